From an optimization exercise on the open Yosys and OpenROAD flow, aimed at small area; shortcuts taken in it are not production practice.
Function was checked by simulation only, so behaviour that the tests miss may differ from the original.
The runs stand in the order in which they began. Some may have run side by side, so a run need not build on the results above it, and the first need not be the original design.
Not every run is shown, and edits may drop behaviour that the tests do not exercise.
Power figures rest on the tool's default switching activity, not on a simulated workload.

[run.sh]
#!/bin/bash
# synth_recipe.tcl (not shown) runs the flow's synth.tcl, then flattens the netlist and writes it again
# the make line also repeats each setting of config.mk as NAME=value (left out here)
make -C /OpenROAD-flow-scripts/flow DESIGN_CONFIG=/design/flow/config.mk WORK_HOME=/design/flow/orfs CLKGATE_MAP_FILE= SYNTH_SCRIPT=/design/flow/synth_recipe.tcl finish
[config.mk]
export PLATFORM = sky130hd
export DESIGN_NAME = pcpu
export DESIGN_NICKNAME = pcpu
export VERILOG_FILES = /design/flow/design.v
export SDC_FILE = /design/flow/constraint.sdc
export NUM_CORES = 4
export LEC_CHECK = 0
export CAP_MARGIN = 20
export CORE_MARGIN = 2
export CORE_UTILIZATION = 40
export PLACE_DENSITY = 0.6
export SLEW_MARGIN = 20
[constraint.sdc]
create_clock -name core_clock -period 8.0 [get_ports {clock}]
set_input_delay 1.6000 -clock core_clock [delete_from_list [all_inputs] [get_ports {clock}]]
set_output_delay 1.6000 -clock core_clock [all_outputs]
set_load 0.01 [all_outputs]
[design.v]
`timescale 1ns / 1ps
module pcpu(
 input wire clock, enable, reset, start,
 input wire [15:0] d_datain,   
 input wire [15:0] i_datain,   
 output  [7:0] i_addr,
 output  [7:0] d_addr,
 output  [15:0] d_dataout,
 output  d_we
    );
reg [15:0] gr [7:0];
reg nf, zf, cf;
reg cf_q;
reg state, next_state;
reg dw;
reg [7:0] pc;
reg [15:0] id_ir;
reg [15:0] wb_ir;
reg [15:0] ex_ir;
reg [15:0] mem_ir;
reg [15:0] smdr;
reg [15:0] smdr1;
reg signed [15:0] reg_C1;
reg signed [15:0] reg_A;
reg signed [15:0] reg_B;
reg signed [15:0] reg_C;
reg signed [15:0] ALUo;
reg signed [15:0] alu_last;
always @(posedge clock)
	begin
		if (!reset)
			state <= 1'b0;
		else
			state <= next_state;
	end
always @(*)
	begin
		case (state)
			1'b0 : 
				if ((enable == 1'b1) 
				&& (start == 1'b1))
					next_state = 1'b1;
				else	
					next_state = 1'b0;
			1'b1 :
				if ((enable == 1'b0) 
				|| (wb_ir[15:11] == 5'b00001))
					next_state = 1'b0;
				else
					next_state = 1'b1;
		endcase
	end
assign i_addr = pc;  
always @(posedge clock or negedge reset)
	begin
		if (!reset)
			begin
            id_ir <= 16'b0;
            pc <= 8'b0;
			end
		else if (state ==1'b1)
		begin
			if((i_datain[15:11] == 5'b01000 
				||i_datain[15:11] == 5'b10001
				||i_datain[15:11] == 5'b01011
				||i_datain[15:11] == 5'b10111 
				||i_datain[15:11] == 5'b01100 
				||i_datain[15:11] == 5'b01101 
				||i_datain[15:11] == 5'b01111 
				||i_datain[15:11] == 5'b01110) 
			  &&( (id_ir[15:11] == 5'b00010 && (id_ir[10:8]  == i_datain[6:4] || id_ir[10:8]  == i_datain[2:0])) 
			    ||(ex_ir[15:11] == 5'b00010 && (ex_ir[10:8]  == i_datain[6:4] || ex_ir[10:8]  == i_datain[2:0]))
				)
			  )  
			    begin
				   id_ir <= 16'b0;
				   pc <= pc;   
			    end		  			
  			else if (( i_datain[15:11] == 5'b00100
			         ||i_datain[15:11] == 5'b00110
					 ||i_datain[15:11] == 5'b00101
					 ||i_datain[15:11] == 5'b00111
					 ||i_datain[15:11] == 5'b00011)
                    &&((id_ir[15:11] == 5'b00010 &&(id_ir[10:8]  == i_datain[6:4])) 
					  ||(ex_ir[15:11] == 5'b00010 &&(ex_ir[10:8]  == i_datain[6:4]))
					  )
					)
					begin
					   id_ir <= 16'b0;
					   pc <= pc;   
					end 
			else if(id_ir[15:14] == 2'b11 || ex_ir[15:14] == 2'b11)
			        begin
				       id_ir <= 16'b0;
					   pc <= pc;   
					end 
			else
			  begin
				if(((mem_ir[15:11] == 5'b11010)
					&& (zf == 1'b1)) 
				|| ((mem_ir[15:11] == 5'b11011)
					&& (zf == 1'b0)))
				begin
					id_ir <= 16'b0;
					pc <= reg_C[7:0];
				end
				else if(((mem_ir[15:11] == 5'b11100)
					&& (nf == 1'b1)) 
				|| ((mem_ir[15:11] == 5'b11101)
					&& (nf == 1'b0)))
				begin
					id_ir <= 16'b0;
					pc <= reg_C[7:0];
				end
				else if(((mem_ir[15:11] == 5'b11110)
					&& (cf == 1'b1)) 
				|| ((mem_ir[15:11] == 5'b11111)
					&& (cf == 1'b0)))
				begin
					id_ir <= 16'b0;
					pc <= reg_C[7:0];
				end
				else if((mem_ir[15:11] == 5'b11000)			
				|| (mem_ir[15:11] == 5'b11001))
				begin
					id_ir <= 16'b0;
					pc <= reg_C[7:0];
				end
				else
				begin
				    id_ir <= i_datain;
					pc <= pc + 1;
				end
			  end   
		end  
	end  
always @(posedge clock or negedge reset) 
    begin
	    if (!reset)
			begin
				ex_ir <= 16'b0;
				reg_A <= 16'b0;
				reg_B <= 16'b0;
				smdr <= 16'b0;
			end
		else if (state == 1'b1)
			begin
				ex_ir <= id_ir;
				 if ((id_ir[15:14] == 2'b11 && id_ir[15:11] != 5'b11000) 
				|| (id_ir[15:11] == 5'b10000)
				|| (id_ir[15:11] == 5'b01001)
				|| (id_ir[15:11] == 5'b10011))
					reg_A <= gr[id_ir[10:8]];
				else if (id_ir[15:11] == 5'b00010) 
					reg_A <= gr[id_ir[6:4]];
				 else if(id_ir[6:4] == ex_ir[10:8])
				      reg_A <= ALUo;
			    else if(id_ir[6:4] == wb_ir[10:8]) 
				      reg_A <= reg_C1;
			    else if(id_ir[6:4] == mem_ir[10:8]) 
				      reg_A <= reg_C;
				else 
					reg_A <= gr[id_ir[6:4]];
			  if (id_ir[15:11] == 5'b00011)
					begin
						reg_B <= {12'b0000_0000_0000, id_ir[3:0]};  
						smdr <= gr[id_ir[10:8]];  
			      end
				else if(id_ir[2:0] == ex_ir[10:8])
				      reg_B <= ALUo;
			    else if(id_ir[2:0] == wb_ir[10:8]) 
				      reg_B <= reg_C1;
			    else if(id_ir[2:0] == mem_ir[10:8]) 
				      reg_B <= reg_C;
				else if  ((id_ir[15:11] == 5'b01000)
                || (id_ir[15:11] == 5'b10001)
				    || (id_ir[15:11] == 5'b01011)
				    || (id_ir[15:11] == 5'b10111)
				    || (id_ir[15:11] == 5'b01100)
					 || (id_ir[15:11] == 5'b01101)
					 || (id_ir[15:11] == 5'b01111)
					 || (id_ir[15:11] == 5'b01110))
					reg_B <= gr[id_ir[2:0]];
			end
	end		
always @ (*) 
    begin
		ALUo = alu_last;
		cf = cf_q;
		if  (ex_ir[15:11] == 5'b11000)
			ALUo = {8'b0, ex_ir[7:0]};
		else if  (ex_ir[15:14] == 2'b11)
		    ALUo = reg_A + {8'b0, ex_ir[7:0]};
		else 
		begin
			case(ex_ir[15:11])
			5'b00010: ALUo = reg_A + {12'b0000_0000_0000, ex_ir[3:0]};
			5'b00011: ALUo = reg_A + reg_B;
			5'b10000: {cf, ALUo} = reg_A + { ex_ir[7:0], 8'b0 };
			5'b01000: {cf, ALUo} = reg_A + reg_B;
			5'b01001:{cf, ALUo} = reg_A + { 8'b0, ex_ir[7:0] };
			5'b10001: {cf, ALUo} = reg_A + reg_B + cf_q;
			5'b01011: {cf, ALUo} = {{1'b0, reg_A} - reg_B};
			5'b10011: {cf, ALUo} = {1'b0, reg_A }- { 8'b0, ex_ir[7:0] };
			5'b10111:{cf, ALUo} = {{1'b0, reg_A} - reg_B - cf_q};
			5'b01100: {cf, ALUo} = {{1'b0, reg_A} - reg_B};
			5'b01101: {cf, ALUo} = {1'b0, reg_A & reg_B};
			5'b01111: {cf, ALUo} = {1'b0, reg_A | reg_B};
			5'b01110: {cf, ALUo} = {1'b0, reg_A ^ reg_B};
			5'b00100: {cf, ALUo} = {reg_A[4'b1111 - ex_ir[3:0]], reg_A << ex_ir[3:0]};
			5'b00110: {cf, ALUo} = {reg_A[ex_ir[3:0] - 4'b0001], reg_A >> ex_ir[3:0]};
			5'b00101: {cf, ALUo} = {reg_A[ex_ir[3:0] - 4'b0001], reg_A <<< ex_ir[3:0]};
			5'b00111: {cf, ALUo} = {reg_A[4'b1111 - ex_ir[3:0]], reg_A >>> ex_ir[3:0]};
			default: begin
					 end
        endcase								
		end
 end
always @(posedge clock or negedge reset)
    begin
	    if (!reset)
			begin
				alu_last <= 16'b0;
				cf_q <= 1'b0;
			end
		else if (state == 1'b1)
			begin
				alu_last <= ALUo;
				cf_q <= cf;
			end
	end
always @(posedge clock or negedge reset) 
    begin
	    if (!reset)
			begin
				mem_ir <= 16'b0;
				reg_C <= 16'b0;
				dw <= 0;
				nf <= 0;
				zf <= 0;
				smdr1 <= 16'b0;
			end
		else if (state == 1'b1)
			begin
				mem_ir <= ex_ir;
				reg_C <= ALUo;
				if (ex_ir[15:11] == 5'b00011)
					begin
						dw <= 1'b1;
						smdr1 <= smdr;
					end
				else if(ex_ir[15:14] != 2'b11 && ex_ir[15:11] != 5'b00010)
				     begin
				       zf <= (ALUo == 0)? 1:0;
					   nf <= (ALUo[15] == 1'b1)? 1:0;
						dw <= 1'b0;
				     end	
            else		
                 dw <= 1'b0;				
			end		
    end
assign d_dataout = smdr1;
assign d_we = dw;
assign d_addr = reg_C[7:0];
always @(posedge clock or negedge reset) 
    begin
	    if (!reset)
			begin
				wb_ir <= 16'b0;
				reg_C1 <= 16'b0;
			end
		else if (state == 1'b1)
			begin
				wb_ir <= mem_ir;			
				if (mem_ir[15:11] == 5'b00010)
					reg_C1 <= d_datain;
				else if(mem_ir[15:14] != 2'b11)
					reg_C1 <= reg_C;				
			end			
	end
always @(posedge clock or negedge reset) 
    begin
	    if (!reset)
			begin
			   gr[0] <= 16'b0;
				gr[1] <= 16'b0;
				gr[2] <= 16'b0;
				gr[3] <= 16'b0;
				gr[4] <= 16'b0;
				gr[5] <= 16'b0;
				gr[6] <= 16'b0;
				gr[7] <= 16'b0;
			end			
		else if (state == 1'b1)
			begin
				if ((wb_ir[15:14] != 2'b11) 
				   &&(wb_ir[15:11] != 5'b00011)		  
				   &&(wb_ir[15:11] != 5'b01100)
				)
					gr[wb_ir[10:8]] <= reg_C1;
			end	
   end
endmodule
==> out/qor.csv, run 1 <==
stage;metric;value;unit
outcome;outcome;timing/DRC/antenna clean;
cells_and_area;final_layout_size_suffix_gt1_share;15.9;%
synthesis;share_of_synthesized_area_occupied_by_flip_flops_and_latches;29.5;%
sta;rsz0062_at_grt;false;
die;floorplan.die_area;0.0623;sq mm
sta;layout_min_cycle_time;6.15;ns
clock_tree;cts_buffer_count;29;
synthesis;synth_edf_count;0;
global_routing;antenna_found_initial;0;
sta;setup_viol;0;
synthesis;mapped_cell_area;0.0241;sq mm
placement;finalWeightedCongestion;1.06;
synthesis;yosys.cell_types.count;95;
critical_path;worst_setup_path_end_kind;register;
clock_tree;cts_tree;built;
critical_path;crit_path_top_delay_cell;nor3_4;
sta;timing.final.max_slew_violations;0;
global_routing;grt_max_degree;133;
critical_path;timing.critical_path.required;8.51;ns
sta;hold_violations;0;
synthesis;syn_inst;2745;
synthesis;synth_top_cells_by_count;284 x dfrtp_1, 223 x nor2_1, 205 x mux2_2;
cells_and_area;design_area;0.0264;sq mm
clock_tree;ctsHoldBuffers;0;
synthesis;yosys.area.top_type;dfrtp_1;
cells_and_area;fillerInstances;5938;
global_routing;globalRouteOverflowTotal;0;
cells_and_area;net_count_of_the_finished_layout;2792;
critical_path;start_kind;register;
sta;final.period_utilization;76.9;%
route;post_detailed_route_count_of_antenna_violating_nets;0;
route;drt-initial-drc-count;2573;
die;placeableCoreArea;0.0600;sq mm
sta;final_critical_path_setup_slack;1.85;ns
global_routing;grt_pass1_wl;160000;um
sta;worst-slew-pin-transition;1.23;ns
sta;finalClockSkew;0.0138;ns
pwr;p_per_area;514;mW/mm^2
pwr;cellLeakagePower;10.7;nW
synthesis;synthArstFlopShare;99.6;%
route;routed_wire_length_per_instance;31.7;um
pwr;p_total;13.6;mW
global_routing;first_global_vias;22344;
placement;placedInstanceArea;0.0255;sq mm
cells_and_area;area_growth;9.51;%
die;start_util;40.2;%
placement;detailedPlacementHpwl;82500;um
placement;place_ws;2.04;ns
clock_tree;post_cts.repair.setup_buffers;0;
synthesis;postSynthRegisterBits;285;
critical_path;timing.critical_path.slowest_cell_delay;0.87;ns
die;number_of_top_level_design_ports;69;
clock_tree;clk_root_buffer_cell;clkbuf_16;
synthesis;ys.warnings.count;2;
synthesis;synth_ff_type;dfrtp_1;
clock_tree;cts_sinks;285;
placement;port_buffers;68;
cells_and_area;register_area;0.00714;sq mm
synthesis;post_synth.cell_area_avg;8.80;sq um
clock_tree;htree_levels;1;
critical_path;worst_endpoint_data_arrival_time;6.66;ns
synthesis;synth.net_count;2865;
die;die_x;250;um
die;chipHeight;250;um
cells_and_area;multi_input_comb_area;0.0157;sq mm
pwr;vdd.ir_drop.worst;0.000223;V
clock_tree;clk_latency;0.57;ns
clock_tree;cts-root-to-sink-buffers;3;
route;drt_drc_violations_left;0;
flow_run;cap_violations;0;
clock_tree;post_cts_resized;0;
cells_and_area;layout.core_utilization;44.1;%
route;postRouteWirelength;110000;um
critical_path;worst_path_class_setup;reg2reg;
clock_tree;clkSlewWorstSetupHoldPaths;0.07;ns
critical_path;worstPathCellList;inv_1 -> ha_1 -> nor2b_1 -> o21ai_0 -> a31oi_1 -> nor3b_1 -> and2_0 -> or4b_4 -> o31ai_1 -> a311oi_2 -> nor3_4 -> and2_4 -> a22o_1;
sta;slew_headroom;17.5;%
die;placementRows;90;
critical_path;worstPathMaxFanout;21;
route;detail_route.vias_per_cell;6.64;
sta;fmax;162;MHz
synthesis;post-synth-top-area-fraction;29.4;%
route;routed-via-count;23096;
sta;totalNegativeSetupSlack;0;ns
synthesis;synth_most_common_cell;dfrtp_1;
route;drt_first_pass_iters;6;
min_path;worstHoldPathType;reg2reg;
synthesis;ys_top_cells_by_area;dfrtp_1 29%, mux2_2 9.6%, mux4_2 5.4%;
global_routing;grt_use_total;34.8;%
[cell type report]
class	instances	share of cell area, %
multi-input cells	2120	59.5
flip-flops and latches	285	27.0
repair buffers	138	4.63
well taps	782	3.70
clock buffers	38	2.95
inverters	98	1.39
clock inverters	14	0.776
diodes	1	0.00946
[logic make-up (layout without fill, tap and decap cells)]
group	count (synthesis)	count (layout)	synth area share (%)
multiplexers	353	353	18.7
AO/OA/AOI/OAI	825	825	22.8
adder cells (fa/ha/maj)	84	84	4.57
AND/OR/NAND/NOR	778	778	15.9
flip-flops	285	285	29.5
buffers and inverters	340	288	5.55
XOR/XNOR	80	80	2.93
other	0	1	0
[worst paths after layout]
path,from,endpoint,slack (ns),depth (start not counted)
setup / recovery,reg_A[4],id_ir[1],1.85,13
hold / removal,smdr[9],smdr[9],0.48,2
setup reg to reg,reg_A[4],id_ir[1],1.85,13
hold reg to reg,smdr[9],smdr[9],0.48,2
max in group asynchronous,reset,reg_B[11],5.68,2
min in group asynchronous,reset,gr[4][9],1.00,1
[where the power goes]
| part | leakage, nW | internal (mW) | switching (mW) |
|---|---|---|---|
| Sequential | 3.61 | 1.98 | 0.923 |
| Combinational | 6.66 | 3.29 | 5.96 |
| Clock | 0.483 | 0.845 | 0.595 |
| Total | 10.7 | 6.11 | 7.48 |
[registers in the layout (all words and copies together) (netlist names), 16 cells and up]
register and cells:
id_ir 16, smdr1 16, ex_ir 16, smdr 16, reg_C1 16, gr 128, reg_A 16, reg_B 16
alu_last 16
[critical path, delay by kind of cell, from the launching register on]
kind / cells / cell delay, ns
flip-flops: 1 / 0.85
adder cells (fa/ha/maj): 1 / 0.77
buffers and inverters: 1 / 0.24
AND/OR/NAND/NOR: 6 / 2.84
AO/OA/AOI/OAI: 5 / 1.36
[routing by layer]
metal	global-route usage, %	vias up	routed length, um
li1	-	10103	-
met1	43.8	11587	43700
met2	57.0	1121	51200
met3	3.58	285	6610
met4	22.7	0	8550
met5	0	-	0
[layout by cell type (no fill, tap or decap), drive strengths merged, types with 23 or more instances in the layout]
cell type      count
a211oi            46
a21oi            176
a221oi            31
a22o              40
a22oi             23
a31oi             25
and3              27
buf               71
clkbuf            38
clkdlybuf4s50     67
dfrtp            284
ha                77
inv               91
mux2             205
mux2i             90
mux4              58
nand2            202
nand2b            26
nand3             58
nand4             27
nor2             223
nor2b             32
nor3              54
o211ai            63
o21ai            194
o22ai             27
xnor2             65
[stage by stage]
stage	cells	hold slack (ns)
after floorplan	2745	0.444
after global placement	3423	0.472
after global routing	3475	0.509
after CTS	3475	0.483
after detailed placement	3423	0.469
final	3476	0.478
==> run 2: changes to the inputs <==
==> design.v (replaced) <==
`timescale 1ns / 1ps
module pcpu(
 input wire clock, enable, reset, start,
 input wire [15:0] d_datain,
 input wire [15:0] i_datain,
 output  [7:0] i_addr,
 output  [7:0] d_addr,
 output  [15:0] d_dataout,
 output  d_we
    );
reg [15:0] gr [7:0];
reg [7:0] gv;           
reg state;
reg [7:0] pc;
reg [15:8] id_hi;       
reg [7:0] id_lo;        
reg [15:8] ex_hi;
reg [7:0] ex_lo;
reg [2:0] mem_d;        
reg m_ctl, m_tk, m_ld, m_nw, m_ht;
reg [2:0] wb_d;
reg w_nw, w_ht, c1v;
reg [15:0] reg_A, reg_B, reg_C, reg_C1, smdr1;
reg nf, zf, cf_q, dw;
wire exec = state;
wire [15:0] id_ir = {id_hi, id_lo};
wire [15:0] ex_ir = {ex_hi, ex_lo};
always @(posedge clock)
  if (!reset) state <= 1'b0;
  else if (state) state <= enable & ~w_ht;
  else state <= enable & start;
assign i_addr = pc;
wire [4:0] iop = i_datain[15:11];
wire [4:0] idop = id_ir[15:11];
wire [4:0] exop = ex_ir[15:11];
wire i_rr = iop == 5'b01000 || iop == 5'b10001 || iop == 5'b01011 || iop == 5'b10111 ||
            iop == 5'b01100 || iop == 5'b01101 || iop == 5'b01111 || iop == 5'b01110;
wire i_sh = iop[4:2] == 3'b001 || iop == 5'b00011;
wire id_ld = idop == 5'b00010;
wire ex_ld = exop == 5'b00010;
wire hz2 = (id_ld && id_ir[10:8] == i_datain[6:4]) || (ex_ld && ex_ir[10:8] == i_datain[6:4]);
wire hz3 = (id_ld && id_ir[10:8] == i_datain[2:0]) || (ex_ld && ex_ir[10:8] == i_datain[2:0]);
wire stall = (i_rr && (hz2 || hz3)) || (i_sh && hz2) ||
             id_ir[15:14] == 2'b11 || ex_ir[15:14] == 2'b11;
wire taken = m_ctl & m_tk;
wire [8:0] pcc;
wire [7:0] pc_inc;
assign pcc[0] = 1'b1;
genvar pj;
generate for (pj = 0; pj < 8; pj = pj + 1) begin : g_inc
  assign pc_inc[pj] = pc[pj] ^ pcc[pj];
  assign pcc[pj+1] = pc[pj] & pcc[pj];
end endgenerate
always @(posedge clock or negedge reset)
  if (!reset) begin
    id_hi <= 8'b0;
    pc <= 8'b0;
  end else if (exec) begin
    if (stall) begin
      id_hi <= 8'b0;
    end else if (taken) begin
      id_hi <= 8'b0;
      pc <= reg_C[7:0];
    end else begin
      id_hi <= i_datain[15:8];
      pc <= pc_inc;
    end
  end
always @(posedge clock)
  if (exec) id_lo <= i_datain[7:0];
wire [2:0] r1 = id_ir[10:8], r2 = id_ir[6:4], r3 = id_ir[2:0];
wire [2:0] exd = ex_ir[10:8];
wire id_ctl = idop[4:3] == 2'b11;
wire id_jmp = idop == 5'b11000;
wire id_st = idop == 5'b00011;
wire id_a1 = (id_ctl && !id_jmp) || idop == 5'b10000 || idop == 5'b01001 || idop == 5'b10011;
wire id_imlo = id_ctl || idop == 5'b01001 || idop == 5'b10011;
wire id_imhi = idop == 5'b10000;
wire a_fw = !id_a1 && !id_ld && !id_jmp;
wire a_ex = r2 == exd;
wire a_wb = r2 == wb_d;
wire a_mm = r2 == mem_d;
wire sa_ex = exec & a_fw & a_ex;
wire sa_wb = exec & a_fw & !a_ex & a_wb;
wire sa_mm = exec & a_fw & !a_ex & !a_wb & a_mm;
wire sa_rf = exec & !id_jmp & !(a_fw & (a_ex | a_wb | a_mm));
wire [2:0] ra = id_a1 ? r1 : r2;
wire b_fw = !id_st && !id_imlo && !id_imhi;
wire b_ex = r3 == exd;
wire b_wb = r3 == wb_d;
wire b_mm = r3 == mem_d;
wire sb_ex = exec & b_fw & b_ex;
wire sb_wb = exec & b_fw & !b_ex & b_wb;
wire sb_mm = exec & b_fw & !b_ex & !b_wb & b_mm;
wire sb_rf = exec & !id_imlo & !id_imhi & !(b_fw & (b_ex | b_wb | b_mm));
wire [2:0] rb = id_st ? r1 : r3;
wire [15:0] ALUo;
reg [15:0] rfa, rfb;
integer k;
always @(*) begin
  rfa = 16'b0;
  rfb = 16'b0;
  for (k = 0; k < 8; k = k + 1) begin
    rfa = rfa | ({16{sa_rf & gv[k] & (ra == k)}} & gr[k]);
    rfb = rfb | ({16{sb_rf & gv[k] & (rb == k)}} & gr[k]);
  end
end
wire [15:0] a_nx = ({16{sa_ex}} & ALUo) | ({16{sa_wb}} & reg_C1) |
                   ({16{sa_mm}} & reg_C) | rfa;
wire [15:0] b_nx = ({16{sb_ex}} & ALUo) | ({16{sb_wb}} & reg_C1) |
                   ({16{sb_mm}} & reg_C) | rfb |
                   ({16{exec & id_imlo}} & {8'b0, id_ir[7:0]}) |
                   ({16{exec & id_imhi}} & {id_ir[7:0], 8'b0});
always @(posedge clock) begin
  reg_A <= a_nx | ({16{~exec}} & reg_A);
  reg_B <= b_nx | ({16{~exec}} & reg_B);
end
always @(posedge clock or negedge reset)
  if (!reset) ex_hi <= 8'b0;
  else if (exec) ex_hi <= id_hi;
always @(posedge clock)
  if (exec) ex_lo <= id_lo;
wire ex_ctl = exop[4:3] == 2'b11;
wire ex_ls = exop[4:1] == 4'b0001;        
wire ex_sub = exop == 5'b01011 || exop == 5'b10011 || exop == 5'b10111 || exop == 5'b01100;
wire ex_add = ex_ctl || ex_ls || exop == 5'b10000 || exop == 5'b01000 ||
              exop == 5'b01001 || exop == 5'b10001 || ex_sub;
wire ex_and = exop == 5'b01101, ex_or = exop == 5'b01111, ex_xor = exop == 5'b01110;
wire ex_shf = exop[4:2] == 3'b001;
wire ex_hold = !(ex_add || ex_and || ex_or || ex_xor || ex_shf);
wire cin = (exop == 5'b10001) ? cf_q : (exop == 5'b10111) ? ~cf_q : ex_sub;
wire [15:0] bop = ex_ls ? {12'b0, ex_ir[3:0]} : reg_B;
wire [15:0] bx = bop ^ {16{ex_sub}};
wire [15:0] p = reg_A ^ bx;
wire [15:0] g = reg_A & bx;
wire [16:0] cy;
assign cy[0] = cin;
genvar gi;
generate for (gi = 0; gi < 16; gi = gi + 1) begin : g_add
  assign cy[gi+1] = g[gi] | (p[gi] & cy[gi]);
end endgenerate
wire cout = cy[16];
wire [15:0] xx = ({16{ex_add}} & cy[15:0]) | ({16{ex_or}} & g) | ({16{ex_and}} & (reg_A | reg_B));
wire [15:0] lo = p ^ xx;
wire [3:0] sh = ex_ir[3:0];
wire sh_r = exop[1];
wire sh_f = exop[1] & exop[0] & reg_A[15];    
wire [15:0] st0, st1, st2, st3, shr;
function [15:0] shstage(input [15:0] x, input en, input r, input f, input integer d);
  integer i;
  begin
    for (i = 0; i < 16; i = i + 1)
      if (!en) shstage[i] = x[i];
      else if (!r) shstage[i] = (i >= d) ? x[i-d] : 1'b0;
      else shstage[i] = (i + d <= 15) ? x[i+d] : f;
  end
endfunction
assign st1 = shstage(reg_A, sh[0], sh_r, sh_f, 1);
assign st2 = shstage(st1, sh[1], sh_r, sh_f, 2);
assign st3 = shstage(st2, sh[2], sh_r, sh_f, 4);
assign shr = shstage(st3, sh[3], sh_r, sh_f, 8);
wire [3:0] shi = (exop[1] ^ exop[0]) ? sh - 4'b0001 : ~sh;
wire shc = reg_A[shi];
assign ALUo = ({16{ex_add | ex_and | ex_or | ex_xor}} & lo) |
              ({16{ex_shf}} & shr) |
              ({16{ex_hold}} & reg_C);
reg cf;
always @(*)
  if (exop == 5'b01000) cf = p[15] ^ cout;
  else if (exop == 5'b10000 || exop == 5'b01001 || exop == 5'b10001) cf = cout;
  else if (ex_sub) cf = ~cout;
  else if (ex_and || ex_or || ex_xor) cf = 1'b0;
  else if (ex_shf) cf = shc;
  else cf = cf_q;
reg cond;
always @(*)
  case (exop[2:0])
    3'b000, 3'b001: cond = 1'b1;
    3'b010: cond = zf;
    3'b011: cond = ~zf;
    3'b100: cond = nf;
    3'b101: cond = ~nf;
    3'b110: cond = cf_q;
    default: cond = ~cf_q;
  endcase
always @(posedge clock or negedge reset)
  if (!reset) begin
    reg_C <= 16'b0;
    cf_q <= 1'b0;
    dw <= 1'b0;
    mem_d <= 3'b0;
    m_ctl <= 1'b0; m_tk <= 1'b0; m_ld <= 1'b0; m_nw <= 1'b0; m_ht <= 1'b0;
  end else if (exec) begin
    reg_C <= ALUo;
    cf_q <= cf;
    dw <= exop == 5'b00011;
    mem_d <= exd;
    m_ctl <= ex_ctl;
    m_tk <= cond;
    m_ld <= ex_ld;
    m_nw <= exop == 5'b00011 || exop == 5'b01100;
    m_ht <= exop == 5'b00001;
  end
always @(posedge clock) if (exec) begin
  smdr1 <= reg_B;
  if (!ex_ctl && !ex_ld && exop != 5'b00011) begin
    zf <= ALUo == 16'b0;
    nf <= ALUo[15];
  end
end
assign d_dataout = smdr1;
assign d_we = dw;
assign d_addr = reg_C[7:0];
always @(posedge clock or negedge reset)
  if (!reset) begin
    wb_d <= 3'b0;
    w_nw <= 1'b0;
    w_ht <= 1'b0;
    c1v <= 1'b0;
  end else if (exec) begin
    wb_d <= mem_d;
    w_nw <= m_ctl | m_nw;
    w_ht <= !m_ctl & m_ht;
    c1v <= 1'b1;
  end
always @(posedge clock)
  if (exec) begin
    if (m_ld) reg_C1 <= d_datain;
    else if (!m_ctl) reg_C1 <= reg_C;
  end
always @(posedge clock or negedge reset)
  if (!reset) gv <= 8'b0;
  else if (exec && !w_nw) gv[wb_d] <= c1v;
always @(posedge clock)
  if (exec && !w_nw) gr[wb_d] <= reg_C1;
endmodule
==> run 2 against run 1 <==
Still clean on timing, DRC and antenna. Fmax is 18% higher. Design area is 31% lower. Non-clock buffer count is 42 lower. Synthesized area is 33% lower. Sequential share of layout area is 14 points higher. Synthesized cell count is 43% lower. Count of clock-buffer cells in the layout is 1 lower. Clock skew is 0.0017 ns lower. Die area is 33% lower. Clock power is 4% lower. Sequential power is about 20% lower. Critical path type unchanged. Largest cell class unchanged. Largest power group unchanged.
==> out/qor.csv, run 2 <==
stage;metric;value;unit;change
clock_tree;post_cts_resized;0;;unchanged
sta;layout_min_cycle_time;5.22;ns;-0.934 ns
placement;detailedPlacementHpwl;40100;um;-51%
flow_run;cap_violations;0;;unchanged
route;post_detailed_route_count_of_antenna_violating_nets;0;;unchanged
sta;totalNegativeSetupSlack;0;ns;unchanged
critical_path;start_kind;register;;
sta;finalClockSkew;0.0122;ns;-0.00166 ns
route;postRouteWirelength;57500;um;-48%
cells_and_area;area_growth;12.0;%;
route;drt_first_pass_iters;6;;unchanged
clock_tree;post_cts.repair.setup_buffers;0;;unchanged
cells_and_area;net_count_of_the_finished_layout;1630;;-42%
clock_tree;htree_levels;1;;unchanged
global_routing;grt_use_total;27.2;%;-7.6 points
clock_tree;clk_latency;0.57;ns;about the same
global_routing;grt_pass1_wl;85600;um;-47%
sta;slew_headroom;27.6;%;+10 points
cells_and_area;most_used_cells_in_the_layout_excluding_fill_and_tap_cells;174 x edfxtp_1, 148 x nand2_1, 125 x nor2_1;;
synthesis;yosys.cell_types.count;100;;+5.3%
pwr;vdd.ir_drop.worst;0.000159;V;-29%
clock_tree;clk_root_buffer_cell;clkbuf_16;;
pwr;p_per_area;338;mW/mm^2;-34%
synthesis;ys.warnings.count;1;;-1
cells_and_area;max_flop_register;gr;;
synthesis;syn_inst;1572;;-43%
synthesis;post-synth-top-area-fraction;32.3;%;+2.9 points
cells_and_area;most_common_cell_after_layout_fill_and_taps_aside;edfxtp_1;;
critical_path;timing.critical_path.required;8.41;ns;-0.10 ns
synthesis;mapped_cell_area;0.0162;sq mm;-33%
critical_path;worst_endpoint_data_arrival_time;5.63;ns;-1.03 ns
synthesis;ys_top_cells_by_area;edfxtp_1 32%, dfrtp_1 9.9%, dfxtp_1 4.1%;;
sta;final.period_utilization;65.2;%;-12 points
cells_and_area;fillerInstances;3782;;-36%
sta;hold_violations;0;;unchanged
route;drt_drc_violations_left;0;;unchanged
pwr;p_total;6.12;mW;-55%
placement;port_buffers;68;;unchanged
sta;worst-slew-pin-transition;1.08;ns;-0.141 ns
clock_tree;cts-root-to-sink-buffers;3;;unchanged
clock_tree;cts_tree;built;;
global_routing;globalRouteOverflowTotal;0;;unchanged
clock_tree;cts_buffer_count;30;;+3.4%
sta;setup_viol;0;;unchanged
synthesis;postSynthRegisterBits;271;;-4.9%
clock_tree;cts_sinks;271;;-4.9%
die;start_util;40.6;%;+0.39 points
cells_and_area;multi_input_comb_area;0.00800;sq mm;-49%
synthesis;synth.net_count;1639;;-43%
synthesis;synth_top_cells_by_count;174 x edfxtp_1, 148 x nand2_1, 126 x nor2_1;;
global_routing;antenna_found_initial;1;;+1
die;placementRows;73;;-19%
critical_path;worst_path_class_setup;reg2reg;;
synthesis;synthArstFlopShare;23.6;%;-76 points
clock_tree;clkSlewWorstSetupHoldPaths;0.06;ns;about the same
cells_and_area;final_layout_size_suffix_gt1_share;10.3;%;-5.6 points
die;floorplan.die_area;0.0421;sq mm;-33%
outcome;outcome;timing/DRC/antenna clean;;
sta;fmax;192;MHz;+18%
global_routing;first_global_vias;13325;;-40%
die;chipHeight;205;um;-18%
synthesis;post_synth.cell_area_avg;10.3;sq um;+17%
cells_and_area;largest_register_ffs;128;;unchanged
synthesis;synth_edf_count;174;;+174
die;number_of_top_level_design_ports;69;;unchanged
route;routed-via-count;13748;;-40%
clock_tree;ctsHoldBuffers;0;;unchanged
global_routing;grt_max_degree;62;;-53%
sta;rsz0062_at_grt;false;;
die;placeableCoreArea;0.0398;sq mm;-34%
sta;timing.final.max_slew_violations;0;;unchanged
critical_path;worst_setup_path_end_kind;register;;
cells_and_area;insertedDiodeCount;0;;-1
route;drt-initial-drc-count;2002;;-22%
synthesis;synth_most_common_cell;edfxtp_1;;
synthesis;synth_ff_type;edfxtp_1;;
synthesis;yosys.area.top_type;edfxtp_1;;
synthesis;share_of_synthesized_area_occupied_by_flip_flops_and_latches;46.3;%;+17 points
cells_and_area;register_area;0.00749;sq mm;+4.9%
critical_path;worstPathMaxFanout;53;;+150%
die;die_x;205;um;-18%
route;detail_route.vias_per_cell;6.51;;-2.0%
min_path;worstHoldPathType;reg2reg;;
route;routed_wire_length_per_instance;27.2;um;-14%
pwr;cellLeakagePower;6.35;nW;-41%
placement;finalWeightedCongestion;0.949;;-10%
## run 2: cell count changes after synthesis, moves of 62 or more
cell	previous run	this run
dfrtp_1	284	64
edfxtp_1	0	174
mux2_2	205	34
o21ai_0	190	54
clkbuf_1	193	70
nor2_1	223	126
a21oi_1	176	82
inv_1	90	23
a222oi_1	1	63
## run 2: cells by family (layout without fill, tap and decap cells)
| logic type | Yosys count | count (layout) | share of synthesized area, % |
|---|---|---|---|
| compound gates | 468 | 468 | 22.3 |
| xor+xnor | 50 | 50 | 2.71 |
| fa+ha+maj | 31 | 31 | 2.40 |
| buf+inv | 162 | 177 | 4.55 |
| flops | 271 | 271 | 46.3 |
| mux | 82 | 82 | 5.93 |
| simple gates | 508 | 508 | 15.8 |
## run 2: area by class of cell
class	instances	share of cell area, %
Multi-Input combinational cell	1139	44.2
Sequential cell	271	41.4
Timing Repair Buffer	96	4.90
Clock buffer	37	4.41
Tap cell	525	3.63
Clock inverter	19	1.02
Inverter	25	0.518
## run 2: metrics by stage
| stage | instances | utilization (%) | worst slack (ns) | hold slack, ns | instance area (sq um) |
|---|---|---|---|---|---|
| after CTS | 2112 | 45.5 | 2.85 | 0.467 | 18100 |
| after detailed placement | 2056 | 43.0 | 2.90 | 0.456 | 17100 |
| final | 2112 | 45.5 | 2.78 | 0.460 | 18100 |
| after global placement | 2056 | 43.0 | 2.96 | 0.457 | 17100 |
| after floorplan | 1572 | - | 3.00 | 0.424 | 16200 |
| after global routing | 2112 | 45.5 | 2.34 | 0.477 | 18100 |
## run 2: worst max-delay path, cell delays in order (launching register included)
cell       delay (ns)
dfrtp_2          0.35
buf_4            0.50
ha_1             0.68
mux2_4           0.29
a22o_1           0.13
buf_4            0.36
xnor2_1          0.13
ha_1             0.35
a21o_1           0.20
a21oi_1          0.38
nand2_1          0.22
a2111oi_2        0.44
nor3_1           0.14
nor4_4           0.37
and4_1           0.24
nand4_1          0.11
nor3_2           0.16
## run 2: path summary, 6_finish.rpt
path                       slack, ns  startpoint  cells past startpoint     to
setup / recovery                2.78   ex_hi[12]                     16     zf
hold / removal                  0.46        w_ht                      1  state
setup reg to reg                2.78   ex_hi[12]                     16     zf
hold reg to reg                 0.46        w_ht                      1  state
max in group asynchronous       6.08       reset                      2   m_ld
min in group asynchronous       0.85       reset                      1  gv[4]
## run 2: per-layer routing
metal	global-route usage, %	up-vias	share of wire [%]
li1	-	6121	-
met1	36.6	6689	41
met2	43.6	764	46
met3	4.44	174	8.6
met4	11.5	0	4.5
met5	0	-	0
## run 2: power by group
group / total (mW) / internal, mW / switching, mW
combinational: 2.43 / 1.01 / 1.41
sequential: 2.31 / 1.76 / 0.554
clock: 1.38 / 0.807 / 0.574
==> run 3: changes to the inputs <==
--- a/design.v
+++ b/design.v
@@ -17,7 +17,7 @@
 reg [15:8] ex_hi;
 reg [7:0] ex_lo;
 reg [2:0] mem_d;        
-reg m_ctl, m_tk, m_ld, m_nw, m_ht;
+reg m_ctl, m_a, m_b;
 reg [2:0] wb_d;
 reg w_nw, w_ht, c1v;
 reg [15:0] reg_A, reg_B, reg_C, reg_C1, smdr1;
@@ -42,7 +42,8 @@
 wire hz3 = (id_ld && id_ir[10:8] == i_datain[2:0]) || (ex_ld && ex_ir[10:8] == i_datain[2:0]);
 wire stall = (i_rr && (hz2 || hz3)) || (i_sh && hz2) ||
              id_ir[15:14] == 2'b11 || ex_ir[15:14] == 2'b11;
-wire taken = m_ctl & m_tk;
+wire taken = m_ctl & m_a;
+wire m_ld = !m_ctl & !m_a & m_b;
 wire [8:0] pcc;
 wire [7:0] pc_inc;
 assign pcc[0] = 1'b1;
@@ -161,9 +162,9 @@
 assign shr = shstage(st3, sh[3], sh_r, sh_f, 8);
 wire [3:0] shi = (exop[1] ^ exop[0]) ? sh - 4'b0001 : ~sh;
 wire shc = reg_A[shi];
-assign ALUo = ({16{ex_add | ex_and | ex_or | ex_xor}} & lo) |
-              ({16{ex_shf}} & shr) |
-              ({16{ex_hold}} & reg_C);
+assign ALUo = ({16{exec & (ex_add | ex_and | ex_or | ex_xor)}} & lo) |
+              ({16{exec & ex_shf}} & shr) |
+              ({16{~exec | ex_hold}} & reg_C);
 reg cf;
 always @(*)
   if (exop == 5'b01000) cf = p[15] ^ cout;
@@ -189,17 +190,17 @@
     cf_q <= 1'b0;
     dw <= 1'b0;
     mem_d <= 3'b0;
-    m_ctl <= 1'b0; m_tk <= 1'b0; m_ld <= 1'b0; m_nw <= 1'b0; m_ht <= 1'b0;
-  end else if (exec) begin
+    m_ctl <= 1'b0; m_a <= 1'b0; m_b <= 1'b0;
+  end else begin
     reg_C <= ALUo;
+    if (exec) begin
     cf_q <= cf;
     dw <= exop == 5'b00011;
     mem_d <= exd;
     m_ctl <= ex_ctl;
-    m_tk <= cond;
-    m_ld <= ex_ld;
-    m_nw <= exop == 5'b00011 || exop == 5'b01100;
-    m_ht <= exop == 5'b00001;
+    m_a <= ex_ctl ? cond : (exop == 5'b00011 || exop == 5'b01100 || exop == 5'b00001);
+    m_b <= !ex_ctl && (ex_ld || exop == 5'b00001);
+    end
   end
 always @(posedge clock) if (exec) begin
   smdr1 <= reg_B;
@@ -219,8 +220,8 @@
     c1v <= 1'b0;
   end else if (exec) begin
     wb_d <= mem_d;
-    w_nw <= m_ctl | m_nw;
-    w_ht <= !m_ctl & m_ht;
+    w_nw <= m_ctl | (m_a & !m_b);
+    w_ht <= !m_ctl & m_a & m_b;
     c1v <= 1'b1;
   end
 always @(posedge clock)
==> flow/run.sh (new file) <==
#!/bin/bash
# Own layout flow: the standard flow (standard.sh, the ORFS make flow with
# the standard flow's config.mk and knobs) with two changes:
#  - synthesis is synth_recipe.tcl unchanged except that ABC maps the logic with
#    an area-oriented script (flow/area.abc); every Yosys step that creates or
#    names registers is the standard one, so the registers are the standard
#    synthesis's, by name and cell;
#  - the port buffers that global placement inserts are the smallest buffer;
#  - clock tree synthesis uses clkbuf_4 in clusters of up to 8 sinks (50 um) and
#    inserts no dummy loads.
# Each tool's full output goes to the ORFS logs under orfs/logs and to
# own_flow.log in the work folder.
set -euo pipefail
W=$(pwd)
F=$W/flow
export OWN_ABC_SCRIPT=$F/area.abc
cat > $W/own_synth.tcl <<EOT
proc abc {args} {
  set i [lsearch -exact \$args -script]
  if {\$i >= 0} { lset args [expr {\$i + 1}] \$::env(OWN_ABC_SCRIPT) }
  yosys abc {*}\$args
}
source $W/synth_recipe.tcl
EOT
grep -q "SYNTH_SCRIPT=" standard.sh
sed -e "s#SYNTH_SCRIPT=[^ ]*#SYNTH_SCRIPT=$W/own_synth.tcl 'BUFFER_PORTS_ARGS=-buffer_cell sky130_fd_sc_hd__buf_1' 'CTS_ARGS=-sink_clustering_enable -repair_clock_nets -dont_use_dummy_load -buf_list sky130_fd_sc_hd__clkbuf_4 -sink_clustering_size 8 -sink_clustering_max_diameter 50'#" \
  standard.sh > $W/own_standard.sh
bash $W/own_standard.sh finish > $W/own_flow.log 2>&1
test -s $W/out/final.def
==> flow/area.abc (new file) <==
&get -n
&st
&syn4
&dch
&nf -R 2000
&put
==> standard.sh (new file) <==
#!/bin/bash
# synth_recipe.tcl (not shown) runs the flow's synth.tcl, then flattens the netlist and writes it again
# the make line also repeats each setting of config.mk as NAME=value (left out here)
make -C /OpenROAD-flow-scripts/flow DESIGN_CONFIG=/design/flow/config.mk WORK_HOME=/design/flow/orfs CLKGATE_MAP_FILE= SYNTH_SCRIPT=/design/flow/synth_recipe.tcl "${@:-finish}"
removed: run.sh
==> run 3 against run 2 <==
Flip-flop and latch count shrank 2. Final cell count shrank 16%. Sequential share of layout area grew 8.6 points. Synthesized cell count shrank 23%. Setup slack lost 1.5 ns. Via count shrank 13%. Fmax shrank 22%.
==> out/qor.csv, run 3 <==
stage;metric;value;unit;change
cells_and_area;most_common_cell_after_layout_fill_and_taps_aside;edfxtp_1;;
synthesis;ys_top_cells_by_area;edfxtp_1 38%, dfrtp_1 11%, a222oi_1 7.9%;;
cells_and_area;most_used_cells_in_the_layout_excluding_fill_and_tap_cells;174 x edfxtp_1, 137 x nor2_1, 116 x nand2_1;;
global_routing;globalRouteOverflowTotal;0;;unchanged
sta;finalClockSkew;0.0612;ns;+0.0491 ns
flow_run;cap_violations;0;;unchanged
cells_and_area;max_flop_register;gr;;
clock_tree;clk_root_buffer_cell;clkbuf_4;;
route;drt_first_pass_iters;11;;+5
sta;totalNegativeSetupSlack;0;ns;unchanged
die;die_x;188;um;-8.1%
route;postRouteWirelength;48900;um;-15%
critical_path;worst_endpoint_data_arrival_time;7.10;ns;+1.47 ns
clock_tree;clk_latency;0.68;ns;+0.11 ns
pwr;p_per_area;295;mW/mm^2;-13%
die;number_of_top_level_design_ports;69;;unchanged
global_routing;use_met3;5.48;%;+1.0 points
critical_path;crit_path_frequent_cell;a21o_1;;
global_routing;grt_busiest_layer;met2;;
die;chipHeight;188;um;-8.1%
cells_and_area;final_layout_size_suffix_gt1_share;5.48;%;-4.9 points
clock_tree;post_cts_resized;0;;unchanged
clock_tree;ctsHoldBuffers;0;;unchanged
cells_and_area;final-instance-count-excl-fill;1782;;-16%
global_routing;grt_use_total;26.9;%;-0.36 points
pwr;cellLeakagePower;5.16;nW;-19%
route;post_detailed_route_count_of_antenna_violating_nets;0;;unchanged
sta;rsz0062_at_grt;false;;
clock_tree;cts-root-to-sink-buffers;3;;unchanged
synthesis;synth_edf_count;174;;unchanged
synthesis;yosys.cell_types.count;51;;-49%
synthesis;synth.net_count;1276;;-22%
global_routing;grt_max_degree;64;;+3.2%
sta;final.period_utilization;83.7;%;+18 points
global_routing;first_global_vias;11461;;-14%
clock_tree;htree_levels;2;;+1
die;floorplan.die_area;0.0355;sq mm;-16%
placement;port_buffers;68;;unchanged
critical_path;worstPathMaxFanout;28;;-47%
route;drt-initial-drc-count;2367;;+18%
clock_tree;cts_sinks;269;;-0.74%
critical_path;worst_setup_path_end_kind;register;;
synthesis;yosys.area.top_type;edfxtp_1;;
pwr;vdd.ir_drop.worst;0.000102;V;-36%
cells_and_area;largest_register_ffs;128;;unchanged
sta;worst-slew-pin-transition;1.17;ns;+0.0889 ns
synthesis;postSynthRegisterBits;269;;-0.74%
placement;numPlacedInstances;1738;;-15%
placement;detailedPlacementHpwl;32700;um;-18%
critical_path;timing.critical_path.slowest_cell_delay;0.51;ns;-0.17 ns
synthesis;share_of_synthesized_area_occupied_by_flip_flops_and_latches;54.6;%;+8.4 points
clock_tree;cts_buffer_count;42;;+40%
route;routed_wire_length_per_instance;27.4;um;+0.78%
global_routing;grt_use_met2;40.5;%;-3.1 points
clock_tree;cts_tree;built;;
critical_path;timing.critical_path.required;8.41;ns;about the same
critical_path;start_kind;register;;
synthesis;mapped_cell_area;0.0136;sq mm;-16%
cells_and_area;area_growth;9.43;%;
die;start_util;40.6;%;about the same
synthesis;post-synth-top-area-fraction;38.4;%;+6.1 points
synthesis;syn_inst;1209;;-23%
cells_and_area;fillerInstances;3192;;-16%
sta;fmax;149;MHz;-22%
synthesis;synth_top_cells_by_count;174 x edfxtp_1, 139 x nor2_1, 116 x nand2_1;;
sta;setup_viol;0;;unchanged
route;drt_drc_violations_left;0;;unchanged
clock_tree;clkSlewWorstSetupHoldPaths;0.09;ns;+0.03 ns
clock_tree;post_cts.repair.setup_buffers;0;;unchanged
sta;hold_violations;0;;unchanged
die;placementRows;67;;-8.2%
critical_path;crit_path_top_delay_cell;ha_1;;
critical_path;worst_path_class_setup;reg2reg;;
synthesis;synth_ff_type;edfxtp_1;;
synthesis;post_synth.cell_area_avg;11.3;sq um;+9.4%
global_routing;antenna_found_initial;2;;+1
sta;fin_hold_ws;0.452;ns;-0.00723 ns
min_path;worstHoldPathType;reg2reg;;
sta;timing.final.max_slew_violations;0;;unchanged
global_routing;global_route.usage.met1;36.8;%;+0.28 points
route;detail_route.vias_per_cell;6.72;;+3.2%
placement;finalWeightedCongestion;0.931;;-2.0%
sta;layout_min_cycle_time;6.70;ns;+1.48 ns
synthesis;ys.warnings.count;1;;unchanged
global_routing;grt_pass1_wl;71800;um;-16%
synthesis;synth_most_common_cell;edfxtp_1;;
synthesis;synthArstFlopShare;23.0;%;-0.57 points
sta;slew_headroom;20.9;%;-6.7 points
cells_and_area;net_count_of_the_finished_layout;1401;;-14%
die;placeableCoreArea;0.0335;sq mm;-16%
route;routed-via-count;11974;;-13%
outcome;outcome;timing/DRC/antenna clean;;
[run 3: cell type report]
cell class | instances | area, sq um | area share (%)
Sequential cell | 269 | 7440 | 49.9
Clock buffer | 42 | 315 | 2.12
Inverter | 23 | 86.3 | 0.580
Tap cell | 448 | 561 | 3.76
Timing Repair Buffer | 89 | 414 | 2.78
Antenna cell | 2 | 5.00 | 0.0336
Multi-Input combinational cell | 909 | 6070 | 40.8
[run 3: path summary, 6_finish.rpt]
| check | from | end | slack (ns) | cells past startpoint |
|---|---|---|---|---|
| min in group asynchronous | reset | wb_d[2] | 1.12 | 2 |
| worst min register to register | w_ht | state | 0.45 | 1 |
| worst min-delay path | w_ht | state | 0.45 | 1 |
| worst max register to register | ex_hi[12] | zf | 1.30 | 32 |
| max in group asynchronous | reset | reg_C[2] | 6.22 | 2 |
| worst max-delay path | ex_hi[12] | zf | 1.30 | 32 |
[run 3: metal layers]
metal,part of all wire (%),vias to the layer above
met1,40,5772
met4,4.8,2
li1,-,5194
met2,43,835
met5,0.033,-
met3,11,171
[run 3: cells by family after synthesis]
group	after synthesis	share of synthesized area, %
compound gates	361	20.6
buf+inv	31	1.08
simple gates	428	14.6
mux	31	2.51
xor+xnor	58	3.73
flops	269	54.6
fa+ha+maj	31	2.85
[run 3: power by group]
part           internal, mW  switching [mW]
Sequential             1.73           0.450
Clock                 0.240           0.460
Combinational         0.639           0.873
[run 3: per-stage QoR]
stage	cell area [sq um]	util [%]	setup slack, ns	power (mW)
detailed placement	14600	43.5	1.40	3.67
floorplan	13600	-	1.82	3.10
global route	14900	44.4	0.784	4.63
CTS	14900	44.4	1.42	4.35
global placement	14600	43.5	1.55	3.65
finish	14900	44.4	1.30	4.39
[run 3: worst max-delay path: cells and delay by family, from the launching register on]
family	cells	cell delay (ns)
AOI/OAI and AO/OA	15	3.24
buffers and inverters	2	0.55
adders and majority gates	2	0.81
DFF	1	0.32
xor gates and xnor gates	1	0.10
and+or+nand+nor	12	1.43
==> run 4: changes to the inputs <==
--- a/design.v
+++ b/design.v
@@ -224,14 +224,18 @@
     w_ht <= !m_ctl & m_a & m_b;
     c1v <= 1'b1;
   end
-always @(posedge clock)
-  if (exec) begin
-    if (m_ld) reg_C1 <= d_datain;
-    else if (!m_ctl) reg_C1 <= reg_C;
-  end
-always @(posedge clock or negedge reset)
-  if (!reset) gv <= 8'b0;
-  else if (exec && !w_nw) gv[wb_d] <= c1v;
+wire c1_ld = exec & m_ld;
+wire c1_c = exec & !m_ctl & !m_ld;
+always @(posedge clock)
+  reg_C1 <= ({16{c1_ld}} & d_datain) | ({16{c1_c}} & reg_C) |
+            ({16{!(c1_ld | c1_c)}} & reg_C1);
+wire gwe = exec & !w_nw;
+genvar gj;
+generate for (gj = 0; gj < 8; gj = gj + 1) begin : g_gv
+  always @(posedge clock or negedge reset)
+    if (!reset) gv[gj] <= 1'b0;
+    else if (gwe && c1v && wb_d == gj) gv[gj] <= 1'b1;
+end endgenerate
 always @(posedge clock)
   if (exec && !w_nw) gr[wb_d] <= reg_C1;
 endmodule
==> run 4 against run 3 <==
Total power is 2.9% higher. Global-route usage rose by 1.0 points. Critical endpoint unchanged. Flip-flop and latch count unchanged. Still clean. Largest cell class unchanged.
==> out/qor.csv, run 4 <==
stage;metric;value;unit;change
critical_path;worst_path_class_setup;reg2reg;;
pwr;vdd.ir_drop.worst;0.000112;V;+10%
synthesis;synth_top_cells_by_count;158 x edfxtp_1, 141 x nand2_1, 125 x nor2_1;;
sta;final_critical_path_setup_slack;1.08;ns;-0.226 ns
cells_and_area;final_layout_size_suffix_gt1_share;5.56;%;+0.075 points
synthesis;yosys.area.top_type;edfxtp_1;;
synthesis;synth.net_count;1255;;-1.6%
die;floorplan.die_area;0.0348;sq mm;-1.9%
clock_tree;post_cts.repair.setup_buffers;0;;unchanged
sta;fmax;144;MHz;-3.3%
cells_and_area;area_growth;9.45;%;about the same
flow_run;cap_violations;0;;unchanged
sta;worst-slew-pin-transition;1.20;ns;+0.0250 ns
clock_tree;cts-root-to-sink-buffers;3;;unchanged
route;drt_drc_violations_left;0;;unchanged
critical_path;worst-path-buf-inv;2;;unchanged
sta;timing.final.max_slew_violations;0;;unchanged
cells_and_area;final-instance-count-excl-fill;1757;;-1.4%
route;drt_first_pass_iters;12;;+1
cells_and_area;max_flop_register;gr;;
clock_tree;clkSlewWorstSetupHoldPaths;0.09;ns;about the same
pwr;cellLeakagePower;5.28;nW;+2.3%
synthesis;mapped_cell_area;0.0133;sq mm;-2.0%
synthesis;synthArstFlopShare;23.0;%;unchanged
pwr;switching_share;40.7;%;+0.060 points
placement;detailedPlacementHpwl;32400;um;-1.1%
cells_and_area;fillerInstances;3165;;-0.85%
die;number_of_top_level_design_ports;69;;unchanged
cells_and_area;most_used_cells_in_the_layout_excluding_fill_and_tap_cells;158 x edfxtp_1, 141 x nand2_1, 123 x nor2_1;;
sta;rsz0062_at_grt;false;;
cells_and_area;multi_input_comb_area;0.00599;sq mm;-1.4%
synthesis;share_of_synthesized_area_occupied_by_flip_flops_and_latches;54.5;%;-0.11 points
global_routing;grt_use_total;27.9;%;+1.0 points
cells_and_area;register_area;0.00728;sq mm;-2.2%
clock_tree;clk_root_buffer_cell;clkbuf_4;;
clock_tree;htree_levels;2;;unchanged
global_routing;grt_max_degree;64;;unchanged
route;post_detailed_route_count_of_antenna_violating_nets;0;;unchanged
critical_path;worst_endpoint_data_arrival_time;7.26;ns;+0.16 ns
clock_tree;post_cts_resized;0;;unchanged
die;start_util;40.8;%;+0.22 points
critical_path;worst_setup_path_end_kind;register;;
global_routing;first_global_vias;11578;;+1.0%
synthesis;syn_inst;1192;;-1.4%
sta;layout_min_cycle_time;6.92;ns;+0.226 ns
cells_and_area;most_common_cell_after_layout_fill_and_taps_aside;edfxtp_1;;
placement;place_ws;1.27;ns;-0.127 ns
route;routed_wire_length_per_instance;28.3;um;+3.0%
clock_tree;cts_buffer_count;42;;unchanged
pwr;pwr-share-clk;15.4;%;-0.6 points
route;drt-initial-drc-count;2176;;-8.1%
synthesis;synth_ff_type;edfxtp_1;;
sta;slew_headroom;20.1;%;-0.84 points
cells_and_area;largest_register_ffs;128;;unchanged
placement;placedInstanceArea;0.0143;sq mm;-2.0%
cells_and_area;design_area;0.0146;sq mm;-1.9%
sta;totalNegativeSetupSlack;0;ns;unchanged
pwr;p_int;2.68;mW;+2.8%
synthesis;yosys.cell_types.count;53;;+3.9%
die;chipHeight;187;um;-0.96%
placement;port_buffers;68;;unchanged
route;routed-via-count;11885;;-0.74%
synthesis;ys.warnings.count;1;;unchanged
synthesis;postSynthRegisterBits;269;;unchanged
min_path;worstHoldPathType;reg2reg;;
critical_path;crit_path_top_delay_cell;o21ai_0;;
clock_tree;cts_sinks;269;;unchanged
critical_path;worstPathMaxFanout;28;;unchanged
global_routing;grt_pass1_wl;73500;um;+2.4%
pwr;power.net_switching;1.84;mW;+3.1%
placement;finalWeightedCongestion;0.934;;+0.33%
sta;final.period_utilization;86.5;%;+2.8 points
sta;setup_viol;0;;unchanged
route;detail_route.vias_per_cell;6.76;;+0.67%
die;placementRows;66;;-1.5%
pwr;comb_power_share;31.6;%;-2.9 points
synthesis;post_synth.cell_area_avg;11.2;sq um;-0.56%
sta;hold_violations;0;;unchanged
placement;numPlacedInstances;1714;;-1.4%
synthesis;synth_edf_count;158;;-9.2%
die;die_x;187;um;-0.96%
global_routing;antenna_found_initial;2;;unchanged
critical_path;timing.critical_path.slowest_cell_delay;0.69;ns;+0.18 ns
synthesis;synth_most_common_cell;edfxtp_1;;
route;postRouteWirelength;49700;um;+1.6%
sta;finalClockSkew;0.148;ns;+0.0868 ns
synthesis;post-synth-top-area-fraction;35.6;%;-2.8 points
clock_tree;ctsHoldBuffers;0;;unchanged
outcome;outcome;timing/DRC/antenna clean;;
cells_and_area;layout.core_utilization;44.7;%;+0.24 points
pwr;seq_power_share;53.0;%;+3.4 points
critical_path;start_kind;register;;
critical_path;crit_family;compound AO/OA/AOI/OAI gates;;
cells_and_area;net_count_of_the_finished_layout;1379;;-1.6%
die;placeableCoreArea;0.0327;sq mm;-2.5%
global_routing;globalRouteOverflowTotal;0;;unchanged
critical_path;timing.critical_path.required;8.34;ns;-0.07 ns
synthesis;ys_top_cells_by_area;edfxtp_1 36%, dfrtp_1 12%, a222oi_1 7.4%;;
critical_path;crit_path_frequent_cell;a21o_1;;
clock_tree;clk_latency;0.71;ns;+0.03 ns
clock_tree;cts_tree;built;;
pwr;p_per_area;309;mW/mm^2;+4.9%
[run 4: cell count changes in the layout (fill, tap and decap cells not counted), moves of 10 or more]
cell      previous run  this run
a21oi_1             42        24
a221o_1             12        31
a222oi_1           108        98
a22oi_1              9        28
dfxtp_1             32        48
edfxtp_1           174       158
mux2_1              25        12
nand2_1            116       141
nor2_1             137       123
xor2_1              28        18
[run 4: metrics by stage]
step / total power, mW / hold WS (ns)
3_5_place_dp: 3.79 / 0.453
6_report: 4.51 / 0.468
2_1_floorplan: 3.19 / 0.429
4_1_cts: 4.48 / 0.476
3_3_place_gp: 3.78 / 0.448
5_1_grt: 4.77 / 0.485
[run 4: area by class of cell]
type	count	share of cell area [%]
antenna	1	0.0171
clock buffer	42	2.16
inverter	16	0.411
multi-input combinational	899	41.0
sequential	269	49.8
tap	442	3.79
timing repair buffer	88	2.78
[run 4: final timing paths]
| path | slack (ns) | cells past startpoint | to | startpoint |
|---|---|---|---|---|
| worst max-delay path | 1.08 | 29 | zf | ex_hi[12] |
| worst min register to register | 0.47 | 1 | reg_A[6] | gr[1][6] |
| min in group asynchronous | 1.12 | 2 | reg_C[15] | reset |
| max in group asynchronous | 6.18 | 2 | reg_C[8] | reset |
| worst max register to register | 1.08 | 29 | zf | ex_hi[12] |
| worst min-delay path | 0.47 | 1 | reg_A[6] | gr[1][6] |
[run 4: cell families after synthesis]
| group | count (synthesis) | synth area share (%) |
|---|---|---|
| DFF | 269 | 54.5 |
| buffers and inverters | 24 | 0.900 |
| xor gates and xnor gates | 55 | 3.61 |
| adders and majority gates | 27 | 2.53 |
| AOI/OAI and AO/OA | 367 | 22.0 |
| muxes | 20 | 1.61 |
| and+or+nand+nor | 430 | 14.8 |
[run 4: worst register-to-register path, delay by kind of cell (launching register included)]
family | cells | cell delay [ns]
xor gates and xnor gates | 1 | 0.10
AOI/OAI and AO/OA | 18 | 4.14
DFF | 1 | 0.34
buffers and inverters | 2 | 0.57
and+or+nand+nor | 6 | 0.68
adders and majority gates | 2 | 0.79
[run 4: layer usage]
| layer | wire (um) | track usage [%] | share of wire (%) |
|---|---|---|---|
| met5 | 13 | 0 | 0.026 |
| met3 | 5620 | 5.74 | 11 |
| met4 | 2420 | 13.6 | 4.9 |
| met1 | 19900 | 38.0 | 40 |
| met2 | 21700 | 42.4 | 44 |
[run 4: power by group through the flow]
stage / Sequential (mW) / Clock (mW) / Combinational [mW]
2_1_floorplan: 2.16 / 0 / 1.03
3_3_place_gp: 2.39 / 0 / 1.39
3_5_place_dp: 2.39 / 0 / 1.40
4_1_cts: 2.36 / 0.708 / 1.41
5_1_grt: 2.42 / 0.765 / 1.58
6_report: 2.39 / 0.696 / 1.43
==> run 5: changes to the inputs <==
--- a/design.v
+++ b/design.v
@@ -96,25 +96,23 @@
 wire sb_rf = exec & !id_imlo & !id_imhi & !(b_fw & (b_ex | b_wb | b_mm));
 wire [2:0] rb = id_st ? r1 : r3;
 wire [15:0] ALUo;
-reg [15:0] rfa, rfb;
-integer k;
-always @(*) begin
-  rfa = 16'b0;
-  rfb = 16'b0;
-  for (k = 0; k < 8; k = k + 1) begin
-    rfa = rfa | ({16{sa_rf & gv[k] & (ra == k)}} & gr[k]);
-    rfb = rfb | ({16{sb_rf & gv[k] & (rb == k)}} & gr[k]);
-  end
-end
-wire [15:0] a_nx = ({16{sa_ex}} & ALUo) | ({16{sa_wb}} & reg_C1) |
-                   ({16{sa_mm}} & reg_C) | rfa;
-wire [15:0] b_nx = ({16{sb_ex}} & ALUo) | ({16{sb_wb}} & reg_C1) |
-                   ({16{sb_mm}} & reg_C) | rfb |
-                   ({16{exec & id_imlo}} & {8'b0, id_ir[7:0]}) |
-                   ({16{exec & id_imhi}} & {id_ir[7:0], 8'b0});
+wire [7:0] sga, sgb;
+genvar gk;
+generate for (gk = 0; gk < 8; gk = gk + 1) begin : g_sel
+  assign sga[gk] = sa_rf & gv[gk] & (ra == gk);
+  assign sgb[gk] = sb_rf & gv[gk] & (rb == gk);
+end endgenerate
+wire [15:0] a_nx, b_nx;
+wire [127:0] grv = {gr[7], gr[6], gr[5], gr[4], gr[3], gr[2], gr[1], gr[0]};
+pcpu_sela sel_a(.sg(sga), .se(sa_ex), .sw(sa_wb), .sm(sa_mm), .sh(~exec),
+  .g(grv), .e(ALUo), .w(reg_C1), .m(reg_C), .h(reg_A), .y(a_nx));
+pcpu_sel sel_b(.sg(sgb), .se(sb_ex), .sw(sb_wb), .sm(sb_mm), .sh(~exec),
+  .si(exec & (id_imlo | id_imhi)),
+  .g(grv), .e(ALUo), .w(reg_C1), .m(reg_C), .h(reg_B),
+  .i(id_imhi ? {id_ir[7:0], 8'b0} : {8'b0, id_ir[7:0]}), .y(b_nx));
 always @(posedge clock) begin
-  reg_A <= a_nx | ({16{~exec}} & reg_A);
-  reg_B <= b_nx | ({16{~exec}} & reg_B);
+  reg_A <= a_nx;
+  reg_B <= b_nx;
 end
 always @(posedge clock or negedge reset)
   if (!reset) ex_hi <= 8'b0;
@@ -144,22 +142,8 @@
 wire [15:0] xx = ({16{ex_add}} & cy[15:0]) | ({16{ex_or}} & g) | ({16{ex_and}} & (reg_A | reg_B));
 wire [15:0] lo = p ^ xx;
 wire [3:0] sh = ex_ir[3:0];
-wire sh_r = exop[1];
-wire sh_f = exop[1] & exop[0] & reg_A[15];    
-wire [15:0] st0, st1, st2, st3, shr;
-function [15:0] shstage(input [15:0] x, input en, input r, input f, input integer d);
-  integer i;
-  begin
-    for (i = 0; i < 16; i = i + 1)
-      if (!en) shstage[i] = x[i];
-      else if (!r) shstage[i] = (i >= d) ? x[i-d] : 1'b0;
-      else shstage[i] = (i + d <= 15) ? x[i+d] : f;
-  end
-endfunction
-assign st1 = shstage(reg_A, sh[0], sh_r, sh_f, 1);
-assign st2 = shstage(st1, sh[1], sh_r, sh_f, 2);
-assign st3 = shstage(st2, sh[2], sh_r, sh_f, 4);
-assign shr = shstage(st3, sh[3], sh_r, sh_f, 8);
+wire [15:0] shr;
+pcpu_shf shf(.a(reg_A), .s(sh), .r(exop[1]), .f(exop[1] & exop[0] & reg_A[15]), .y(shr));
 wire [3:0] shi = (exop[1] ^ exop[0]) ? sh - 4'b0001 : ~sh;
 wire shc = reg_A[shi];
 assign ALUo = ({16{exec & (ex_add | ex_and | ex_or | ex_xor)}} & lo) |
@@ -239,3 +223,55 @@
 always @(posedge clock)
   if (exec && !w_nw) gr[wb_d] <= reg_C1;
 endmodule
+module pcpu_sel(
+ input wire [7:0] sg,
+ input wire se, sw, sm, sh, si,
+ input wire [127:0] g,
+ input wire [15:0] e, w, m, h, i,
+ output wire [15:0] y
+    );
+genvar b;
+generate for (b = 0; b < 16; b = b + 1) begin : g_bit
+  wire t0 = (sg[0] & g[b]) | (sg[1] & g[16+b]) | (sg[2] & g[32+b]);
+  wire t1 = (sg[3] & g[48+b]) | (sg[4] & g[64+b]) | (sg[5] & g[80+b]);
+  wire t2 = (sg[6] & g[96+b]) | (sg[7] & g[112+b]) | (sh & h[b]);
+  wire t3 = (se & e[b]) | (sw & w[b]) | (sm & m[b]);
+  assign y[b] = t0 | t1 | t2 | t3 | (si & i[b]);
+end endgenerate
+endmodule
+module pcpu_shf(
+ input wire [15:0] a,
+ input wire [3:0] s,
+ input wire r, f,
+ output wire [15:0] y
+    );
+wire [3:0] kp = ~s, kl = s & {4{~r}}, kr = s & {4{r}};
+wire [15:0] n1, p2, n3;
+genvar b;
+generate for (b = 0; b < 16; b = b + 1) begin : g_bit
+  assign n1[b] = ~((kp[0] & a[b]) | (kl[0] & (b >= 1 ? a[b-1] : 1'b0)) |
+                   (kr[0] & (b <= 14 ? a[b+1] : f)));
+  assign p2[b] = ~((kp[1] & n1[b]) | (kl[1] & (b >= 2 ? n1[b-2] : 1'b1)) |
+                   (kr[1] & (b <= 13 ? n1[b+2] : ~f)));
+  assign n3[b] = ~((kp[2] & p2[b]) | (kl[2] & (b >= 4 ? p2[b-4] : 1'b0)) |
+                   (kr[2] & (b <= 11 ? p2[b+4] : f)));
+  assign y[b] = ~((kp[3] & n3[b]) | (kl[3] & (b >= 8 ? n3[b-8] : 1'b1)) |
+                  (kr[3] & (b <= 7 ? n3[b+8] : ~f)));
+end endgenerate
+endmodule
+module pcpu_sela(
+ input wire [7:0] sg,
+ input wire se, sw, sm, sh,
+ input wire [127:0] g,
+ input wire [15:0] e, w, m, h,
+ output wire [15:0] y
+    );
+genvar b;
+generate for (b = 0; b < 16; b = b + 1) begin : g_bit
+  wire t0 = (sg[0] & g[b]) | (sg[1] & g[16+b]) | (sg[2] & g[32+b]);
+  wire t1 = (sg[3] & g[48+b]) | (sg[4] & g[64+b]) | (sg[5] & g[80+b]);
+  wire t2 = (sg[6] & g[96+b]) | (sg[7] & g[112+b]) | (sh & h[b]);
+  wire t3 = (se & e[b]) | (sw & w[b]) | (sm & m[b]);
+  assign y[b] = t0 | t1 | t2 | t3;
+end endgenerate
+endmodule
==> flow/run.sh (replaced) <==
#!/bin/bash
# Own layout flow: the standard flow (standard.sh, the ORFS make flow with
# the standard flow's config.mk and knobs) with these changes:
#  - the port buffers that global placement inserts are the smallest buffer;
#  - clock tree synthesis uses clkbuf_4 in clusters of up to 8 sinks (50 um) and
#    inserts no dummy loads.
# Each tool's full output goes to the ORFS logs under orfs/logs and to
# own_flow.log in the work folder.
set -euo pipefail
W=$(pwd)
F=$W/flow
export OWN_ABC_SCRIPT=$F/area.abc
export OWN_ABC_PLAIN=$F/plain.abc
cat > $W/own_synth.tcl <<EOT
proc abc {args} {
  set i [lsearch -exact \$args -script]
  if {\$i < 0} { yosys abc {*}\$args; return }
  set a1 \$args
  lset a1 [expr {\$i + 1}] \$::env(OWN_ABC_PLAIN)
  yosys abc {*}\$a1 pcpu_sel pcpu_sela pcpu_shf
  set a2 \$args
  lset a2 [expr {\$i + 1}] \$::env(OWN_ABC_SCRIPT)
  yosys abc {*}\$a2 pcpu
}
source $W/synth_recipe.tcl
EOT
grep -q "SYNTH_SCRIPT=" standard.sh
sed -e "s#SYNTH_SCRIPT=[^ ]*#SYNTH_SCRIPT=$W/own_synth.tcl SYNTH_HIERARCHICAL=1 'BUFFER_PORTS_ARGS=-buffer_cell sky130_fd_sc_hd__buf_1' 'CTS_ARGS=-sink_clustering_enable -repair_clock_nets -dont_use_dummy_load -buf_list sky130_fd_sc_hd__clkbuf_4 -sink_clustering_size 8 -sink_clustering_max_diameter 50'#" \
  standard.sh > $W/own_standard.sh
bash $W/own_standard.sh finish > $W/own_flow.log 2>&1
test -s $W/out/final.def
==> flow/plain.abc (new file) <==
&get -n
&st
&nf -R 2000
&put
==> run 5 against run 4 <==
Total power decreased by 1.8%. Synthesized area decreased by 0.44%. Sequential share of layout area increased by 0.11 points. Sequential power about the same. Combinational power decreased by 6%. Critical endpoint is now reg_B[15]. Clock power increased by 1%. Largest cell class unchanged. Setup slack got worse by 0.31 ns.
==> out/qor.csv, run 5 <==
stage;metric;value;unit;change
pwr;vdd.ir_drop.worst;0.000120;V;+6.3%
pwr;pwr-share-clk;15.8;%;+0.4 points
clock_tree;ctsHoldBuffers;0;;unchanged
die;placementRows;66;;unchanged
sta;finalClockSkew;0.0963;ns;-0.0518 ns
clock_tree;clk_root_buffer_cell;clkbuf_4;;
synthesis;synth_top_cells_by_count;161 x a222oi_1, 158 x edfxtp_1, 96 x nor2_1;;
synthesis;synthArstFlopShare;23.0;%;unchanged
critical_path;crit_path_frequent_cell;a21o_1;;
min_path;worstHoldPathType;reg2reg;;
pwr;power.net_switching;1.79;mW;-2.8%
die;number_of_top_level_design_ports;69;;unchanged
sta;timing.final.max_slew_violations;0;;unchanged
sta;worst-slew-pin-transition;1.00;ns;-0.197 ns
clock_tree;cts_buffer_count;42;;unchanged
global_routing;grt_pass1_wl;68100;um;-7.3%
route;routed-via-count;11515;;-3.1%
global_routing;globalRouteOverflowTotal;0;;unchanged
cells_and_area;most_common_cell_after_layout_fill_and_taps_aside;a222oi_1;;
global_routing;first_global_vias;10780;;-6.9%
pwr;comb_power_share;30.3;%;-1.3 points
sta;totalNegativeSetupSlack;0;ns;unchanged
clock_tree;cts-root-to-sink-buffers;3;;unchanged
critical_path;worst_path_class_setup;reg2reg;;
die;placeableCoreArea;0.0326;sq mm;-0.25%
die;die_x;186;um;-0.21%
outcome;outcome;timing/DRC/antenna clean;;
synthesis;mapped_cell_area;0.0133;sq mm;-0.44%
global_routing;grt_max_degree;65;;+1.6%
sta;fmax;138;MHz;-4.3%
synthesis;synth_most_common_cell;a222oi_1;;
die;start_util;40.7;%;-0.077 points
route;post_detailed_route_count_of_antenna_violating_nets;0;;unchanged
critical_path;timing.critical_path.required;8.53;ns;+0.19 ns
clock_tree;clkSlewWorstSetupHoldPaths;0.09;ns;about the same
critical_path;worst_setup_path_end_kind;register;;
flow_run;cap_violations;0;;unchanged
clock_tree;htree_levels;2;;unchanged
pwr;cellLeakagePower;5.22;nW;-1.1%
cells_and_area;final_layout_size_suffix_gt1_share;5.74;%;+0.18 points
sta;hold_violations;0;;unchanged
route;detail_route.vias_per_cell;6.71;;-0.74%
synthesis;post_synth.cell_area_avg;11.6;sq um;+3.5%
clock_tree;cts_tree;built;;
cells_and_area;net_count_of_the_finished_layout;1337;;-3.0%
placement;finalWeightedCongestion;0.885;;-5.2%
sta;rsz0062_at_grt;false;;
synthesis;ys.warnings.count;7;;+6
die;chipHeight;186;um;-0.21%
synthesis;syn_inst;1147;;-3.8%
route;routed_wire_length_per_instance;26.3;um;-7.1%
pwr;switching_share;40.3;%;-0.41 points
synthesis;post-synth-top-area-fraction;35.7;%;+0.16 points
route;drt_drc_violations_left;0;;unchanged
cells_and_area;fillerInstances;3047;;-3.7%
sta;final.period_utilization;90.4;%;+3.9 points
critical_path;worst-path-buf-inv;2;;unchanged
synthesis;synth.net_count;1210;;-3.6%
placement;port_buffers;68;;unchanged
synthesis;synth_ff_type;edfxtp_1;;
cells_and_area;most_used_cells_in_the_layout_excluding_fill_and_tap_cells;161 x a222oi_1, 158 x edfxtp_1, 95 x nor2_1;;
clock_tree;cts_sinks;269;;unchanged
placement;detailedPlacementHpwl;31300;um;-3.2%
cells_and_area;largest_register_ffs;128;;unchanged
global_routing;antenna_found_initial;2;;unchanged
critical_path;start_kind;register;;
route;drt-initial-drc-count;2201;;+1.1%
global_routing;grt_use_total;26.3;%;-1.6 points
pwr;p_per_area;304;mW/mm^2;-1.6%
pwr;p_int;2.65;mW;-1.1%
critical_path;worst_endpoint_data_arrival_time;7.76;ns;+0.50 ns
cells_and_area;max_flop_register;gr;;
pwr;seq_power_share;53.8;%;+0.8 points
clock_tree;post_cts_resized;0;;unchanged
synthesis;synth_edf_count;158;;unchanged
synthesis;yosys.area.top_type;edfxtp_1;;
synthesis;postSynthRegisterBits;269;;unchanged
sta;slew_headroom;32.3;%;+12 points
critical_path;worstPathMaxFanout;22;;-21%
critical_path;timing.critical_path.slowest_cell_delay;0.81;ns;+0.12 ns
cells_and_area;area_growth;9.69;%;
sta;fin_hold_ws;0.462;ns;-0.00588 ns
critical_path;crit_family;compound AO/OA/AOI/OAI gates;;
synthesis;share_of_synthesized_area_occupied_by_flip_flops_and_latches;54.8;%;+0.24 points
clock_tree;post_cts.repair.setup_buffers;0;;unchanged
critical_path;crit_path_top_delay_cell;dfrtp_1;;
sta;setup_viol;0;;unchanged
die;floorplan.die_area;0.0347;sq mm;-0.43%
clock_tree;clk_latency;0.68;ns;-0.03 ns
synthesis;ys_top_cells_by_area;edfxtp_1 36%, a222oi_1 12%, dfrtp_1 12%;;
synthesis;yosys.cell_types.count;48;;-9.4%
route;drt_first_pass_iters;10;;-2
sta;layout_min_cycle_time;7.23;ns;+0.310 ns
route;postRouteWirelength;45100;um;-9.3%
## run 5: cell types whose count changed after synthesis, sizes merged, moves of 24 or more
cell    change
a221o      -28
nand3      -29
nand2      -58
o22ai      -28
nor2       -29
nand4      +24
a21oi      +29
a222oi     +63
## run 5: cells by family (layout without fill, tap and decap cells)
| group | Yosys count | after routing | synth area share, % |
|---|---|---|---|
| muxes | 12 | 12 | 0.970 |
| adders and majority gates | 27 | 27 | 2.54 |
| buffers and inverters | 37 | 162 | 1.27 |
| and+or+nand+nor | 337 | 337 | 12.4 |
| xor gates and xnor gates | 55 | 55 | 3.63 |
| other | 0 | 1 | 0 |
| DFF | 269 | 269 | 54.8 |
| AOI/OAI and AO/OA | 410 | 410 | 24.5 |
## run 5: final cells by class
type / instances / area [sq um] / share of cell area (%)
Inverter: 29 / 109 / 0.747
Sequential cell: 269 / 7280 / 49.9
Antenna cell: 1 / 2.50 / 0.0172
Tap cell: 442 / 553 / 3.79
Timing Repair Buffer: 91 / 429 / 2.94
Clock buffer: 42 / 315 / 2.16
Multi-Input combinational cell: 841 / 5890 / 40.4
## run 5: per-module statistics from Yosys, one instance, submodules excluded
module	area (sq um)	copies in the design	flip-flops and latches	cells inside
pcpu	10900	1	269	865
pcpu_sel	861	1	0	96
pcpu_sela	741	1	0	80
pcpu_shf	734	1	0	106
## run 5: path summary, 6_finish.rpt
path	slack, ns	cells after the start	start	end
max	0.77	31	ex_hi[12]	reg_B[15]
min	0.46	1	w_ht	state
max reg2reg	0.77	31	ex_hi[12]	reg_B[15]
min reg2reg	0.46	1	w_ht	state
max in group asynchronous	6.23	2	reset	reg_C[8]
min in group asynchronous	1.10	2	reset	gv[1]
## run 5: power groups by stage
| stage | combinational, mW | sequential (mW) | clock [mW] |
|---|---|---|---|
| 2_1_floorplan | 1.01 | 2.14 | 0 |
| 3_3_place_gp | 1.31 | 2.38 | 0 |
| 3_5_place_dp | 1.33 | 2.39 | 0 |
| 4_1_cts | 1.34 | 2.36 | 0.724 |
| 5_1_grt | 1.50 | 2.42 | 0.777 |
| 6_report | 1.34 | 2.39 | 0.703 |
## run 5: routing by layer
| metal | track usage, % | wire, um | up-vias | share of wire (%) |
|---|---|---|---|---|
| li1 | - | - | 5075 | - |
| met1 | 37.4 | 18600 | 5636 | 41 |
| met2 | 41.0 | 20200 | 696 | 45 |
| met3 | 3.74 | 4530 | 106 | 10 |
| met4 | 9.29 | 1740 | 2 | 3.9 |
| met5 | 0 | 13 | - | 0.029 |
## run 5: stage by stage
| stage | utilization (%) | cell area, sq um | setup WS (ns) | power, mW | cells |
|---|---|---|---|---|---|
| after floorplan | - | 13300 | 1.73 | 3.15 | 1147 |
| after global placement | 43.7 | 14200 | 1.16 | 3.69 | 1672 |
| after detailed placement | 43.7 | 14300 | 0.900 | 3.73 | 1672 |
| after CTS | 44.7 | 14600 | 0.821 | 4.42 | 1714 |
| after global routing | 44.7 | 14600 | 0.201 | 4.70 | 1715 |
| final | 44.7 | 14600 | 0.768 | 4.43 | 1715 |

port drivers added, routing unchanged:
The results above use ideal ports. As a check the final layouts listed here were re-extracted and re-timed, cells and wires unchanged.
Step 1, drivers: a clkbuf_16 drives clock and a buf_2 each remaining input, both assumed.
Step 2 adds t to the input delays and takes it off the output delays; t is the mean of the earliest and latest rising clock arrival at the registers after step 1. Input paths then give back, and output paths get back, about the clock's delay inside the block.
Three values: ideal ports, drivers, drivers and shift; two values: the first two.
| run | shift t [ns] | slack for setup (ns) | clock arrival spread, ns |
|---|---|---|---|
| run 1 | 0.621 | 1.846 / 1.846 / 1.846 | 0.016 / 0.015 |
| run 2 | 0.617 | 2.780 / 2.780 / 2.780 | 0.013 / 0.013 |
| run 3 | 0.698 | 1.303 / 1.303 / 1.303 | 0.062 / 0.061 |
| run 4 | 0.687 | 1.078 / 1.078 / 1.078 | 0.148 / 0.148 |
| run 5 | 0.676 | 0.768 / 0.768 / 0.768 | 0.113 / 0.113 |
After both steps every run listed still meets setup and hold.
